This is an optimization exercise on Yosys and OpenROAD, whose aim is small area and a short achievable clock period, not a production implementation. Function was checked by simulation only, so behaviour that the tests miss may differ from the original. Runs are listed by start time; runs that overlapped did not see each other's results, and the first one shown may already differ from the original design. The series may have gaps, and a smaller design here may also do less where the tests do not look. No activity file was given, so power comes from the tool's default toggle rates.

--- flow/run.sh ---
#!/bin/bash
# synth_recipe.tcl (not shown) runs the flow's synth.tcl, then flattens the netlist and writes it again
# the make line also repeats each setting of config.mk as NAME=value (left out here)
make -C /OpenROAD-flow-scripts/flow DESIGN_CONFIG=/design/flow/config.mk WORK_HOME=/design/flow/orfs CLKGATE_MAP_FILE= SYNTH_SCRIPT=/design/flow/synth_recipe.tcl finish
--- flow/config.mk ---
export PLATFORM = sky130hd
export DESIGN_NAME = pipeline_riscv
export DESIGN_NICKNAME = pipeline_riscv
export VERILOG_FILES = /design/flow/design.v
export SDC_FILE = /design/flow/constraint.sdc
export NUM_CORES = 4
export LEC_CHECK = 0
export CAP_MARGIN = 20
export CORE_MARGIN = 2
export CORE_UTILIZATION = 40
export SLEW_MARGIN = 20
--- flow/constraint.sdc ---
create_clock -name core_clock -period 16.0 [get_ports {clk}]
set_input_delay 3.2000 -clock core_clock [delete_from_list [all_inputs] [get_ports {clk}]]
set_output_delay 3.2000 -clock core_clock [all_outputs]
set_load 0.01 [all_outputs]
--- flow/design.v ---
module alu(
    input [31:0] input_a,
    input [31:0] input_b,
    input [4:0] instruction,
    output reg [31:0] result
);
    reg [32:0] temp;       
    wire overflow;       
    wire zero;       
    wire lt_unsigned;       
    wire lt;       
    always @(input_a or input_b or instruction)
        begin
            case (instruction)
                5'b00000: temp <= {1'b0, input_a} + {1'b0, input_b};
                5'b00110: temp <= {1'b0, input_a} & {1'b0, input_b};
                5'b00100:  temp <= {1'b0, input_a} | {1'b0, input_b};
                5'b00101: temp <= {1'b0, input_a} ^ {1'b0, input_b};
                5'b00111: temp <= {1'b0, input_b};
                default:temp <= {1'b0, input_a} - {1'b0, input_b};  
            endcase
        end
    assign overflow = (input_a[31:31] & (~input_b[31:31]) & (~temp[31:31])) | (~input_a[31:31] & input_b[31:31] & temp[31:31]);
    assign zero = temp == 0;
    assign lt_unsigned = temp[32:32] == 0;
    assign lt = temp[31:31] ^ overflow;
    always @(temp or zero or lt_unsigned or lt or instruction)
        begin
            case (instruction)
                5'b01010:result <= lt ? 1:0;
                5'b01100: result <= lt_unsigned ? 1:0;
                5'b01011: result <= lt ? 0:1;
                5'b01101: result <= lt_unsigned ? 0:1;
                5'b01000: result <= zero ? 1:0;
                5'b01001: result <= zero ? 0:1;
                default:result <= temp[31:0];
            endcase
        end
endmodule
module shift(
    input [4:0] instruction,
    input [31:0] input_a,
    input [4:0] input_b,
    output [31:0] result
);
    reg [31:0] tmp;
    always @(instruction or input_a or input_b or tmp)
        begin
            tmp = input_a;
            if (input_b[0]) tmp = (instruction == 5'b10001) ? tmp << 1:(instruction == 5'b10011) ? tmp >> 1:tmp >>> 1;
            if (input_b[1]) tmp = (instruction == 5'b10001) ? tmp << 2:(instruction == 5'b10011) ? tmp >> 2:tmp >>> 2;
            if (input_b[2]) tmp = (instruction == 5'b10001) ? tmp << 4:(instruction == 5'b10011) ? tmp >> 4:tmp >>> 4;
            if (input_b[3]) tmp = (instruction == 5'b10001) ? tmp << 8:(instruction == 5'b10011) ? tmp >> 8:tmp >>> 8;
            if (input_b[4]) tmp = (instruction == 5'b10001) ? tmp << 16:(instruction == 5'b10011) ? tmp >> 16:tmp >>> 16;
        end
    assign result = tmp;
endmodule
module forward(
    input [4:0] execute_destination_register_number,
    input [31:0] execute_result_forward,
    input execute_forward_enable,
    input [4:0] memory_access_destination_register_number,
    input [31:0] memory_access_result_forward,
    input memory_access_forward_enable,
    input [4:0] write_back_destination_register_number,
    input [31:0] write_back_result_forward,
    input [4:0] register_number_a,
    input [31:0] register_value_a,
    output reg [31:0] result_a,
    input [4:0] register_number_b,
    input [31:0] register_value_b,
    output reg [31:0] result_b
);
    always @(*) begin
        result_a = (
                execute_destination_register_number == register_number_a &&
                execute_forward_enable
            ) ? execute_result_forward : ((
                memory_access_destination_register_number == register_number_a &&
                memory_access_forward_enable
            ) ? memory_access_result_forward : ((
                write_back_destination_register_number == register_number_a &&
                write_back_destination_register_number != 0
            ) ? write_back_result_forward : register_value_a));
        result_b = (
                execute_destination_register_number == register_number_b &&
                execute_forward_enable
            ) ? execute_result_forward : ((
                memory_access_destination_register_number == register_number_b &&
                memory_access_forward_enable
            ) ? memory_access_result_forward : ((
                write_back_destination_register_number == register_number_b &&
                write_back_destination_register_number != 0
            ) ? write_back_result_forward : register_value_b));
    end
endmodule
module rf(
    input clk,
    input [4:0] register_number_a,
    input [4:0] register_number_b,
    output [31:0] data_a,
    output [31:0] data_b,
    input [4:0] destination_register_numer,
    input [31:0] write_data
);
    reg [31:0] register_file [1:31];
    always @(posedge clk)
        begin
            if (destination_register_numer != 5'b00000)
                register_file[destination_register_numer] <= write_data;
        end
    assign data_a = (register_number_a != 0) ? register_file[register_number_a]:32'h0000_0000;
    assign data_b = (register_number_b != 0) ? register_file[register_number_b]:32'h0000_0000;
endmodule  
module instruction_decoder(
    input wire [31:0] IR,
    output reg [4:0] alu_instruction,
    output reg [31:0] immediate_value,
    output reg [2:0] instruction_format_type,
    output reg [1:0] write_back_type,
    output reg [1:0] read_status,
    output reg [1:0] write_status,
    output reg [4:0] destination_register_number,
    output reg load_signed,
    output reg pc_for_input_a,
    output reg change_branch_instruction
);
    always @(IR)
        begin
            instruction_format_type <= 3'b000;
            alu_instruction <= 5'b00000;   
            write_back_type <= 2'b00;
            write_status <= 2'b00;   
            read_status <= 2'b00;
            load_signed <= 0;    
            pc_for_input_a <= 0;    
            change_branch_instruction <= 0;   
            case (IR[6:0])
                7'b0110111:
                begin
                    instruction_format_type <= 3'b100;
                    alu_instruction <= 5'b00111;
                end
                7'b0010111:
                begin
                    instruction_format_type <= 3'b100;
                    pc_for_input_a <= 1;
                end
                7'b1101111:
                begin
                    instruction_format_type <= 3'b101;
                    pc_for_input_a <= 1;
                    change_branch_instruction <= 1;
                    write_back_type <= 2'b10;
                end
                7'b1100111:
                begin
                    instruction_format_type <= 3'b010;
                    change_branch_instruction <= 1;
                    write_back_type <= 2'b10;
                end
                7'b1100011:
                begin
                    instruction_format_type <= 3'b110;
                    change_branch_instruction <= 1'b1;
                    case (IR[14:12] )
                        3'b000: begin alu_instruction <= 5'b01000; end  
                        3'b001: begin alu_instruction <= 5'b01001; end  
                        3'b100: begin alu_instruction <= 5'b01010; end  
                        3'b101: begin alu_instruction <= 5'b01011; end  
                        3'b110: begin alu_instruction <= 5'b01100; end  
                        3'b111: begin alu_instruction <= 5'b01101; end  
                    endcase  
                end
                7'b0000011:
                begin
                    instruction_format_type <= 3'b010;
                    write_back_type <= 2'b01;
                    case (IR[14:12] )
                        3'b000: begin
                            read_status <= 2'b01;
                            load_signed <= 1;
                        end  
                        3'b001: begin
                            read_status <= 2'b10;
                            load_signed <= 1;
                        end  
                        3'b010: begin
                            read_status <= 2'b11;
                            load_signed <= 1;
                        end  
                        3'b100: begin read_status <= 2'b01; end  
                        3'b101: begin read_status <= 2'b10; end  
                        3'b110: begin read_status <= 2'b11; end  
                    endcase  
                end
                7'b0100011:
                begin
                    instruction_format_type <= 3'b011;
                    case (IR[14:12])
                        3'b000: begin write_status <= 2'b01; end  
                        3'b001: begin write_status <= 2'b10; end  
                        3'b010: begin write_status <= 2'b11; end  
                    endcase  
                end
                7'b0010011:  
                begin
                    instruction_format_type <= 3'b010;
                    case (IR[14:12])
                        3'b000: begin alu_instruction <= 5'b00000; end  
                        3'b001:
                            begin
                            if (IR[31:25] == 7'b0000000) alu_instruction <= 5'b10001;       
                            end
                        3'b010: begin alu_instruction <= 5'b01010; end  
                        3'b011: begin alu_instruction <= 5'b01100; end  
                        3'b100: begin alu_instruction <= 5'b00101; end  
                        3'b101:
                            begin
                            if (IR[31:25] == 7'b0000000) alu_instruction <= 5'b10011; else  
                            if (IR[31:25] == 7'b0100000) alu_instruction <= 5'b10010;       
                            end
                        3'b110: begin alu_instruction <= 5'b00100; end  
                        3'b111: begin alu_instruction <= 5'b00110; end  
                    endcase  
                end
                7'b0110011:  
                begin
                    instruction_format_type <= 3'b001;
                    case (IR[14:12])
                        3'b000:
                            begin
                            if (IR[31:25] == 7'b0000000) alu_instruction <= 5'b00000; else  
                            if (IR[31:25] == 7'b0100000) alu_instruction <= 5'b00001;       
                            end
                        3'b001:
                            begin
                            if (IR[31:25] == 7'b0000000) alu_instruction <= 5'b10001;       
                            end
                        3'b010:
                            begin
                            if (IR[31:25] == 7'b0000000) alu_instruction <= 5'b01010;        
                            end
                        3'b011:
                            begin
                            if (IR[31:25] == 7'b0000000) alu_instruction <= 5'b01100;       
                            end
                        3'b100:
                            begin
                            if (IR[31:25] == 7'b0000000) alu_instruction <= 5'b00101;       
                            end
                        3'b101:
                            begin
                            if (IR[31:25] == 7'b0000000) alu_instruction <= 5'b10011; else  
                            if (IR[31:25] == 7'b0100000) alu_instruction <= 5'b10010;       
                            end
                        3'b110:
                            begin
                            if (IR[31:25] == 7'b0000000) alu_instruction <= 5'b00100;        
                            end
                        3'b111:
                            begin
                            if (IR[31:25] == 7'b0000000) alu_instruction <= 5'b00110;       
                            end
                    endcase  
                end
                7'b0001111:  
                begin
                end
                7'b1110011:  
                begin
                end
            endcase  
        end
    always @(*)
        begin
            destination_register_number <= 5'b0000;  
            case (instruction_format_type)
                3'b001, 3'b010, 3'b100, 3'b101 :destination_register_number <= IR[11: 7];
            endcase  
        end
    always @(*)
        begin
            immediate_value <= {{20{IR[31]}}, IR[31:20]};                                               
            case (instruction_format_type)
                3'b011:immediate_value <= {{20{IR[31]}}, IR[31:25], IR[11: 7] };            
                3'b110:immediate_value <= {{20{IR[31]}}, IR[7], IR[30:25], IR[11:8], 1'b0};            
                3'b100:immediate_value <= {IR[31:12], 12'h000};            
                3'b101:immediate_value <= {{11{IR[31]}}, IR[31], IR[19:12], IR[20], IR[30:21], 1'b0};  
            endcase  
        end
endmodule
module daligner#(
    parameter DMEM_BASE=32'h0010_0000
)   (
        input clk,
        input [31:0] alu_result,
        input [31:0] input_data,
        output reg [31:0] read_output,
        input [1:0] write_status,  
        input [1:0] read_status,  
        input load_signed,  
        output [14:0] mem_addr,
        input [31:0] mem_rdata,
        output mem_we,
        output [3:0] mem_wstrb,
        output [31:0] mem_wdata
    );
    wire [31:2] memory_address;
    wire enable_data_memory;
    wire [31:0] data_memory_output;
    reg [3:0] write_flag;
    reg [31:0] write_data;
    assign memory_address = alu_result[31:2];
    always @(*)
        begin
            case (write_status)
                2'b01: 
                    case (alu_result[1:0])  
                        2'b00:
                            begin
                                write_data <= {input_data[7:0], 24'h00_0000};
                                write_flag <= 4'b1000;
                            end
                        2'b01:
                            begin
                                write_data <= {8'h00, input_data[7:0], 16'h0000};
                                write_flag <= 4'b0100;
                            end
                        2'b10:
                            begin
                                write_data <= {16'h0000, input_data[7:0], 8'h00};
                                write_flag <= 4'b0010;
                            end
                        2'b11:
                            begin
                                write_data <= {24'h0000_00, input_data[7:0]};
                                write_flag <= 4'b0001;
                            end
                    endcase
                2'b10: 
                    case (alu_result[1])  
                        1'b0:
                            begin
                                write_data <= {input_data[7:0], input_data[15:8], 16'h0000};
                                write_flag <= 4'b1100;
                            end
                        1'b1:
                            begin
                                write_data <= {16'h0000, input_data[7:0], input_data[15:8]};
                                write_flag <= 4'b0011;
                            end
                    endcase
                2'b11:         
                    begin
                        write_data <= {input_data[7:0], input_data[15:8], input_data[23:16], input_data[31:24]};
                        write_flag <= 4'b1111;
                    end
                default:     
                    begin
                        write_data <= 32'h0000_0000;
                        write_flag <= 4'b0000;
                    end
            endcase
        end
    always @(*)
        begin
            case (read_status)
                2'b01:
                    case (alu_result[1:0])     
                        2'b00: read_output <= {{24{(load_signed) ? data_memory_output[31]:1'b0}}, data_memory_output[31:24]};
                        2'b01: read_output <= {{24{(load_signed) ? data_memory_output[23]:1'b0}}, data_memory_output[23:16]};
                        2'b10: read_output <= {{24{(load_signed) ? data_memory_output[15]:1'b0}}, data_memory_output[15:8]};
                        2'b11: read_output <= {{24{(load_signed) ? data_memory_output[7]:1'b0}}, data_memory_output[7:0]};
                    endcase
                2'b10:
                    case (alu_result[1])     
                        1'b0: read_output <= {{16{(load_signed) ? data_memory_output[23]:1'b0}}, data_memory_output[23:16], data_memory_output[31:24]};
                        1'b1: read_output <= {{16{(load_signed) ? data_memory_output[7]:1'b0}}, data_memory_output[7:0], data_memory_output[15:8]};
                    endcase
                2'b11:   
                    read_output <= {data_memory_output[7:0], data_memory_output[15:8], data_memory_output[23:16], data_memory_output[31:24]};
                default:
                    read_output <= 32'h0000_0000;
            endcase  
        end
    assign enable_data_memory = ((write_status != 2'b00) && (memory_address[31:20] == DMEM_BASE[31:20]));
    assign data_memory_output = mem_rdata;
    assign mem_addr = memory_address[16:2];
    assign mem_we = enable_data_memory && (| write_flag);
    assign mem_wstrb = write_flag;
    assign mem_wdata = write_data;
endmodule
module fetch_decode(
    input clk,
    input reset,
    input [31: 0] predict_pc,
    input jalr,
    input ret,
    input [31: 0] stage_r_pc,
    input mispredict,
    input [31: 0] stage_e_pc,
    output [31:0] imem_addr,
    input [31:0] imem_data,
    output reg [4:0] execute_instruction,
    output reg [31:0] immediate_value,
    output reg [2:0] instruction_format_type,
    output reg [1:0] write_back_type,
    output reg [1:0] read_status,
    output reg [1:0] write_status,
    output reg [4:0] destination_register_number,
    output reg [4:0] register_number_a,
    output reg [4:0] register_number_b,
    output reg load_signed,
    output reg pc_for_input_a,
    output reg immediate_value_for_b,
    output reg change_branch_instruction,
    output reg jalr_output,
    output reg condition_branch,
    output reg taken,
    output reg [31: 0] predict_pc_output,
    output reg reset_ra_and_ex,
    output reg [31:0] pc
);
    reg[31:0] pc_internal;
    wire[31:0] be_instruction;
    wire[31:0] instruction;
    reg prev_hiccup;
    reg prev_jalr;
    wire need_hiccup;
    reg prev_load;
    reg [4:0] prev_destination_register_number;
    wire [4:0] register_number_a_wire;
    wire [4:0] register_number_b_wire;
    always @(posedge clk or posedge reset)
        begin
            if(reset) begin
                pc_internal <= 32'h0000_0000;
                reset_ra_and_ex <= 0;
            end else begin
                if (jalr == 1) begin  
                    pc_internal <= stage_r_pc;
                    reset_ra_and_ex <= 0;
                end else if (mispredict == 1) begin  
                    pc_internal <= stage_e_pc;
                    reset_ra_and_ex <= 1;
                end else if (!prev_hiccup) begin  
                    pc_internal <= predict_pc;
                    reset_ra_and_ex <= 0;
                end
            end
        end
    assign imem_addr = pc_internal;
    assign be_instruction = imem_data;
    assign instruction = {be_instruction[7:0], be_instruction[15:8], be_instruction[23:16], be_instruction[31:24]};
    assign register_number_a_wire = instruction[19:15];
    assign register_number_b_wire = instruction[24:20];
    assign need_hiccup = (
        !prev_hiccup && ((
            prev_load == 1 && (
                prev_destination_register_number == register_number_a_wire ||
                prev_destination_register_number == register_number_b_wire
            )
        ) ||(prev_jalr))) || ret;
    wire [4:0] execute_instruction_wire;
    wire [31:0] immediate_value_wire;
    wire [2:0] instruction_format_type_wire;
    wire [1:0] write_back_type_wire;
    wire [1:0] read_status_wire;
    wire [1:0] write_status_wire;
    wire [4:0] destination_register_number_wire;
    wire load_signed_wire;
    wire pc_for_input_a_wire;
    wire change_branch_instruction_wire;
    instruction_decoder decoder(
        .IR(instruction),
        .alu_instruction(execute_instruction_wire),
        .immediate_value(immediate_value_wire),
        .instruction_format_type(instruction_format_type_wire),
        .write_back_type(write_back_type_wire),
        .read_status(read_status_wire),
        .write_status(write_status_wire),
        .load_signed(load_signed_wire),
        .destination_register_number(destination_register_number_wire),
        .pc_for_input_a(pc_for_input_a_wire),
        .change_branch_instruction(change_branch_instruction_wire)
    );
    always @(negedge clk) begin
        execute_instruction <= execute_instruction_wire;
        immediate_value <= immediate_value_wire;
        instruction_format_type <= instruction_format_type_wire;
        read_status <= read_status_wire;
        write_status <= write_status_wire;
        load_signed <= load_signed_wire;
        destination_register_number <= destination_register_number_wire;
        pc_for_input_a <= pc_for_input_a_wire;
        immediate_value_for_b <= (instruction_format_type_wire != 3'b001 && instruction_format_type_wire != 3'b110);
        change_branch_instruction <= change_branch_instruction_wire;
        register_number_a <= register_number_a_wire;
        register_number_b <= register_number_b_wire;
        pc <= pc_internal;
        condition_branch <= instruction_format_type_wire == 3'b110;
        jalr_output <= (write_back_type_wire == 2'b10 && instruction_format_type_wire == 3'b010);
        taken <= instruction_format_type_wire != 3'b110;
        if(change_branch_instruction_wire && instruction_format_type_wire == 3'b101) begin
            predict_pc_output <= pc_internal + immediate_value_wire;
        end else begin  
            predict_pc_output <= pc_internal + 4;
        end
        prev_jalr <= (write_back_type_wire == 2'b10 && instruction_format_type_wire == 3'b010);
    end
    always @(negedge clk or posedge reset) begin
        if (reset) begin
            write_back_type <= 2'b11;
            prev_load <= 0;
            prev_destination_register_number <= 5'b00000;
            prev_hiccup <= 0;
        end else begin
            write_back_type <= need_hiccup ? 2'b11 : write_back_type_wire;
            prev_load <= write_back_type_wire == 2'b01;
            prev_destination_register_number <= destination_register_number_wire;
            prev_hiccup <= prev_hiccup ? 0 : need_hiccup;
        end
    end
endmodule
module register_access(
    input clk,
    input reset,
    input core_reset,
    input [4:0] register_number_a,
    input [4:0] register_number_b,
    input pc_for_a,
    input immediate_value_for_b,
    input [31:0] pc,
    input [31:0] immediate_value,
    input [4:0] execute_instruction_input,
    input condition_branch_input,
    input taken_input,
    input [1:0] read_status_input,
    input [1:0] write_status_input,
    input load_signed_input,
    input [4:0] destination_register_number_input,
    input [1:0] write_back_type_input,
    output reg [31:0] data_a,
    output reg [31:0] data_b,
    output reg [31: 0] rs2_value,
    output reg [4:0] execute_instruction_output,
    output reg condition_branch_output,
    output reg taken_output,
    output reg [31:0] immediate_value_output,
    output reg [31:0] pc_output,
    output reg [1:0] read_status_output,
    output reg [1:0] write_status_output,
    output reg load_signed_output,
    output reg [4:0] destination_register_number_output,
    output reg [1:0] write_back_type_output,
    input [4:0] destination_register_number,
    input [31:0] write_back_data,
    input jalr_input,
    output reg jalr_output,
    output reg [31:0] new_pc,
    output reg ret,
    input [4:0] execute_destination_register_number,
    input [31:0] execute_result_forward,
    input execute_forward_enable,
    input [4:0] memory_access_destination_register_number,
    input [31:0] memory_access_result_forward,
    input memory_access_forward_enable
);
    wire [31:0] register_data_a_internal;
    wire [31:0] register_data_b_internal;
    wire [31:0] result_a_internal;
    wire [31:0] result_b_internal;
    rf rf(
        .clk(clk),
        .register_number_a(register_number_a),
        .data_a(register_data_a_internal),
        .register_number_b(register_number_b),
        .data_b(register_data_b_internal),
        .destination_register_numer(destination_register_number),
        .write_data(write_back_data)
    );
    reg jalr_internal;
    reg pc_for_a_internal;
    reg immediate_value_for_b_internal;
    reg [31:0] pc_internal;
    reg [31:0] immediate_value_internal;
    reg condition_branch_internal;
    reg taken_internal;
    reg [1:0] read_status_internal;
    reg [1:0] write_status_internal;
    reg load_signed_internal;
    reg [4:0] destination_register_number_internal;
    reg [1:0] write_back_type_internal;
    reg [4:0] execute_instruction_internal;
    always @(posedge clk) begin
        pc_internal <= pc;
        destination_register_number_internal <= destination_register_number_input;
        write_back_type_internal <= write_back_type_input;
        pc_for_a_internal <= pc_for_a;
        immediate_value_for_b_internal <= immediate_value_for_b;
        immediate_value_internal <= immediate_value;
        execute_instruction_internal <= execute_instruction_input;
        condition_branch_internal <= condition_branch_input;
        taken_internal <= taken_input;
        read_status_internal <= read_status_input;
        write_status_internal <= write_status_input;
        load_signed_internal <= load_signed_input;
        jalr_internal <= jalr_input;
    end
    forward fd (
        .execute_destination_register_number(execute_destination_register_number),
        .execute_result_forward(execute_result_forward),
        .execute_forward_enable(execute_forward_enable),
        .memory_access_destination_register_number(memory_access_destination_register_number),
        .memory_access_result_forward(memory_access_result_forward),
        .memory_access_forward_enable(memory_access_forward_enable),
        .write_back_destination_register_number(destination_register_number),
        .write_back_result_forward(write_back_data),
        .register_number_a(register_number_a),
        .register_value_a(register_data_a_internal),
        .result_a(result_a_internal),
        .register_number_b(register_number_b),
        .register_value_b(register_data_b_internal),
        .result_b(result_b_internal)
    );
    always @(negedge clk or posedge core_reset) begin
        if (core_reset)
            ret <= 0;
        else if (jalr_internal)
            ret <= write_back_type_internal !=2'b11 && destination_register_number_internal == 5'b00000;
    end
    always@(negedge clk) begin
        jalr_output <= jalr_internal && write_back_type_internal !=2'b11;
        if(jalr_internal) begin
            new_pc <= (pc_for_a_internal ? pc_internal : result_a_internal) + immediate_value_internal;
        end
        data_a <= pc_for_a_internal ? pc_internal : result_a_internal;
        data_b <= immediate_value_for_b_internal ? immediate_value_internal : result_b_internal;
        rs2_value <= result_b_internal;
        execute_instruction_output <= execute_instruction_internal;
        condition_branch_output <= condition_branch_internal;
        taken_output <= taken_internal;
        immediate_value_output <= immediate_value_internal;
        pc_output <= pc_internal;
        read_status_output <= read_status_internal;
        write_status_output <= reset ? 2'b00 : write_status_internal;
        load_signed_output <= load_signed_internal;
        destination_register_number_output <= destination_register_number_internal;
        write_back_type_output <= reset ? 2'b11 : write_back_type_internal;
    end
endmodule
module execute(
    input clk,
    input reset,
    input [31:0] data_a,
    input [31:0] data_b,
    input [31:0] rs2_value_input,
    input [31:0] immediate_value,
    input [4:0] instruction,
    input [31:0] pc,
    input condition_branch,
    input taken,
    input [1:0] read_status_input,
    input [1:0] write_status_input,
    input load_signed_input,
    input [4:0] destination_register_number_input,
    input [1:0] write_back_type_input,
    output reg [31:0] pc_output,
    output reg [31:0] result,
    output reg mispredict,
    output reg [31:0] new_pc,
    output reg [31:0] rs2_value_output,
    output reg [1:0] read_status_output,
    output reg [1:0] write_status_output,
    output reg load_signed_output,
    output reg [4:0] destination_register_number_output,
    output reg [1:0] write_back_type_output,
    output [31:0] value_forward,
    output [4:0] register_forward,
    output forward_enable
);
    wire [31:0] alu_output;
    wire [31:0] shift_output;
    alu alu(
        .input_a(data_a),
        .input_b(data_b),
        .instruction(instruction),
        .result(alu_output)
    );
    shift shift(
        .input_a(data_a),
        .input_b(data_b[4:0]),
        .instruction(instruction),
        .result(shift_output)
    );
    reg [31:0] result_internal;
    reg mispredict_internal;
    reg [31:0] new_pc_internal;
    reg [31:0] rs2_value_internal;
    reg [1:0] read_status_internal;
    reg [1:0] write_status_internal;
    reg load_signed_internal;
    reg [31:0] pc_internal;
    reg [4:0] destination_register_number_internal;
    reg [1:0] write_back_type_internal;
    reg condition_branch_internal;
    reg taken_internal;
    reg [31:0] immediate_value_internal;
    assign value_forward = (instruction[4:2] == 3'b100) ? shift_output : alu_output;
    assign forward_enable = (write_back_type_input == 2'b00) && (write_back_type_input != 2'b11) && destination_register_number_input != 0;
    assign register_forward = destination_register_number_input;
    always @(posedge clk) begin
        pc_internal <= pc;
        result_internal <= (instruction[4:2] == 3'b100) ? shift_output : alu_output;
        rs2_value_internal <= rs2_value_input;
        read_status_internal <= read_status_input;
        write_status_internal <= write_status_input;
        load_signed_internal <= load_signed_input;
        destination_register_number_internal <= destination_register_number_input;
        write_back_type_internal <= write_back_type_input;
        condition_branch_internal <= condition_branch;
        taken_internal <= taken;
        immediate_value_internal <= immediate_value;
    end
    always @(negedge clk) begin
        result <= result_internal;
        if (write_back_type_internal != 2'b11 && condition_branch_internal && result_internal[0] && !taken_internal) begin
            mispredict <= 1;
            new_pc <= pc_internal + immediate_value_internal;
        end else begin
            mispredict <= 0;
        end
        rs2_value_output <= rs2_value_internal;
        read_status_output <= read_status_internal;
        write_status_output <= reset ? 2'b00 : write_status_internal;
        load_signed_output <= load_signed_internal;
        pc_output <= pc_internal;
        destination_register_number_output <=  destination_register_number_internal;
        write_back_type_output <= reset ? 2'b11 : write_back_type_internal;
    end
endmodule
module memory_access#(
    parameter DMEM_BASE=32'h0010_0000
) (
    input clk,
    input [31:0] execute_result,
    input [31:0] write_input,
    input [1:0] read_status,
    input [1:0] write_status,
    input load_signed,
    input [31:0] pc_input,
    input [4:0] destination_register_number_input,
    input [1:0] write_back_type_input,
    output reg [31:0] read_output,
    output reg [31:0] execute_result_output,
    output reg [31:0] pc_output,
    output reg [4:0] destination_register_number_output,
    output reg [1:0] write_back_type_output,
    output [31:0] value_forward,
    output [4:0] register_forward,
    output forward_enable,
    output [14:0] mem_addr,
    input [31:0] mem_rdata,
    output mem_we,
    output [3:0] mem_wstrb,
    output [31:0] mem_wdata
);
    wire [31:0] da_output;  
    reg [31:0] pc_internal; 
    reg [4:0] destination_register_number_internal;
    reg [1:0] write_back_type_internal;
    reg [31:0] write_input_internal;
    reg [31:0] read_output_internal;
    reg [1:0] write_status_internal;
    reg [31:0] execute_result_internal;
    reg load_signed_internal;
    reg hiccup_internal;
    wire hiccup;
    wire [1:0] write_status_for_da;
    assign hiccup = (write_back_type_input == 2'b11);
    assign write_status_for_da = hiccup ? 2'b00 : write_status;
    daligner #(
        .DMEM_BASE(DMEM_BASE)
    ) da (
        .clk(clk),
        .alu_result(execute_result),
        .input_data(write_input_internal),
        .read_output(da_output),
        .read_status(read_status),
        .write_status(write_status_internal),
        .load_signed(load_signed),
        .mem_addr(mem_addr),
        .mem_rdata(mem_rdata),
        .mem_we(mem_we),
        .mem_wstrb(mem_wstrb),
        .mem_wdata(mem_wdata)
    );
    assign forward_enable = (write_back_type_input == 2'b01 || write_back_type_input == 2'b00) && destination_register_number_input != 0;
    assign value_forward = write_back_type_input == 2'b01 ? da_output : execute_result;
    assign register_forward = destination_register_number_input;
    always @(posedge clk) begin
        pc_internal <= pc_input;
        destination_register_number_internal <= destination_register_number_input;
        write_back_type_internal <= write_back_type_input;
        write_input_internal <= write_input;
        write_status_internal <= write_status_for_da;
        load_signed_internal <= load_signed;
        execute_result_internal <= execute_result;
        hiccup_internal <= hiccup;
        read_output_internal <= da_output;
    end
    always @(negedge clk) begin
        pc_output <= pc_internal;
        read_output <= read_output_internal;
        execute_result_output <= execute_result_internal;
        destination_register_number_output <= destination_register_number_internal;
        write_back_type_output <= write_back_type_internal;
    end
endmodule
module write_back(
    input clk,
    input [1:0] write_back_type,
    input [31:0] pc,
    input [31:0] memory_read_output,
    input [31:0] execute_result,
    input [4:0] write_back_register_input,
    output [31:0] write_back_value,
    output [4:0] write_back_register
);
    reg [31:0] write_back_value_internal;
    reg [4:0] write_back_register_internal;
    assign write_back_value = (write_back_type == 2'b01) ? 
        memory_read_output : (
            (write_back_type == 2'b10) ? pc + 4 : (
                (write_back_type == 2'b00) ? execute_result : 0
            )
        );
    assign write_back_register = write_back_type == 2'b11 ? 5'b00000 : write_back_register_input;
endmodule
module pipeline_riscv#(
    parameter DMEM_BASE=32'h0010_0000
)(
    input clk,   
    input reset_n,  
    output [31:0] imem_addr,
    input [31:0] imem_data,
    output [14:0] dmem_addr,
    input [31:0] dmem_rdata,
    output dmem_we,
    output [3:0] dmem_wstrb,
    output [31:0] dmem_wdata,
    output [31:0] write_back_value,
    output [4:0] write_back_register
);
    wire reset;
    assign reset = ~reset_n;
    wire [31: 0] predict_pc;
    wire ra_jalr_output;
    wire ra_jalr_input;
    wire [31: 0] stage_e_pc;
    wire mispredict;
    wire [31: 0] stage_r_pc;
    wire jalr;
    wire ret;
    wire [4:0] execute_instruction_input_ra;
    wire [31:0] immediate_value_ra_input;
    wire [2:0] instruction_format_type;
    wire [1:0] write_back_type_ra_input;
    wire [1:0] read_status_ra_input;
    wire [1:0] write_status_ra_input;
    wire [4:0] destination_register_number_ra_input;
    wire [4:0] register_number_a;
    wire [4:0] register_number_b;
    wire load_signed_ra_input;
    wire pc_for_input_a;
    wire immediate_value_for_b;
    wire change_branch_instruction;
    wire [31:0] pc_ra_input;
    wire condition_branch_input_ra;
    wire taken_input_ra;
    wire reset_ra_and_ex;
    wire [31:0] data_a;
    wire [31:0] data_b;
    wire [4:0] execute_instruction;
    wire condition_branch;
    wire taken;
    wire [31:0] pc_ex_input;
    wire [31:0]immediate_value_ex_input;
    wire [31:0] rs2_value_ex_input;
    wire [1:0] read_status_ex_input;
    wire [1:0] write_status_ex_input;
    wire load_signed_ex_input;
    wire [4:0] destination_register_number_ex_input;
    wire [1:0] write_back_type_ex_input;
    wire [31:0] ex_result_ma_input;
    wire [31:0] rs2_value;
    wire [1:0] read_status;
    wire [1:0] write_status;
    wire load_signed;
    wire [31:0] pc_ma_input;
    wire [4:0] destination_register_number_ma_input;
    wire [1:0] write_back_type_ma_input;
    wire [31:0] ex_value_forward;
    wire [4:0] ex_register_forward;
    wire ex_forward_enable;
    wire [31:0] read_ouput;
    wire [31:0] ex_result;
    wire [31:0] pc;
    wire [4:0] destination_register_number_wb_input;
    wire [1:0] write_back_type;
    wire [31:0] ma_value_forward;
    wire [4:0] ma_register_forward;
    wire ma_forward_enable;
    wire [4:0] destination_register_number;
    fetch_decode fd (
        .clk(clk),
        .reset(reset),
        .predict_pc(predict_pc),
        .jalr(ra_jalr_output),
        .ret(ret),
        .stage_r_pc(stage_r_pc),
        .mispredict(mispredict),
        .stage_e_pc(stage_e_pc),
        .imem_addr(imem_addr),
        .imem_data(imem_data),
        .execute_instruction(execute_instruction_input_ra),
        .immediate_value(immediate_value_ra_input),
        .instruction_format_type(instruction_format_type),
        .write_back_type(write_back_type_ra_input),
        .read_status(read_status_ra_input),
        .write_status(write_status_ra_input),
        .destination_register_number(destination_register_number_ra_input),
        .register_number_a(register_number_a),
        .register_number_b(register_number_b),
        .load_signed(load_signed_ra_input),
        .pc_for_input_a(pc_for_input_a),
        .immediate_value_for_b(immediate_value_for_b),
        .change_branch_instruction(change_branch_instruction),
        .jalr_output(jalr),
        .predict_pc_output(predict_pc),
        .pc(pc_ra_input),
        .condition_branch(condition_branch_input_ra),
        .taken(taken_input_ra),
        .reset_ra_and_ex(reset_ra_and_ex)
    );
    register_access ra(
        .clk(clk),
        .reset(reset_ra_and_ex),
        .core_reset(reset),
        .register_number_a(register_number_a),
        .register_number_b(register_number_b),
        .pc_for_a(pc_for_input_a),
        .immediate_value_for_b(immediate_value_for_b),
        .immediate_value(immediate_value_ra_input),
        .pc(pc_ra_input),
        .execute_instruction_input(execute_instruction_input_ra),
        .condition_branch_input(condition_branch_input_ra),
        .taken_input(taken_input_ra),
        .read_status_input(read_status_ra_input),
        .write_status_input(write_status_ra_input),
        .load_signed_input(load_signed_ra_input),
        .destination_register_number_input(destination_register_number_ra_input),
        .write_back_type_input(write_back_type_ra_input),
        .data_a(data_a),
        .data_b(data_b),
        .execute_instruction_output(execute_instruction),
        .condition_branch_output(condition_branch),
        .taken_output(taken),
        .read_status_output(read_status_ex_input),
        .write_status_output(write_status_ex_input),
        .load_signed_output(load_signed_ex_input),
        .destination_register_number_output(destination_register_number_ex_input),
        .write_back_type_output(write_back_type_ex_input),
        .destination_register_number(destination_register_number),
        .write_back_data(write_back_value),
        .jalr_input(jalr),
        .jalr_output(ra_jalr_output),
        .new_pc(stage_r_pc),
        .ret(ret),
        .pc_output(pc_ex_input),
        .immediate_value_output(immediate_value_ex_input),
        .rs2_value(rs2_value_ex_input),
        .execute_destination_register_number(ex_register_forward),
        .execute_result_forward(ex_value_forward),
        .execute_forward_enable(ex_forward_enable),
        .memory_access_destination_register_number(ma_register_forward),
        .memory_access_result_forward(ma_value_forward),
        .memory_access_forward_enable(ma_forward_enable)
    );
    execute ex(
        .clk(clk),
        .reset(reset_ra_and_ex),
        .data_a(data_a),
        .data_b(data_b),
        .rs2_value_input(rs2_value_ex_input),
        .immediate_value(immediate_value_ex_input),
        .instruction(execute_instruction),
        .pc(pc_ex_input),
        .condition_branch(condition_branch),
        .taken(taken),
        .read_status_input(read_status_ex_input),
        .write_status_input(write_status_ex_input),
        .load_signed_input(load_signed_ex_input),
        .destination_register_number_input(destination_register_number_ex_input),
        .write_back_type_input(write_back_type_ex_input),
        .pc_output(pc_ma_input),
        .result(ex_result_ma_input),
        .mispredict(mispredict),
        .new_pc(stage_e_pc),
        .rs2_value_output(rs2_value),
        .read_status_output(read_status),
        .write_status_output(write_status),
        .load_signed_output(load_signed),
        .destination_register_number_output(destination_register_number_ma_input),
        .write_back_type_output(write_back_type_ma_input),
        .value_forward(ex_value_forward),
        .register_forward(ex_register_forward),
        .forward_enable(ex_forward_enable)
    );
    memory_access #(
        .DMEM_BASE(DMEM_BASE)
    ) ma (
        .clk(clk),
        .pc_input(pc_ma_input),
        .execute_result(ex_result_ma_input),
        .write_input(rs2_value),
        .read_status(read_status),
        .write_status(write_status),
        .load_signed(load_signed),
        .destination_register_number_input(destination_register_number_ma_input),
        .write_back_type_input(write_back_type_ma_input),
        .read_output(read_ouput),
        .execute_result_output(ex_result),
        .pc_output(pc),
        .destination_register_number_output(destination_register_number_wb_input),
        .write_back_type_output(write_back_type),
        .value_forward(ma_value_forward),
        .register_forward(ma_register_forward),
        .forward_enable(ma_forward_enable),
        .mem_addr(dmem_addr),
        .mem_rdata(dmem_rdata),
        .mem_we(dmem_we),
        .mem_wstrb(dmem_wstrb),
        .mem_wdata(dmem_wdata)
    );
    assign write_back_register = destination_register_number;
    write_back wb(
        .clk(clk),
        .write_back_type(write_back_type),
        .pc(pc),
        .memory_read_output(read_ouput),
        .execute_result(ex_result),
        .write_back_register_input(destination_register_number_wb_input),
        .write_back_value(write_back_value),
        .write_back_register(destination_register_number)
    );
endmodule
==> flow_summary.toml, run 1 <==
[status]
outcome = "complete, no violations"

[worst_setup_path]
r2r-start = "ra.execute_instruction_output[4]"
end_kind = "register"
r2r_cells = 19
criticalPathCategory = "in -> reg"
worstSetupStartpointType = "input pin"
setup.worst_path.start = "dmem_rdata[9]"
crit_path_max_fanout = 3
crit_slowest_cell = "mux4_2"
worstPathRequired_ps = 8580
cpPeakStageDelay_ps = 460
regToRegSetupSlack_ps = 1250
arrival_ps = 8350

[global_routing]
grt-ovfl-total = 0
use_met2 = 0.416
grt_busiest_layer = "met2"
antenna_found_initial = 28
grt_max_degree = 112
grt_use_met3 = 0.0610
grt_pass1_wl_mm = 445
met1_usage = 0.385
grt_pass1_vias = 61208
grt.total_usage = 0.278

[floorplanning]
initial_core_util = 0.403
fp.dieH_um = 472
core_region_area_um2 = 217000
die_w_um = 472
rows = 171
io_pins = 187
dieArea_um2 = 223000

[cells_and_area]
layout_commonest_cell = "edfxtp_1"
nFillCells = 19169
final_area_um2 = 104000
regMostFlops = "ra.rf.register_file"
area_delta_synth_final_pct = 18.3
post-route-util = 0.477
fin_cells = 10713
drive_gt1_frac = 0.169
largest_register_ffs = 992
most-common-layout-cells = "1056 x edfxtp_1, 864 x dfxtp_1, 780 x inv_1, 483 x nor2_1, 429 x a21oi_1"
finalNetCount = 7943

[synthesis]
synth.avg_cell_area_um2 = 13.0
synth_fa_ha_area_frac = 0.0286
synth_top_area_frac = 0.362
synthMuxAreaShare = 0.167
ys_async_sr_fraction = 0.0217
ys_seq_elements = 1982
synth_cells = 6759
synth_top_flop_cell = "edfxtp_1"
synth_edf_count = 1056
synthSimpleGateAreaFrac = 0.0686
synth_compound_area_frac = 0.108
synth_top_family_by_area = "multiplexers"
yosysUniqueCellTypes = 99
yosysSeqAreaShare = 0.576
synth_xor_area_frac = 0.0225
synth_warnings = 10
netlist_top_cells_area = "edfxtp_1 36%, dfxtp_1 20%, mux4_2 11%, mux2i_1 4.7%, ha_1 2.8%"
yosys.area.top_type = "edfxtp_1"
synthesis.area_um2 = 87600

[clock_tree]
clk_latency_ps = 870
clkTransAtPathRegs_ps = 50
clockRootBuffer = "clkbuf_16"
cts_tree = "built"
cts-htree-levels = 4
numCtsBuffers = 198
cts.path.max_buffers = 3
clock-sinks = 1982

[min_path]
hp-class = "reg -> reg"
holdPathStages = 1
hold_start = "fd.prev_hiccup"

[sta]
final.setup.tns_ps = 0
timing.hold.ws_ps = 453
slew_headroom = 0.167
setup_viol = 0
finalWorstSetupSlack_ps = 225
hold_viol_final = 0
final_max_slew_viol_count = 0
worst_slew_pin_slew_ps = 1240
skew_ps = 107

[placement]
place_area_um2 = 94500
routabilityCongestion = 0.986
pre_cts_ws_ps = -1190
dp.cells = 9746
port_buffers = 186
dp_hpwl_mm = 212

[route]
dr.first_iter.drc_count = 7991
wl_mm = 318
drc = 0
ant_nets = 0
firstDrtPassIters = 6
wl_per_cell_um = 29.7
vias = 64052
via_per_inst = 5.98

[power_and_ir_drop]
p_per_area_nw_per_um2 = 141
cellLeakagePower_nw = 40.8
peakVddDrop_v = 0.000123
total_power_mw = 14.6

[flow_run]
maxCapViolations = 0
==> worst paths after layout <==
| kind | to |
|---|---|
| worst min-delay path | fd.prev_hiccup |
| max in group asynchronous | fd.write_back_type[1] |
| worst max register to register | ex.result_internal[0] |
| min in group asynchronous | fd.pc_internal[29] |
| worst max-delay path | ra.new_pc[23] |
| worst min register to register | fd.prev_hiccup |
==> critical path, delay by kind of cell <==
| family | cells | cell delay [ps] |
|---|---|---|
| mux | 4 | 1350 |
| compound gates | 9 | 1630 |
| xor+xnor | 1 | 90 |
| fa+ha+maj | 1 | 280 |
| simple gates | 9 | 950 |
| buf+inv | 4 | 860 |
==> metal layers <==
metal  part of all wire  wire length, µm
met1               0.41           130000
met3               0.10            31700
met5            0.00064              204
met2               0.44           139000
met4              0.052            16600
==> repair_timing <==
action,4_1_cts,5_1_grt
resized for setup,4,19
endpoints found under the setup margin,9,10
pin swaps,1,7
hold buffers,0,0
setup buffers,1,4
==> report_power, final <==
part / switching, mW / internal, mW
sequential: 0.541 / 6.01
clock: 2.46 / 2.92
combinational: 1.60 / 1.07
==> cells in the mapped netlist (all sizes together) (24+ instances only) <==
master and number:
a211oi 74, a21o 70, a21oi 437, a221oi 136
a22oi 63, a31oi 69, and2 44, and3 36
buf 146, clkbuf 282, dfrtp 33, dfxtp 883
edfxtp 1056, ha 194, inv 201, mux2 81
mux2i 415, mux4 425, nand2 405, nand3 84
nand4 26, nor2 517, nor2b 39, nor3 59
o211ai 49, o21a 24, o21ai 293, o22ai 57
xnor2 149, xor2 76
==> final cells by class <==
type / count / area (µm²) / share of cell area
multi-input cells: 4145 / 35000 / 0.338
clock inverters: 707 / 3610 / 0.0348
inverters: 203 / 767 / 0.00740
clock buffers: 246 / 5330 / 0.0514
repair buffers: 565 / 4790 / 0.0462
well taps: 2854 / 3570 / 0.0345
flip-flops and latches: 1982 / 50500 / 0.487
diodes: 11 / 27.5 / 0.000266
==> logic make-up (layout without fill, tap and decap cells) <==
family / count (synthesis) / after routing
compound gates: 1465 / 1465
xor+xnor: 225 / 225
fa+ha+maj: 198 / 198
buf+inv: 632 / 1721
flops: 1982 / 1982
mux: 921 / 921
other cells: 0 / 11
simple gates: 1336 / 1336
==> run 2, diff against run 1 <==
==> flow/design.v (replaced) <==
module pipeline_riscv(
    input clk,
    input reset_n,
    output [31:0] imem_addr,
    input [31:0] imem_data,
    output [14:0] dmem_addr,
    input [31:0] dmem_rdata,
    output dmem_we,
    output [3:0] dmem_wstrb,
    output [31:0] dmem_wdata,
    output [31:0] write_back_value,
    output [4:0] write_back_register
);
    localparam [1:0] WB_NORMAL = 2'b00, WB_LOAD = 2'b01, WB_JAL = 2'b10, WB_HICCUP = 2'b11;
    localparam [1:0] DM_NONE = 2'b00, DM_BYTE = 2'b01, DM_HWORD = 2'b10, DM_WORD = 2'b11;
    reg [31:0] f_ir;       
    reg [31:0] f_pc;       
    reg [1:0]  f_wbt;      
    reg        f_pload;    
    reg        f_phic;     
    reg        f_rst;      
    reg [31:0] r_a;        
    reg [31:0] r_b;        
    reg [31:0] r_x;        
    reg [4:0]  r_op;       
    reg        r_cb;       
    reg [1:0]  r_ws;       
    reg [1:0]  r_rs;       
    reg        r_ls;       
    reg [4:0]  r_rd;
    reg [1:0]  r_wbt;
    reg        r_jalr;     
    reg        r_ret;      
    reg [31:0] e_res;      
    reg [31:0] e_wd;       
    reg        e_mis;      
    reg        e_we;       
    reg [1:0]  e_ws;
    reg [1:0]  e_rs;
    reg        e_ls;
    reg [4:0]  e_rd;
    reg [1:0]  e_wbt;
    reg        fl_prev;    
    reg [31:0] rf [1:31];
    wire [31:0] alu_sum;
    wire f_isjal  = f_ir[6:0] == 7'b1101111;
    wire f_isjalr = f_ir[6:0] == 7'b1100111;
    wire [31:0] f_immj = {{11{f_ir[31]}}, f_ir[31], f_ir[19:12], f_ir[20], f_ir[30:21], 1'b0};
    wire [31:0] f_next = f_pc + (f_isjal ? f_immj : 32'd4);
    wire [31:0] pc_cur = r_jalr ? alu_sum :
                         e_mis ? e_res :
                         (f_phic | f_rst) ? f_pc : f_next;
    assign imem_addr = pc_cur;
    wire [31:0] ins = {imem_data[7:0], imem_data[15:8], imem_data[23:16], imem_data[31:24]};
    wire in_load = ins[6:0] == 7'b0000011;
    wire in_jal  = ins[6:0] == 7'b1101111 || ins[6:0] == 7'b1100111;
    wire need_hiccup = (!f_phic && ((f_pload && (f_ir[11:7] == ins[19:15] || f_ir[11:7] == ins[24:20])) || f_isjalr)) || r_ret;
    always @(posedge clk or negedge reset_n) begin
        if (!reset_n) begin
            f_pc <= 32'd0;
            f_wbt <= WB_HICCUP;
            f_pload <= 1'b0;
            f_phic <= 1'b0;
            f_rst <= 1'b1;
        end else begin
            f_pc <= pc_cur;
            f_wbt <= need_hiccup ? WB_HICCUP : (in_jal ? WB_JAL : in_load ? WB_LOAD : WB_NORMAL);
            f_pload <= in_load;
            f_phic <= f_phic ? 1'b0 : need_hiccup;
            f_rst <= 1'b0;
        end
    end
    always @(posedge clk)
        f_ir <= ins;
    wire [6:0] op = f_ir[6:0];
    wire [2:0] f3 = f_ir[14:12];
    wire [6:0] f7 = f_ir[31:25];
    wire d_lui = op == 7'b0110111, d_auipc = op == 7'b0010111, d_jal = op == 7'b1101111, d_jalr = op == 7'b1100111;
    wire d_br = op == 7'b1100011, d_load = op == 7'b0000011, d_store = op == 7'b0100011;
    wire d_f1 = op == 7'b0010011, d_f2 = op == 7'b0110011;
    wire ft_u = d_lui | d_auipc;
    wire ft_i = d_jalr | d_load | d_f1;
    wire has_rd = ft_u | ft_i | d_jal | d_f2;
    wire [4:0] d_rd = has_rd ? f_ir[11:7] : 5'd0;
    wire [31:0] d_imm = d_store ? {{20{f_ir[31]}}, f7, f_ir[11:7]} :
                        d_br ? {{20{f_ir[31]}}, f_ir[7], f_ir[30:25], f_ir[11:8], 1'b0} :
                        ft_u ? {f_ir[31:12], 12'h000} :
                        d_jal ? f_immj :
                        {{20{f_ir[31]}}, f_ir[31:20]};
    wire d_pfa = d_auipc | d_jal;
    wire d_ifb = !(d_f2 | d_br);
    reg [4:0] d_op;
    always @(*) begin
        d_op = 5'b00000;
        if (d_lui) d_op = 5'b00111;
        else if (d_br) begin
            case (f3)
                3'b000: d_op = 5'b01000;
                3'b001: d_op = 5'b01001;
                3'b100: d_op = 5'b01010;
                3'b101: d_op = 5'b01011;
                3'b110: d_op = 5'b01100;
                3'b111: d_op = 5'b01101;
                default: d_op = 5'b00000;
            endcase
        end else if (d_f1 || d_f2) begin
            case (f3)
                3'b000: d_op = (d_f2 && f7 == 7'b0100000) ? 5'b00001 : 5'b00000;
                3'b001: d_op = (f7 == 7'b0000000) ? 5'b10001 : 5'b00000;
                3'b010: d_op = (d_f1 || f7 == 7'b0000000) ? 5'b01010 : 5'b00000;
                3'b011: d_op = (d_f1 || f7 == 7'b0000000) ? 5'b01100 : 5'b00000;
                3'b100: d_op = (d_f1 || f7 == 7'b0000000) ? 5'b00101 : 5'b00000;
                3'b101: d_op = (f7 == 7'b0000000) ? 5'b10011 : (f7 == 7'b0100000) ? 5'b10010 : 5'b00000;
                3'b110: d_op = (d_f1 || f7 == 7'b0000000) ? 5'b00100 : 5'b00000;
                default: d_op = (d_f1 || f7 == 7'b0000000) ? 5'b00110 : 5'b00000;
            endcase
        end
    end
    wire [1:0] d_ws = (d_store && f3 == 3'b000) ? DM_BYTE :
                      (d_store && f3 == 3'b001) ? DM_HWORD :
                      (d_store && f3 == 3'b010) ? DM_WORD : DM_NONE;
    wire d_ldok = d_load && f3[1:0] != 2'b11;
    wire [1:0] d_rs = d_ldok ? (f3[1:0] == 2'b00 ? DM_BYTE : f3[1:0] == 2'b01 ? DM_HWORD : DM_WORD) : DM_NONE;
    wire d_ls = d_ldok && !f3[2];
    wire [31:0] alu_out;
    wire [31:0] wbv;
    wire [4:0] ra = f_ir[19:15];
    wire [4:0] rb = f_ir[24:20];
    wire [31:0] rf_a = (ra != 5'd0) ? rf[ra] : 32'd0;
    wire [31:0] rf_b = (rb != 5'd0) ? rf[rb] : 32'd0;
    wire r_fwd = r_wbt == WB_NORMAL && r_rd != 5'd0;
    wire e_fwd = (e_wbt == WB_LOAD || e_wbt == WB_NORMAL) && e_rd != 5'd0;
    wire [31:0] fwd_a = (r_fwd && r_rd == ra) ? alu_out : (e_fwd && e_rd == ra) ? wbv : rf_a;
    wire [31:0] fwd_b = (r_fwd && r_rd == rb) ? alu_out : (e_fwd && e_rd == rb) ? wbv : rf_b;
    wire fl = r_jalr ? 1'b0 : e_mis ? 1'b1 : !f_phic ? 1'b0 : fl_prev;
    always @(posedge clk) begin
        r_a <= d_pfa ? f_pc : fwd_a;
        r_b <= d_ifb ? d_imm : fwd_b;
        r_x <= d_store ? fwd_b : f_pc + (d_br ? d_imm : 32'd4);
        r_op <= d_op;
        r_cb <= d_br;
        r_ws <= d_ws;
        r_rs <= d_rs;
        r_ls <= d_ls;
        r_rd <= d_rd;
        r_wbt <= fl ? WB_HICCUP : f_wbt;
        fl_prev <= fl;
    end
    always @(posedge clk or negedge reset_n) begin
        if (!reset_n) begin
            r_jalr <= 1'b0;
            r_ret <= 1'b0;
        end else begin
            r_jalr <= d_jalr && f_wbt != WB_HICCUP;
            if (d_jalr) r_ret <= f_wbt != WB_HICCUP && f_ir[11:7] == 5'd0;
        end
    end
    wire sub = r_op != 5'b00000;
    wire [32:0] sum = {1'b0, r_a} + {1'b0, r_b ^ {32{sub}}} + {32'd0, sub};
    assign alu_sum = sum[31:0];
    wire eq = r_a == r_b;
    wire lt = (r_a[31] ^ r_b[31]) ? r_a[31] : sum[31];
    wire geu = sum[32];
    wire cmp = (r_op[2:1] == 2'b00 ? eq : r_op[2:1] == 2'b01 ? lt : geu) ^ r_op[0];
    wire shl = r_op[1] == 1'b0;
    reg [31:0] sh_in, sh_rev;
    integer k;
    always @(*) for (k = 0; k < 32; k = k + 1) sh_in[k] = shl ? r_a[31 - k] : r_a[k];
    wire [31:0] sh_o = sh_in >> r_b[4:0];
    always @(*) for (k = 0; k < 32; k = k + 1) sh_rev[k] = shl ? sh_o[31 - k] : sh_o[k];
    reg [31:0] alu_r;
    always @(*) begin
        case (r_op[4:3])
            2'b10, 2'b11: alu_r = sh_rev;
            2'b01: alu_r = {31'd0, cmp};
            default:
                case (r_op[2:0])
                    3'b100: alu_r = r_a | r_b;
                    3'b101: alu_r = r_a ^ r_b;
                    3'b110: alu_r = r_a & r_b;
                    3'b111: alu_r = r_b;
                    default: alu_r = sum[31:0];
                endcase
        endcase
    end
    assign alu_out = alu_r;
    wire [31:0] st_fmt = r_ws == DM_BYTE ? {4{r_x[7:0]}} :
                         r_ws == DM_HWORD ? {2{r_x[7:0], r_x[15:8]}} :
                         {r_x[7:0], r_x[15:8], r_x[23:16], r_x[31:24]};
    always @(posedge clk) begin
        e_res <= (r_wbt == WB_JAL || r_cb) ? r_x : alu_out;
        e_wd <= st_fmt;
        e_we <= !fl && r_wbt != WB_HICCUP && r_ws != DM_NONE && alu_out[31:20] == 12'h001;
        e_ws <= r_ws;
        e_rs <= r_rs;
        e_ls <= r_ls;
        e_rd <= r_rd;
        e_wbt <= fl ? WB_HICCUP : r_wbt;
    end
    always @(posedge clk or negedge reset_n) begin
        if (!reset_n) e_mis <= 1'b0;
        else e_mis <= r_wbt != WB_HICCUP && r_cb && alu_out[0];
    end
    assign dmem_addr = e_res[16:2];
    assign dmem_we = e_we;
    assign dmem_wdata = e_wd;
    assign dmem_wstrb = e_ws == DM_BYTE ? (4'b1000 >> e_res[1:0]) :
                        e_ws == DM_HWORD ? (e_res[1] ? 4'b0011 : 4'b1100) :
                        e_ws == DM_WORD ? 4'b1111 : 4'b0000;
    wire [31:0] d = dmem_rdata;
    reg [31:0] ldata;
    reg [7:0] lb;
    always @(*) begin
        case (e_res[1:0])
            2'b00: lb = d[31:24];
            2'b01: lb = d[23:16];
            2'b10: lb = d[15:8];
            default: lb = d[7:0];
        endcase
        case (e_rs)
            DM_BYTE: ldata = {{24{e_ls & lb[7]}}, lb};
            DM_HWORD: ldata = e_res[1] ? {{16{e_ls & d[7]}}, d[7:0], d[15:8]} : {{16{e_ls & d[23]}}, d[23:16], d[31:24]};
            DM_WORD: ldata = {d[7:0], d[15:8], d[23:16], d[31:24]};
            default: ldata = 32'd0;
        endcase
    end
    assign wbv = (e_wbt == WB_LOAD) ? ldata : e_res;
    wire [4:0] wbr = (e_wbt == WB_HICCUP) ? 5'd0 : e_rd;
    assign write_back_value = wbv;
    assign write_back_register = wbr;
    always @(posedge clk)
        if (wbr != 5'd0) rf[wbr] <= wbv;
endmodule
==> run 2 against run 1 <==
Effect of this change: sequential cell count fell by 726; sequential power decreased by 33%; largest cell class unchanged; final cell count shrank 30%; clock power decreased by 39%; wire length is 15% lower.
==> flow_summary.toml, run 2 <==
[status]
outcome = "complete, no violations"

[sta]
period_needed_ps = 10040
skew_ps = 43.7
final_max_slew_viol_count = 0
timing.fmax_mhz = 99.6
hold_viol_final = 0
final.setup.tns_ps = 0
worst_slew_pin_slew_ps = 1300
setup_viol = 0
slew_headroom = 0.135
grt_setup_unrepaired = "no"
finalWorstSetupSlack_ps = 5960
fin_crit_sh = 0.627

[clock_tree]
clockRootBuffer = "clkbuf_16"
ctsResizeCount = 0
cts-htree-levels = 4
cts.path.max_buffers = 3
clkTransAtPathRegs_ps = 60
clk_latency_ps = 830
clock-sinks = 1256
post-cts-setup-buffers = 0
numCtsBuffers = 140
cts_tree = "built"
cts_hold_buf = 0

[synthesis]
synth_warnings = 1
synthMuxAreaShare = 0.236
yosys-top-cells-count = "992 x edfxtp_1, 569 x mux4_2, 379 x a21oi_1"
yosys.area.top_type = "edfxtp_1"
synthesis.area_um2 = 68100
synth_cells = 5078
synth_top_family_by_area = "multiplexers"
synthSimpleGateAreaFrac = 0.0660
synth_compound_area_frac = 0.101
synth.avg_cell_area_um2 = 13.4
yosysUniqueCellTypes = 85
synth_xor_area_frac = 0.0174
yosysSeqAreaShare = 0.518
ys_async_sr_fraction = 0.0318
netlist_top_cells_area = "edfxtp_1 44%, mux4_2 19%, dfxtp_1 6.6%, mux2i_1 3.5%, ha_1 2.9%"
synth_top_flop_cell = "edfxtp_1"
synth_edf_count = 992
ys_seq_elements = 1256
synth_fa_ha_area_frac = 0.0295
synth_most_common_cell = "edfxtp_1"
synth_top_area_frac = 0.437

[cells_and_area]
nFillCells = 15026
largest_register_ffs = 992
drive_gt1_frac = 0.214
post-route-util = 0.458
layout_commonest_cell = "edfxtp_1"
most-common-layout-cells = "992 x edfxtp_1, 569 x mux4_2, 377 x a21oi_1, 363 x nand2_1, 332 x nor2_1"
regMostFlops = "rf"
area_delta_synth_final_pct = 13.8
finalNetCount = 5418

[floorplanning]
die_w_um = 417
core_region_area_um2 = 169000
initial_core_util = 0.402
fp.dieH_um = 417
io_pins = 187
rows = 151
dieArea_um2 = 174000

[route]
drc = 0
wl_met1_mm = 101
firstDrtPassIters = 6
route.met3.wl_mm = 28.2
ant_nets = 0
routed.top_layer = "met5"
vias = 49566
wl_per_cell_um = 35.8
dr.first_iter.drc_count = 7052
via_per_inst = 6.59
wl_met2_mm = 123
wl_mm = 270

[worst_setup_path]
crit_family = "compound AO/OA/AOI/OAI gates"
end_kind = "output port"
worstPathRequired_ps = 12800
criticalPathCategory = "reg -> out"
cpPeakStageDelay_ps = 660
crit_path_max_fanout = 32
regToRegSetupSlack_ps = 9560
crit_path_cell_trace = "buf_4, or2_1, or2_2, buf_4, xnor2_1, ha_1, nand2_1, o211a_1, nor4_1, o21a_1, o21ai_1, o21bai_1, a21oi_1, xor2_1, a21oi_1, o21ai_0, a21oi_1, clkdlybuf4s50_1"
path_buf_inv = 3
arrival_ps = 6840
cpMostUsedCell = "a21oi_1"
worstSetupStartpointType = "register"
crit_slowest_cell = "nor4_1"

[placement]
dp_hpwl_mm = 173
port_buffers = 186
routabilityCongestion = 1.01
pre_cts_ws_ps = 6360

[global_routing]
grt-ovfl-total = 0
grt_pass1_vias = 47534
grt.total_usage = 0.305
grt_pass1_wl_mm = 372
antenna_found_initial = 16
grt_max_degree = 105

[min_path]
hp-class = "reg -> reg"

[power_and_ir_drop]
peakVddDrop_v = 0.000127
total_power_mw = 9.93
p_per_area_nw_per_um2 = 128
cellLeakagePower_nw = 26.9

[flow_run]
maxCapViolations = 0
## run 2: path summary, 6_finish.rpt
kind	startpoint	end	depth (start not counted)
min in group asynchronous	reset_n	f_pc[9]	2
worst min register to register	r_rs[0]	e_rs[0]	0
worst max-delay path	r_op[4]	imem_addr[26]	18
max in group asynchronous	reset_n	f_pc[20]	2
worst max register to register	r_op[4]	e_we	16
worst min-delay path	r_rs[0]	e_rs[0]	0
## run 2: routing by layer
metal | up-vias | global-route usage
met5 | - | 0
met4 | 12 | 0.174
met3 | 685 | 0.0783
met2 | 3076 | 0.474
met1 | 25511 | 0.390
li1 | 20282 | -
## run 2: worst register-to-register path: stages, from the launching register on
cell and delay [ps]:
dfxtp_1 310, buf_4 320, or2_1 590, or2_2 220, buf_4 470, xnor2_1 140
ha_1 370, nand2_1 150, o211a_1 280, nor4_1 660, o21ai_0 360, a21oi_1 250
xor2_1 200, a221oi_1 860, and4_1 320, nand4b_1 130, nor4_2 620
## run 2: metrics by stage
step / instance area [µm²] / std cells / hold WS (ps)
final: 77500 / 7527 / 345
after global routing: 77500 / 7523 / 345
after CTS: 77500 / 7523 / 337
after detailed placement: 72900 / 7269 / 321
after global placement: 72800 / 7268 / 317
after floorplan: 68100 / 5079 / 310
## run 2: layout make-up
cell class | count | area, µm² | share of cell area
diodes | 4 | 10.0 | 0.000129
clock buffers | 167 | 3670 | 0.0473
inverters | 145 | 549 | 0.00708
flip-flops and latches | 1256 | 35300 | 0.456
well taps | 2218 | 2780 | 0.0358
multi-input cells | 3306 | 31100 | 0.401
repair buffers | 344 | 3100 | 0.0399
clock inverters | 87 | 1010 | 0.0130
## run 2: cell families after synthesis
kind of cell,count (synthesis)
flops,1256
compound gates,1106
fa+ha+maj,159
simple gates,1017
buf+inv,517
mux,887
xor+xnor,135
other cells,1
## run 2: report_power, final
| part | switching (mW) | internal [mW] | total [mW] | leakage (nW) |
|---|---|---|---|---|
| combinational | 1.44 | 0.828 | 2.27 | 13.4 |
| sequential | 0.371 | 4.00 | 4.37 | 11.3 |
| clock | 1.45 | 1.85 | 3.30 | 2.26 |
==> run 3, diff against run 2 <==
--- a/flow/design.v
+++ b/flow/design.v
@@ -13,16 +13,17 @@
 );
     localparam [1:0] WB_NORMAL = 2'b00, WB_LOAD = 2'b01, WB_JAL = 2'b10, WB_HICCUP = 2'b11;
     localparam [1:0] DM_NONE = 2'b00, DM_BYTE = 2'b01, DM_HWORD = 2'b10, DM_WORD = 2'b11;
+    reg [31:0] pc;         
     reg [31:0] f_ir;       
     reg [31:0] f_pc;       
     reg [1:0]  f_wbt;      
     reg        f_pload;    
     reg        f_phic;     
-    reg        f_rst;      
     reg [31:0] r_a;        
     reg [31:0] r_b;        
     reg [31:0] r_x;        
     reg [4:0]  r_op;       
+    reg        r_sub;      
     reg        r_cb;       
     reg [1:0]  r_ws;       
     reg [1:0]  r_rs;       
@@ -35,43 +36,42 @@
     reg [31:0] e_wd;       
     reg        e_mis;      
     reg        e_we;       
-    reg [1:0]  e_ws;
-    reg [1:0]  e_rs;
-    reg        e_ls;
-    reg [4:0]  e_rd;
-    reg [1:0]  e_wbt;
+    reg [1:0]  e_ws;       
+    reg [4:0]  e_wbr;      
+    reg        e_jal;      
+    reg        e_nl;       
+    reg        e_l0_31, e_l0_23, e_l0_15, e_l0_7;    
+    reg        e_l1_23, e_l1_7;                      
+    reg        e_bs31, e_bs23, e_bs15, e_bs7;        
+    reg        e_w;                                  
+    reg        e_hs31, e_hs23, e_hs15, e_hs7;        
     reg        fl_prev;    
     reg [31:0] rf [1:31];
-    wire [31:0] alu_sum;
-    wire f_isjal  = f_ir[6:0] == 7'b1101111;
-    wire f_isjalr = f_ir[6:0] == 7'b1100111;
-    wire [31:0] f_immj = {{11{f_ir[31]}}, f_ir[31], f_ir[19:12], f_ir[20], f_ir[30:21], 1'b0};
-    wire [31:0] f_next = f_pc + (f_isjal ? f_immj : 32'd4);
-    wire [31:0] pc_cur = r_jalr ? alu_sum :
-                         e_mis ? e_res :
-                         (f_phic | f_rst) ? f_pc : f_next;
-    assign imem_addr = pc_cur;
+    assign imem_addr = pc;
     wire [31:0] ins = {imem_data[7:0], imem_data[15:8], imem_data[23:16], imem_data[31:24]};
     wire in_load = ins[6:0] == 7'b0000011;
-    wire in_jal  = ins[6:0] == 7'b1101111 || ins[6:0] == 7'b1100111;
+    wire in_jal  = ins[6:0] == 7'b1101111;
+    wire in_jl   = in_jal || ins[6:0] == 7'b1100111;
+    wire [31:0] in_immj = {{11{ins[31]}}, ins[31], ins[19:12], ins[20], ins[30:21], 1'b0};
+    wire f_isjalr = f_ir[6:0] == 7'b1100111;
     wire need_hiccup = (!f_phic && ((f_pload && (f_ir[11:7] == ins[19:15] || f_ir[11:7] == ins[24:20])) || f_isjalr)) || r_ret;
+    wire phic_n = f_phic ? 1'b0 : need_hiccup;
+    wire [31:0] ppc = pc + (in_jal ? in_immj : 32'd4);
     always @(posedge clk or negedge reset_n) begin
         if (!reset_n) begin
-            f_pc <= 32'd0;
             f_wbt <= WB_HICCUP;
             f_pload <= 1'b0;
             f_phic <= 1'b0;
-            f_rst <= 1'b1;
         end else begin
-            f_pc <= pc_cur;
-            f_wbt <= need_hiccup ? WB_HICCUP : (in_jal ? WB_JAL : in_load ? WB_LOAD : WB_NORMAL);
+            f_wbt <= need_hiccup ? WB_HICCUP : (in_jl ? WB_JAL : in_load ? WB_LOAD : WB_NORMAL);
             f_pload <= in_load;
-            f_phic <= f_phic ? 1'b0 : need_hiccup;
-            f_rst <= 1'b0;
+            f_phic <= phic_n;
         end
     end
-    always @(posedge clk)
+    always @(posedge clk) begin
         f_ir <= ins;
+        f_pc <= pc;
+    end
     wire [6:0] op = f_ir[6:0];
     wire [2:0] f3 = f_ir[14:12];
     wire [6:0] f7 = f_ir[31:25];
@@ -85,7 +85,7 @@
     wire [31:0] d_imm = d_store ? {{20{f_ir[31]}}, f7, f_ir[11:7]} :
                         d_br ? {{20{f_ir[31]}}, f_ir[7], f_ir[30:25], f_ir[11:8], 1'b0} :
                         ft_u ? {f_ir[31:12], 12'h000} :
-                        d_jal ? f_immj :
+                        d_jal ? {{11{f_ir[31]}}, f_ir[31], f_ir[19:12], f_ir[20], f_ir[30:21], 1'b0} :
                         {{20{f_ir[31]}}, f_ir[31:20]};
     wire d_pfa = d_auipc | d_jal;
     wire d_ifb = !(d_f2 | d_br);
@@ -126,38 +126,43 @@
     wire [31:0] wbv;
     wire [4:0] ra = f_ir[19:15];
     wire [4:0] rb = f_ir[24:20];
-    wire [31:0] rf_a = (ra != 5'd0) ? rf[ra] : 32'd0;
-    wire [31:0] rf_b = (rb != 5'd0) ? rf[rb] : 32'd0;
+    reg [31:0] rf_a, rf_b;
+    integer i;
+    always @(*) begin
+        rf_a = 32'd0;
+        rf_b = 32'd0;
+        for (i = 1; i < 32; i = i + 1) begin
+            rf_a = rf_a | ({32{ra == i}} & rf[i]);
+            rf_b = rf_b | ({32{rb == i}} & rf[i]);
+        end
+    end
     wire r_fwd = r_wbt == WB_NORMAL && r_rd != 5'd0;
-    wire e_fwd = (e_wbt == WB_LOAD || e_wbt == WB_NORMAL) && e_rd != 5'd0;
-    wire [31:0] fwd_a = (r_fwd && r_rd == ra) ? alu_out : (e_fwd && e_rd == ra) ? wbv : rf_a;
-    wire [31:0] fwd_b = (r_fwd && r_rd == rb) ? alu_out : (e_fwd && e_rd == rb) ? wbv : rf_b;
+    wire e_fwd = !e_jal && e_wbr != 5'd0;
+    wire [31:0] fwd_a = (r_fwd && r_rd == ra) ? alu_out : (e_fwd && e_wbr == ra) ? wbv : rf_a;
+    wire [31:0] fwd_b = (r_fwd && r_rd == rb) ? alu_out : (e_fwd && e_wbr == rb) ? wbv : rf_b;
     wire fl = r_jalr ? 1'b0 : e_mis ? 1'b1 : !f_phic ? 1'b0 : fl_prev;
+    wire jalr_n = d_jalr && f_wbt != WB_HICCUP;
+    wire [31:0] x_n = d_store ? fwd_b : f_pc + (d_br ? d_imm : 32'd4);
     always @(posedge clk) begin
         r_a <= d_pfa ? f_pc : fwd_a;
         r_b <= d_ifb ? d_imm : fwd_b;
-        r_x <= d_store ? fwd_b : f_pc + (d_br ? d_imm : 32'd4);
+        r_x <= x_n;
         r_op <= d_op;
+        r_sub <= d_op != 5'b00000;
         r_cb <= d_br;
         r_ws <= d_ws;
         r_rs <= d_rs;
         r_ls <= d_ls;
         r_rd <= d_rd;
         r_wbt <= fl ? WB_HICCUP : f_wbt;
+        r_jalr <= jalr_n;
         fl_prev <= fl;
     end
     always @(posedge clk or negedge reset_n) begin
-        if (!reset_n) begin
-            r_jalr <= 1'b0;
-            r_ret <= 1'b0;
-        end else begin
-            r_jalr <= d_jalr && f_wbt != WB_HICCUP;
-            if (d_jalr) r_ret <= f_wbt != WB_HICCUP && f_ir[11:7] == 5'd0;
-        end
-    end
-    wire sub = r_op != 5'b00000;
-    wire [32:0] sum = {1'b0, r_a} + {1'b0, r_b ^ {32{sub}}} + {32'd0, sub};
-    assign alu_sum = sum[31:0];
+        if (!reset_n) r_ret <= 1'b0;
+        else if (d_jalr) r_ret <= f_wbt != WB_HICCUP && f_ir[11:7] == 5'd0;
+    end
+    wire [32:0] sum = {1'b0, r_a} + {1'b0, r_b ^ {32{r_sub}}} + {32'd0, r_sub};
     wire eq = r_a == r_b;
     wire lt = (r_a[31] ^ r_b[31]) ? r_a[31] : sum[31];
     wire geu = sum[32];
@@ -184,22 +189,48 @@
         endcase
     end
     assign alu_out = alu_r;
+    wire mis_n = r_wbt != WB_HICCUP && r_cb && alu_out[0];
     wire [31:0] st_fmt = r_ws == DM_BYTE ? {4{r_x[7:0]}} :
                          r_ws == DM_HWORD ? {2{r_x[7:0], r_x[15:8]}} :
                          {r_x[7:0], r_x[15:8], r_x[23:16], r_x[31:24]};
+    wire [1:0] off = alu_out[1:0];
+    wire lw = r_rs == DM_WORD;
+    wire lh0 = r_rs == DM_HWORD && !off[1];
+    wire lh1 = r_rs == DM_HWORD && off[1];
+    wire lb0 = r_rs == DM_BYTE && off == 2'd0;
+    wire lb1 = r_rs == DM_BYTE && off == 2'd1;
+    wire lb2 = r_rs == DM_BYTE && off == 2'd2;
+    wire lb3 = r_rs == DM_BYTE && off == 2'd3;
     always @(posedge clk) begin
         e_res <= (r_wbt == WB_JAL || r_cb) ? r_x : alu_out;
         e_wd <= st_fmt;
+        e_mis <= mis_n;
         e_we <= !fl && r_wbt != WB_HICCUP && r_ws != DM_NONE && alu_out[31:20] == 12'h001;
         e_ws <= r_ws;
-        e_rs <= r_rs;
-        e_ls <= r_ls;
-        e_rd <= r_rd;
-        e_wbt <= fl ? WB_HICCUP : r_wbt;
-    end
+        e_wbr <= (fl || r_wbt == WB_HICCUP) ? 5'd0 : r_rd;
+        e_jal <= r_wbt == WB_JAL;
+        e_nl <= r_wbt != WB_LOAD;
+        e_l0_31 <= lw | lh0 | lb0;
+        e_l0_23 <= lb1;
+        e_l0_15 <= lh1 | lb2;
+        e_l0_7 <= lb3;
+        e_l1_23 <= lw | lh0;
+        e_l1_7 <= lh1;
+        e_bs31 <= r_ls & lb0;
+        e_bs23 <= r_ls & lb1;
+        e_bs15 <= r_ls & lb2;
+        e_bs7 <= r_ls & lb3;
+        e_w <= lw;
+        e_hs31 <= r_ls & lb0;
+        e_hs23 <= r_ls & (lb1 | lh0);
+        e_hs15 <= r_ls & lb2;
+        e_hs7 <= r_ls & (lb3 | lh1);
+    end
+    wire [31:0] jt_n = fwd_a + d_imm;
+    wire [31:0] pc_n = jalr_n ? jt_n : mis_n ? r_x : phic_n ? pc : ppc;
     always @(posedge clk or negedge reset_n) begin
-        if (!reset_n) e_mis <= 1'b0;
-        else e_mis <= r_wbt != WB_HICCUP && r_cb && alu_out[0];
+        if (!reset_n) pc <= 32'd0;
+        else pc <= pc_n;
     end
     assign dmem_addr = e_res[16:2];
     assign dmem_we = e_we;
@@ -208,26 +239,14 @@
                         e_ws == DM_HWORD ? (e_res[1] ? 4'b0011 : 4'b1100) :
                         e_ws == DM_WORD ? 4'b1111 : 4'b0000;
     wire [31:0] d = dmem_rdata;
-    reg [31:0] ldata;
-    reg [7:0] lb;
-    always @(*) begin
-        case (e_res[1:0])
-            2'b00: lb = d[31:24];
-            2'b01: lb = d[23:16];
-            2'b10: lb = d[15:8];
-            default: lb = d[7:0];
-        endcase
-        case (e_rs)
-            DM_BYTE: ldata = {{24{e_ls & lb[7]}}, lb};
-            DM_HWORD: ldata = e_res[1] ? {{16{e_ls & d[7]}}, d[7:0], d[15:8]} : {{16{e_ls & d[23]}}, d[23:16], d[31:24]};
-            DM_WORD: ldata = {d[7:0], d[15:8], d[23:16], d[31:24]};
-            default: ldata = 32'd0;
-        endcase
-    end
-    assign wbv = (e_wbt == WB_LOAD) ? ldata : e_res;
-    wire [4:0] wbr = (e_wbt == WB_HICCUP) ? 5'd0 : e_rd;
+    wire bsign = e_bs31 & d[31] | e_bs23 & d[23] | e_bs15 & d[15] | e_bs7 & d[7];
+    wire hsign = e_hs31 & d[31] | e_hs23 & d[23] | e_hs15 & d[15] | e_hs7 & d[7];
+    wire [7:0] lane0 = {8{e_l0_31}} & d[31:24] | {8{e_l0_23}} & d[23:16] | {8{e_l0_15}} & d[15:8] | {8{e_l0_7}} & d[7:0];
+    wire [7:0] lane1 = {8{e_l1_23}} & d[23:16] | {8{e_l1_7}} & d[7:0] | {8{bsign}};
+    wire [15:0] lane23 = {16{e_w}} & {d[7:0], d[15:8]} | {16{hsign}};
+    assign wbv = {lane23, lane1, lane0} | ({32{e_nl}} & e_res);
     assign write_back_value = wbv;
-    assign write_back_register = wbr;
+    assign write_back_register = e_wbr;
     always @(posedge clk)
-        if (wbr != 5'd0) rf[wbr] <= wbv;
+        if (e_wbr != 5'd0) rf[e_wbr] <= wbv;
 endmodule
==> run 3 against run 2 <==
Effect of this change: first-iteration DRC count is 97% higher; global-route usage rose by 8.2 points; critical path depth fell by 13; sequential power up 6.6%.
==> flow_summary.toml, run 3 <==
[clock_tree]
clk_latency_ps = 820
clkTransAtPathRegs_ps = 60
cts_hold_buf = 0
cts_tree = "built"
ctsResizeCount = 0
clock-sinks = 1298
cts.path.max_buffers = 3
numCtsBuffers = 136
cts-htree-levels = 4
clockRootBuffer = "clkbuf_16"
post-cts-setup-buffers = 0

[cells_and_area]
layout_commonest_cell = "edfxtp_1"
area_delta_synth_final_pct = 15.1
post-route-util = 0.465
most-common-layout-cells = "992 x edfxtp_1, 443 x a22oi_1, 316 x nand2_1, 265 x dfxtp_1, 253 x a22o_1"
finalNetCount = 5732
drive_gt1_frac = 0.130
largest_register_ffs = 992
regMostFlops = "rf"

[floorplanning]
initial_core_util = 0.404
io_pins = 187
rows = 146
fp.dieH_um = 404
dieArea_um2 = 164000
die_w_um = 404
core_region_area_um2 = 159000

[global_routing]
grt-ovfl-total = 0
grt.total_usage = 0.387
grt_pass1_vias = 52347
antenna_found_initial = 18
grt_max_degree = 67
grt_pass1_wl_mm = 435

[sta]
setup_viol = 0
fin_crit_sh = 0.561
final.setup.tns_ps = 0
timing.fmax_mhz = 111
skew_ps = 44.7
hold_viol_final = 0
final_max_slew_viol_count = 0
worst_slew_pin_slew_ps = 1310
grt_setup_unrepaired = "no"
slew_headroom = 0.122
period_needed_ps = 8970

[worst_setup_path]
r2r_cells = 22
criticalPathCategory = "in -> out"
crit_path_max_fanout = 34
arrival_ps = 5770
worstPathRequired_ps = 12800
regToRegSetupSlack_ps = 7370
worstSetupStartpointType = "input pin"
end_kind = "output port"

[placement]
port_buffers = 186
dp_hpwl_mm = 199
routabilityCongestion = 1.01

[synthesis]
synthesis.area_um2 = 64100
synth_edf_count = 992
synth_cells = 5321
synth_warnings = 1
ys_seq_elements = 1298
synth_most_common_cell = "edfxtp_1"
yosysSeqAreaShare = 0.563
yosysUniqueCellTypes = 99
synth_top_area_frac = 0.465
synth.avg_cell_area_um2 = 12.0
yosys.area.top_type = "edfxtp_1"
synth_top_flop_cell = "edfxtp_1"
yosys-top-cells-count = "992 x edfxtp_1, 443 x a22oi_1, 317 x nand2_1"
netlist_top_cells_area = "edfxtp_1 46%, dfxtp_1 8.4%, a22oi_1 5.2%, ha_1 3.6%, a22o_1 3.5%"
ys_async_sr_fraction = 0.0285

[route]
firstDrtPassIters = 11
wl_mm = 327
vias = 57254
drc = 0
dr.first_iter.drc_count = 13916
wl_per_cell_um = 42.6
ant_nets = 0
via_per_inst = 7.47

[min_path]
hp-class = "reg -> reg"
holdPathStages = 0

[power_and_ir_drop]
cellLeakagePower_nw = 25.9
p_per_area_nw_per_um2 = 142
peakVddDrop_v = 0.000121

[flow_run]
maxCapViolations = 0

[status]
outcome = "complete, no violations"
-- run 3: report_power, final --
part           switching (mW)  leakage [nW]  total, mW  internal, mW
registers               0.438          11.6       4.66          4.22
logic                    1.70          12.2       2.60         0.905
clock network            1.44          2.14       3.26          1.81
total                    3.58          25.9       10.5          6.94
-- run 3: worst paths after layout --
path,from,end
max,dmem_rdata[0],write_back_value[8]
min,pc[0],f_pc[0]
max reg2reg,f_ir[15],pc[28]
min reg2reg,pc[0],f_pc[0]
max in group asynchronous,reset_n,f_wbt[1]
min in group asynchronous,reset_n,pc[19]
-- run 3: area by class of cell --
type                    instances  area, µm²
diodes                          8       20.0
repair buffers                387       3400
multi-input cells            3505      26600
fillers                     14064      84900
clock inverters                73        835
flip-flops and latches       1298      36100
clock buffers                 171       3640
well taps                    2072       2590
inverters                     147        557
-- run 3: metrics by stage --
step                instance area, µm²  power [mW]  setup slack [ps]  hold WS, ps  instances
floorplan                        64100        5.76              8240          373       5321
global placement                 69200        7.16              6720          399       7403
detailed placement               69200        7.17              6670          399       7403
CTS                              73700        10.3              6670          417       7647
global route                     73800        10.7              6950          434       7653
finish                           73800        10.5              7030          421       7661
-- run 3: critical path: stages --
cell	delay, ps
clkdlybuf4s50_1	720
a222oi_1	810
nand2_1	130
buf_4	270
clkdlybuf4s50_1	630
-- run 3: logic make-up (layout without fill, tap and decap cells) --
family / Yosys count / count (layout) / synth area share
adder cells (fa/ha/maj): 191 / 191 / 0.0377
AND/OR/NAND/NOR: 1152 / 1152 / 0.0859
flip-flops: 1298 / 1298 / 0.563
other: 1 / 9 / 0.0000585
AO/OA/AOI/OAI: 1772 / 1772 / 0.207
multiplexers: 229 / 229 / 0.0508
buffers and inverters: 518 / 778 / 0.0332
XOR/XNOR: 160 / 160 / 0.0219
-- run 3: layer usage --
metal,vias to the layer above,global-route usage,wire (µm)
li1,21667,-,-
met1,27776,0.520,118000
met2,6297,0.511,124000
met3,1504,0.171,59200
met4,10,0.226,25400
met5,-,0,98
==> run 4, diff against run 3 <==
--- a/flow/design.v
+++ b/flow/design.v
@@ -13,6 +13,26 @@
 );
     localparam [1:0] WB_NORMAL = 2'b00, WB_LOAD = 2'b01, WB_JAL = 2'b10, WB_HICCUP = 2'b11;
     localparam [1:0] DM_NONE = 2'b00, DM_BYTE = 2'b01, DM_HWORD = 2'b10, DM_WORD = 2'b11;
+    function [32:0] add32;
+        input [31:0] a;
+        input [31:0] b;
+        input ci;
+        reg [31:0] g, p, p0;
+        integer i, k;
+        begin
+            p0 = a ^ b;
+            g = a & b;
+            p = p0;
+            g[0] = g[0] | (p0[0] & ci);
+            for (k = 1; k < 32; k = k * 2)
+                for (i = 31; i >= 0; i = i - 1)
+                    if (i & k) begin
+                        g[i] = g[i] | (p[i] & g[(i & ~(k - 1)) - 1]);
+                        p[i] = p[i] & p[(i & ~(k - 1)) - 1];
+                    end
+            add32 = {g[31], p0 ^ {g[30:0], ci}};
+        end
+    endfunction
     reg [31:0] pc;         
     reg [31:0] f_ir;       
     reg [31:0] f_pc;       
@@ -45,9 +65,13 @@
     reg        e_bs31, e_bs23, e_bs15, e_bs7;        
     reg        e_w;                                  
     reg        e_hs31, e_hs23, e_hs15, e_hs7;        
+    reg [1:0]  e_rs;       
+    reg        e_ls;       
     reg        fl_prev;    
     reg [31:0] rf [1:31];
-    assign imem_addr = pc;
+    wire [32:0] sum;
+    wire [31:0] cur_pc = r_jalr ? sum[31:0] : pc;
+    assign imem_addr = cur_pc;
     wire [31:0] ins = {imem_data[7:0], imem_data[15:8], imem_data[23:16], imem_data[31:24]};
     wire in_load = ins[6:0] == 7'b0000011;
     wire in_jal  = ins[6:0] == 7'b1101111;
@@ -56,7 +80,8 @@
     wire f_isjalr = f_ir[6:0] == 7'b1100111;
     wire need_hiccup = (!f_phic && ((f_pload && (f_ir[11:7] == ins[19:15] || f_ir[11:7] == ins[24:20])) || f_isjalr)) || r_ret;
     wire phic_n = f_phic ? 1'b0 : need_hiccup;
-    wire [31:0] ppc = pc + (in_jal ? in_immj : 32'd4);
+    wire [32:0] ppc_s = add32(cur_pc, in_jal ? in_immj : 32'd4, 1'b0);
+    wire [31:0] ppc = ppc_s[31:0];
     always @(posedge clk or negedge reset_n) begin
         if (!reset_n) begin
             f_wbt <= WB_HICCUP;
@@ -70,7 +95,7 @@
     end
     always @(posedge clk) begin
         f_ir <= ins;
-        f_pc <= pc;
+        f_pc <= cur_pc;
     end
     wire [6:0] op = f_ir[6:0];
     wire [2:0] f3 = f_ir[14:12];
@@ -142,7 +167,8 @@
     wire [31:0] fwd_b = (r_fwd && r_rd == rb) ? alu_out : (e_fwd && e_wbr == rb) ? wbv : rf_b;
     wire fl = r_jalr ? 1'b0 : e_mis ? 1'b1 : !f_phic ? 1'b0 : fl_prev;
     wire jalr_n = d_jalr && f_wbt != WB_HICCUP;
-    wire [31:0] x_n = d_store ? fwd_b : f_pc + (d_br ? d_imm : 32'd4);
+    wire [32:0] x_s = add32(f_pc, d_br ? d_imm : 32'd4, 1'b0);
+    wire [31:0] x_n = d_store ? fwd_b : x_s[31:0];
     always @(posedge clk) begin
         r_a <= d_pfa ? f_pc : fwd_a;
         r_b <= d_ifb ? d_imm : fwd_b;
@@ -162,7 +188,7 @@
         if (!reset_n) r_ret <= 1'b0;
         else if (d_jalr) r_ret <= f_wbt != WB_HICCUP && f_ir[11:7] == 5'd0;
     end
-    wire [32:0] sum = {1'b0, r_a} + {1'b0, r_b ^ {32{r_sub}}} + {32'd0, r_sub};
+    assign sum = add32(r_a, r_b ^ {32{r_sub}}, r_sub);
     wire eq = r_a == r_b;
     wire lt = (r_a[31] ^ r_b[31]) ? r_a[31] : sum[31];
     wire geu = sum[32];
@@ -225,9 +251,10 @@
         e_hs23 <= r_ls & (lb1 | lh0);
         e_hs15 <= r_ls & lb2;
         e_hs7 <= r_ls & (lb3 | lh1);
-    end
-    wire [31:0] jt_n = fwd_a + d_imm;
-    wire [31:0] pc_n = jalr_n ? jt_n : mis_n ? r_x : phic_n ? pc : ppc;
+        e_rs <= r_rs;
+        e_ls <= r_ls;
+    end
+    wire [31:0] pc_n = mis_n ? r_x : phic_n ? cur_pc : ppc;
     always @(posedge clk or negedge reset_n) begin
         if (!reset_n) pc <= 32'd0;
         else pc <= pc_n;
@@ -244,8 +271,24 @@
     wire [7:0] lane0 = {8{e_l0_31}} & d[31:24] | {8{e_l0_23}} & d[23:16] | {8{e_l0_15}} & d[15:8] | {8{e_l0_7}} & d[7:0];
     wire [7:0] lane1 = {8{e_l1_23}} & d[23:16] | {8{e_l1_7}} & d[7:0] | {8{bsign}};
     wire [15:0] lane23 = {16{e_w}} & {d[7:0], d[15:8]} | {16{hsign}};
-    assign wbv = {lane23, lane1, lane0} | ({32{e_nl}} & e_res);
-    assign write_back_value = wbv;
+    reg [31:0] ldata;
+    reg [7:0] lb;
+    always @(*) begin
+        case (e_res[1:0])
+            2'b00: lb = d[31:24];
+            2'b01: lb = d[23:16];
+            2'b10: lb = d[15:8];
+            default: lb = d[7:0];
+        endcase
+        case (e_rs)
+            DM_BYTE: ldata = {{24{e_ls & lb[7]}}, lb};
+            DM_HWORD: ldata = e_res[1] ? {{16{e_ls & d[7]}}, d[7:0], d[15:8]} : {{16{e_ls & d[23]}}, d[23:16], d[31:24]};
+            DM_WORD: ldata = {d[7:0], d[15:8], d[23:16], d[31:24]};
+            default: ldata = 32'd0;
+        endcase
+    end
+    assign wbv = e_nl ? e_res : ldata;
+    assign write_back_value = {lane23, lane1, lane0} | ({32{e_nl}} & e_res);
     assign write_back_register = e_wbr;
     always @(posedge clk)
         if (e_wbr != 5'd0) rf[e_wbr] <= wbv;
==> flow/flow/run.sh (new file) <==
#!/bin/bash
set -euo pipefail
bash standard.sh CORE_UTILIZATION=55 CTS_BUF_LIST=sky130_fd_sc_hd__clkbuf_8 SETUP_SLACK_MARGIN=8.5 "BUFFER_PORTS_ARGS=-buffer_cell sky130_fd_sc_hd__buf_2" finish > standard_flow.log 2>&1
==> flow/standard.sh (new file) <==
#!/bin/bash
# synth_recipe.tcl (not shown) runs the flow's synth.tcl, then flattens the netlist and writes it again
# the make line also repeats each setting of config.mk as NAME=value (left out here)
make -C /OpenROAD-flow-scripts/flow DESIGN_CONFIG=/design/flow/config.mk WORK_HOME=/design/flow/orfs CLKGATE_MAP_FILE= SYNTH_SCRIPT=/design/flow/synth_recipe.tcl "${@:-finish}"
removed: flow/run.sh
==> run 4 against run 3 <==
Effect of this change: area after synthesis decreased by 1.9%; sequential share of layout area increased by 1.7 points; worst hold slack got worse by 27 ps; clock-buffer cell count increased by 52; critical path type unchanged; final cell count decreased by 7.7%; critical path depth unchanged; clock power decreased by about 10%; wire length decreased by 4.9%; register-to-register slack improved by 2400 ps; non-clock buffer count increased by 4; core utilization increased by 16 points.
==> flow_summary.toml, run 4 <==
[synthesis]
synth_top_family_by_area = "compound AO/OA/AOI/OAI gates"
synth_xor_area_frac = 0.0182
netlist_top_cells_area = "edfxtp_1 47%, dfxtp_1 8.7%, a22oi_1 5.1%, a221oi_1 3.6%, a22o_1 3.5%"
synth_fa_ha_area_frac = 0.0351
yosysSeqAreaShare = 0.575
synth_edf_count = 992
synthesis.area_um2 = 62900
yosys.area.top_type = "edfxtp_1"
yosysUniqueCellTypes = 93
synthSimpleGateAreaFrac = 0.0858
synth_warnings = 1
synth_compound_area_frac = 0.194
synth_most_common_cell = "edfxtp_1"
synth_cells = 5167
synth_top_flop_cell = "edfxtp_1"
yosys-top-cells-count = "992 x edfxtp_1, 428 x a22oi_1, 341 x nor2_1"
synth_top_area_frac = 0.473
synth.avg_cell_area_um2 = 12.2
synthMuxAreaShare = 0.0576
ys_seq_elements = 1301
ys_async_sr_fraction = 0.0284

[sta]
skew_ps = 74.9
final_max_slew_viol_count = 0
grt_setup_unrepaired = "yes"
period_needed_ps = 7700
hold_viol_final = 0
final.setup.tns_ps = 0
setup_viol = 0
timing.fmax_mhz = 130
worst_slew_pin_slew_ps = 1300
fin_crit_sh = 0.481
slew_headroom = 0.124

[floorplanning]
io_pins = 187
initial_core_util = 0.553
fp.dieH_um = 342
rows = 124
dieArea_um2 = 117000
core_region_area_um2 = 114000
die_w_um = 342

[worst_setup_path]
criticalPathCategory = "in -> out"
worstPathRequired_ps = 12800
crit_family = "compound AO/OA/AOI/OAI gates"
cpPeakStageDelay_ps = 480
crit_path_cell_trace = "buf_12, a22o_4, a221o_4, a221o_1, buf_2"
crit_slowest_cell = "a221o_4"
arrival_ps = 4500
path_buf_inv = 2
end_kind = "output port"
worstSetupStartpointType = "input pin"
crit_path_max_fanout = 8

[route]
dr.first_iter.drc_count = 13149
vias = 55924
wl_per_cell_um = 43.9
drc = 0
firstDrtPassIters = 13
ant_nets = 0
via_per_inst = 7.91
wl_mm = 311

[power_and_ir_drop]
switching_share = 0.351
power.switching_mw = 3.54
peakVddDrop_v = 0.000110
p_seq_frac = 0.459
pwr-share-comb = 0.250
pwr-share-clk = 0.291
p_per_area_nw_per_um2 = 141
p_int_mw = 6.54
cellLeakagePower_nw = 25.9

[cells_and_area]
largest_register_ffs = 992
nFillCells = 8977
area_delta_synth_final_pct = 13.5
most-common-layout-cells = "992 x edfxtp_1, 428 x a22oi_1, 279 x nand2_1, 266 x dfxtp_1, 256 x a221oi_1"
finalNetCount = 5619
final_area_um2 = 71400
layout_commonest_cell = "edfxtp_1"
drive_gt1_frac = 0.192
regMostFlops = "rf"

[clock_tree]
clk_latency_ps = 980
numCtsBuffers = 208
cts_tree = "built"
cts.path.max_buffers = 3
clock-sinks = 1301
clkTransAtPathRegs_ps = 50
clockRootBuffer = "clkbuf_8"
cts-htree-levels = 4
cts_hold_buf = 0

[global_routing]
grt_pass1_wl_mm = 416
grt-ovfl-total = 0
grt.total_usage = 0.519
grt_max_degree = 68
antenna_found_initial = 24
grt_pass1_vias = 51995

[status]
outcome = "complete, no violations"

[placement]
port_buffers = 186
routabilityCongestion = 1.06
dp_hpwl_mm = 186
place_area_um2 = 66400

[flow_run]
maxCapViolations = 0

[min_path]
hp-class = "reg -> reg"
==> run 4: path summary, 6_finish.rpt <==
path	slack [ps]	to	start	cells past startpoint
worst min register to register	390	e_ls	r_ls	0
worst min-delay path	390	e_ls	r_ls	0
max in group asynchronous	12980	pc[15]	reset_n	1
worst max-delay path	8300	write_back_value[18]	dmem_rdata[15]	5
worst max register to register	9790	pc[30]	r_sub	21
min in group asynchronous	2410	pc[12]	reset_n	1
==> run 4: through the flow <==
step / total power, mW / cells / setup WS [ps] / utilization / hold WS [ps]
3_5_place_dp: 6.95 / 6656 / 8010 / 0.583 / 377
6_report: 10.1 / 7074 / 8300 / 0.627 / 395
2_1_floorplan: 5.74 / 5167 / 8530 / - / 351
3_3_place_gp: 6.93 / 6656 / 8030 / 0.583 / 358
5_1_grt: 10.3 / 7072 / 8280 / 0.627 / 404
4_1_cts: 9.85 / 7060 / 8320 / 0.624 / 389
==> run 4: cell type report <==
type | instances | area, µm² | area share
Timing Repair Buffer | 391 | 2610 | 0.0365
Antenna cell | 4 | 10.0 | 0.000140
Clock buffer | 223 | 3070 | 0.0430
Sequential cell | 1301 | 36200 | 0.507
Tap cell | 1512 | 1890 | 0.0265
Inverter | 155 | 584 | 0.00818
Clock inverter | 160 | 1090 | 0.0153
Multi-Input combinational cell | 3328 | 26000 | 0.364
==> run 4: timing repair <==
| item | CTS | global route |
|---|---|---|
| endpoints found under the setup margin | 53 | 46 |
| gates cloned | 3 | 0 |
| buffers inserted | 18 | 9 |
| pin swaps | 18 | 24 |
| gates resized for setup | 65 | 44 |
==> run 4: kinds of logic after synthesis <==
| group | Yosys count |
|---|---|
| and+or+nand+nor | 1137 |
| muxes | 258 |
| adders and majority gates | 168 |
| xor gates and xnor gates | 131 |
| buffers and inverters | 539 |
| DFF | 1301 |
| other | 1 |
| AOI/OAI and AO/OA | 1632 |
==> run 4: metal layers <==
metal | GRT usage | part of all wire
met3 | 0.278 | 0.20
met4 | 0.301 | 0.076
met5 | 0.00368 | 0.0022
met2 | 0.672 | 0.38
met1 | 0.684 | 0.34
==> run 4: power groups by stage <==
stage	sequential (mW)	combinational, mW	clock, mW
after floorplan	4.45	1.28	0
after global placement	4.66	2.27	0
after detailed placement	4.65	2.29	0
after CTS	4.59	2.36	2.91
after global routing	4.61	2.62	3.05
final	4.63	2.52	2.93
==> run 5, diff against run 4 <==
==> flow/flow/run.sh (replaced) <==
#!/bin/bash
set -euo pipefail
bash standard.sh CORE_UTILIZATION=55 CTS_BUF_LIST=sky130_fd_sc_hd__clkbuf_8 SLEW_MARGIN=10 CAP_MARGIN=10 SETUP_SLACK_MARGIN=8.5 "BUFFER_PORTS_ARGS=-buffer_cell sky130_fd_sc_hd__buf_2" finish > standard_flow.log 2>&1
==> run 5 against run 4 <==
Effect of this change: first-iteration DRC count shrank 1.7%; combinational power is essentially flat; synthesized cell count is the same; final cell count grew 0.57%; die area is the same; worst setup slack lost 1.5 ps; critical path depth is the same; wire length grew 0.27%; largest cell class unchanged; largest power group unchanged.
==> flow_summary.toml, run 5 <==
[sta]
final_max_slew_viol_count = 0
slew_headroom = 0.0898
final.setup.tns_ps = 0
grt_setup_unrepaired = "yes"
worst_slew_pin_slew_ps = 1360
setup_viol = 0
hold_viol_final = 0
timing.fmax_mhz = 130
fin_crit_sh = 0.482
finalWorstSetupSlack_ps = 8290
period_needed_ps = 7710
skew_ps = 55.6

[global_routing]
grt_pass1_vias = 52084
grt_pass1_wl_mm = 417
grt_max_degree = 68
grt.total_usage = 0.521
antenna_found_initial = 19
grt-ovfl-total = 0

[synthesis]
synth_edf_count = 992
netlist_top_cells_area = "edfxtp_1 47%, dfxtp_1 8.7%, a22oi_1 5.1%, a221oi_1 3.6%, a22o_1 3.5%"
synth.avg_cell_area_um2 = 12.2
yosys.area.top_type = "edfxtp_1"
ys_seq_elements = 1301
synth_most_common_cell = "edfxtp_1"
yosysSeqAreaShare = 0.575
synth_warnings = 1
synth_top_flop_cell = "edfxtp_1"
synthesis.area_um2 = 62900
yosys-top-cells-count = "992 x edfxtp_1, 428 x a22oi_1, 341 x nor2_1"
ys_async_sr_fraction = 0.0284
synth_top_area_frac = 0.473
synth_cells = 5167
yosysUniqueCellTypes = 93

[clock_tree]
clk_latency_ps = 1010
cts_hold_buf = 0
numCtsBuffers = 211
cts.path.max_buffers = 3
cts-htree-levels = 4
clockRootBuffer = "clkbuf_8"
clkTransAtPathRegs_ps = 50
cts_tree = "built"
clock-sinks = 1301

[route]
wl_mm = 312
firstDrtPassIters = 19
vias = 56658
wl_per_cell_um = 43.8
drc = 0
ant_nets = 0
via_per_inst = 7.96
dr.first_iter.drc_count = 12923

[flow_run]
maxCapViolations = 0

[placement]
place_area_um2 = 66300
port_buffers = 186
routabilityCongestion = 1.06
pre_cts_ws_ps = 8010
dp_hpwl_mm = 186

[min_path]
hold_path_end = "e_ls"
hold_start = "r_ls"
holdPathStages = 0
hp-class = "reg -> reg"

[floorplanning]
die_w_um = 342
rows = 124
core_region_area_um2 = 114000
initial_core_util = 0.553
io_pins = 187
dieArea_um2 = 117000
fp.dieH_um = 342

[worst_setup_path]
criticalPathCategory = "in -> out"
reg2reg_to = "pc[30]"
worstPathRequired_ps = 12800
r2r_cells = 21
crit_path_cell_trace = "buf_12, a22o_4, a221o_4, a221o_1, buf_2"
end_kind = "output port"
regToRegSetupSlack_ps = 9710
crit_path_max_fanout = 8
worstSetupStartpointType = "input pin"
cpPeakStageDelay_ps = 470
crit_slowest_cell = "a221o_4"
arrival_ps = 4510
r2r-start = "r_sub"
setup.worst_path.start = "dmem_rdata[15]"

[cells_and_area]
largest_register_ffs = 992
regMostFlops = "rf"
nFillCells = 9004
most-common-layout-cells = "992 x edfxtp_1, 428 x a22oi_1, 279 x nand2_1, 266 x dfxtp_1, 256 x a221oi_1"
finalNetCount = 5648
drive_gt1_frac = 0.194
layout_commonest_cell = "edfxtp_1"
final_area_um2 = 71600
area_delta_synth_final_pct = 13.8

[power_and_ir_drop]
peakVddDrop_v = 0.000114
p_per_area_nw_per_um2 = 142
cellLeakagePower_nw = 26.0

[status]
outcome = "complete, no violations"
## run 5: through the flow
step | hold slack, ps | cells | utilization | power (mW)
after floorplan | 351 | 5167 | - | 5.74
after global placement | 358 | 6656 | 0.583 | 6.93
after detailed placement | 372 | 6656 | 0.583 | 6.95
after CTS | 384 | 7073 | 0.626 | 9.90
after global routing | 402 | 7100 | 0.629 | 10.3
final | 387 | 7114 | 0.629 | 10.1
## run 5: final cells by class
cell class,count,area (µm²),share of cell area
repair buffers,417,2830,0.0394
clock buffers,226,3110,0.0434
well taps,1512,1890,0.0264
flip-flops and latches,1301,36200,0.505
diodes,17,42.5,0.000594
clock inverters,158,1110,0.0154
multi-input cells,3328,25900,0.361
inverters,155,582,0.00812
## run 5: power breakdown
part           internal (mW)  switching, mW
Combinational          0.819           1.72
Sequential              4.24          0.392
Clock                   1.52           1.44
## run 5: logic make-up after synthesis
family                     synth area share
AOI/OAI and AO/OA                     0.194
xor gates and xnor gates             0.0182
adders and majority gates            0.0351
buffers and inverters                0.0341
DFF                                   0.575
muxes                                0.0576
other                             0.0000596
and+or+nand+nor                      0.0858
## run 5: worst max path at each step
stage | endpoint | slack (ps) | cells past startpoint
after floorplan | write_back_value[17] | 8530 | 4
after global placement | write_back_value[19] | 8030 | 5
after detailed placement | write_back_value[26] | 8010 | 5
after CTS | write_back_value[26] | 8320 | 5
after global routing | write_back_value[30] | 8290 | 5
final | write_back_value[26] | 8290 | 5
## run 5: critical path: cells and delay by family
kind            cells  cell delay, ps
buf+inv             2             260
compound gates      3            1030
## run 5: layer usage
layer / vias to the layer above / GRT usage / share of wire
li1: 21152 / - / -
met1: 27367 / 0.693 / 0.35
met2: 6539 / 0.672 / 0.38
met3: 1580 / 0.270 / 0.20
met4: 20 / 0.300 / 0.076
met5: - / 0.0102 / 0.0016
## run 5: timing repair
item	CTS	global route
pin swaps	18	34
cloned	4	0
setup endpoints to repair	53	48
buffers inserted	29	24
gates resized for setup	74	28
==> run 6, diff against run 5 <==
--- a/flow/design.v
+++ b/flow/design.v
@@ -1,3 +1,17 @@
+module wb_ao6(
+    input [5:0] s,
+    input [5:0] v,
+    output y
+);
+    assign y = |(s & v);
+endmodule
+module wb_ao7(
+    input [6:0] s,
+    input [6:0] v,
+    output y
+);
+    assign y = |(s & v);
+endmodule
 module pipeline_riscv(
     input clk,
     input reset_n,
@@ -141,6 +155,7 @@
             endcase
         end
     end
+    wire d_sub = d_op == 5'b00001 || d_op[4:3] == 2'b01;
     wire [1:0] d_ws = (d_store && f3 == 3'b000) ? DM_BYTE :
                       (d_store && f3 == 3'b001) ? DM_HWORD :
                       (d_store && f3 == 3'b010) ? DM_WORD : DM_NONE;
@@ -171,10 +186,10 @@
     wire [31:0] x_n = d_store ? fwd_b : x_s[31:0];
     always @(posedge clk) begin
         r_a <= d_pfa ? f_pc : fwd_a;
-        r_b <= d_ifb ? d_imm : fwd_b;
+        r_b <= (d_ifb ? d_imm : fwd_b) ^ {32{d_sub}};
         r_x <= x_n;
         r_op <= d_op;
-        r_sub <= d_op != 5'b00000;
+        r_sub <= d_sub;
         r_cb <= d_br;
         r_ws <= d_ws;
         r_rs <= d_rs;
@@ -188,9 +203,9 @@
         if (!reset_n) r_ret <= 1'b0;
         else if (d_jalr) r_ret <= f_wbt != WB_HICCUP && f_ir[11:7] == 5'd0;
     end
-    assign sum = add32(r_a, r_b ^ {32{r_sub}}, r_sub);
-    wire eq = r_a == r_b;
-    wire lt = (r_a[31] ^ r_b[31]) ? r_a[31] : sum[31];
+    assign sum = add32(r_a, r_b, r_sub);
+    wire eq = sum[31:0] == 32'd0;
+    wire lt = (r_a[31] ^ ~r_b[31]) ? r_a[31] : sum[31];
     wire geu = sum[32];
     wire cmp = (r_op[2:1] == 2'b00 ? eq : r_op[2:1] == 2'b01 ? lt : geu) ^ r_op[0];
     wire shl = r_op[1] == 1'b0;
@@ -266,11 +281,7 @@
                         e_ws == DM_HWORD ? (e_res[1] ? 4'b0011 : 4'b1100) :
                         e_ws == DM_WORD ? 4'b1111 : 4'b0000;
     wire [31:0] d = dmem_rdata;
-    wire bsign = e_bs31 & d[31] | e_bs23 & d[23] | e_bs15 & d[15] | e_bs7 & d[7];
-    wire hsign = e_hs31 & d[31] | e_hs23 & d[23] | e_hs15 & d[15] | e_hs7 & d[7];
     wire [7:0] lane0 = {8{e_l0_31}} & d[31:24] | {8{e_l0_23}} & d[23:16] | {8{e_l0_15}} & d[15:8] | {8{e_l0_7}} & d[7:0];
-    wire [7:0] lane1 = {8{e_l1_23}} & d[23:16] | {8{e_l1_7}} & d[7:0] | {8{bsign}};
-    wire [15:0] lane23 = {16{e_w}} & {d[7:0], d[15:8]} | {16{hsign}};
     reg [31:0] ldata;
     reg [7:0] lb;
     always @(*) begin
@@ -288,7 +299,23 @@
         endcase
     end
     assign wbv = e_nl ? e_res : ldata;
-    assign write_back_value = {lane23, lane1, lane0} | ({32{e_nl}} & e_res);
+    wire [31:0] wd_sw = {d[7:0], d[15:8], d[23:16], d[31:24]};
+    wire [31:0] wbo;
+    assign wbo[7:0] = lane0 | ({8{e_nl}} & e_res[7:0]);
+    genvar gk;
+    generate
+        for (gk = 8; gk < 16; gk = gk + 1) begin : wbl1
+            wb_ao7 u(.s({e_l1_23, e_l1_7, e_nl, e_bs31, e_bs23, e_bs15, e_bs7}),
+                     .v({d[gk + 8], d[gk - 8], e_res[gk], d[31], d[23], d[15], d[7]}),
+                     .y(wbo[gk]));
+        end
+        for (gk = 16; gk < 32; gk = gk + 1) begin : wbl2
+            wb_ao6 u(.s({e_w, e_nl, e_hs31, e_hs23, e_hs15, e_hs7}),
+                     .v({wd_sw[gk], e_res[gk], d[31], d[23], d[15], d[7]}),
+                     .y(wbo[gk]));
+        end
+    endgenerate
+    assign write_back_value = wbo;
     assign write_back_register = e_wbr;
     always @(posedge clk)
         if (e_wbr != 5'd0) rf[e_wbr] <= wbv;
==> flow/flow/run.sh (replaced) <==
#!/bin/bash
set -euo pipefail
bash standard.sh SYNTH_HIERARCHICAL=1 SYNTH_MINIMUM_KEEP_SIZE=0 CORE_UTILIZATION=55 CTS_BUF_LIST=sky130_fd_sc_hd__clkbuf_8 SETUP_SLACK_MARGIN=8.5 "BUFFER_PORTS_ARGS=-buffer_cell sky130_fd_sc_hd__buf_2" finish > standard_flow.log 2>&1
--- a/flow/config.mk
+++ b/flow/config.mk
@@ -7,5 +7,7 @@
 export LEC_CHECK = 0
 export CAP_MARGIN = 20
 export CORE_MARGIN = 2
-export CORE_UTILIZATION = 40
+export CORE_UTILIZATION = 55
 export SLEW_MARGIN = 20
+export SYNTH_HIERARCHICAL = 1
+export SYNTH_MINIMUM_KEEP_SIZE = 0
==> run 6 against run 5 <==
Effect of this change: now fails the layout checks on capacitance limit, slew limit; die area is essentially flat; core utilization fell by 0.22 points; final cell count is 1.0% higher; combinational power fell by 4%; wire length about the same; clock skew rose by 33 ps; synthesized cell count is 1.4% higher; critical path depth fell by 1; register-to-register slack worse by 330 ps; sequential share of layout area is 0.25 points higher; via count rose by 0.91%; largest cell class unchanged.
==> flow_summary.toml, run 6 <==
[status]
outcome = "complete, but fails checks"
so_faults = "capacitance limit, slew limit"

[cells_and_area]
most-common-layout-cells = "992 x edfxtp_1, 491 x a22oi_1, 279 x nand2_1, 258 x a221oi_1, 252 x a22o_1"
finalNetCount = 5676
drive_gt1_frac = 0.187
largest_register_ffs = 992
final_area_um2 = 71400
layout_commonest_cell = "edfxtp_1"
area_delta_synth_final_pct = 13.5
fin_cells = 7186
regMostFlops = "rf"
post-route-util = 0.627

[synthesis]
yosys-top-cells-count = "992 x edfxtp_1, 491 x a22oi_1, 337 x nor2_1"
synth_edf_count = 992
synth_cells = 5237
yosysUniqueCellTypes = 84
synth_top_area_frac = 0.474
synthesis.area_um2 = 62900
ys_async_sr_fraction = 0.0284
ys_seq_elements = 1301
netlist_top_cells_area = "edfxtp_1 47%, dfxtp_1 8.7%, a22oi_1 5.9%, a221oi_1 3.6%, a22o_1 3.5%"
yosysSeqAreaShare = 0.575
synth.avg_cell_area_um2 = 12.0
synth_warnings = 7
synth_top_flop_cell = "edfxtp_1"
yosys.area.top_type = "edfxtp_1"
synth_most_common_cell = "edfxtp_1"

[route]
wl_mm = 311
vias = 57172
firstDrtPassIters = 13
ant_nets = 0
dr.first_iter.drc_count = 14014
drc = 0
via_per_inst = 7.96
wl_per_cell_um = 43.3

[worst_setup_path]
reg2reg_to = "pc[17]"
crit_path_max_fanout = 29
r2r-start = "r_b[0]"
criticalPathCategory = "in -> out"
r2r_cells = 24
arrival_ps = 4270
end_kind = "output port"
worstSetupStartpointType = "input pin"
crit_path_cell_trace = "buf_2, a222oi_1, nand2_1, buf_2"
worstPathRequired_ps = 12800
regToRegSetupSlack_ps = 9380
crit_slowest_cell = "a222oi_1"
cpPeakStageDelay_ps = 450
cpMostUsedCell = "buf_2"

[clock_tree]
cts.path.max_buffers = 3
cts_tree = "built"
cts-htree-levels = 4
clkTransAtPathRegs_ps = 60
cts_hold_buf = 0
clock-sinks = 1301
clk_latency_ps = 950
clockRootBuffer = "clkbuf_8"
numCtsBuffers = 203

[placement]
routabilityCongestion = 1.03
pre_cts_ws_ps = 7990
dp_hpwl_mm = 186
dp.cells = 6742
port_buffers = 186
place_area_um2 = 66500

[floorplanning]
core_region_area_um2 = 114000
dieArea_um2 = 117000
io_pins = 187
die_w_um = 342
fp.dieH_um = 342
initial_core_util = 0.552
rows = 124

[global_routing]
grt_max_degree = 80
antenna_found_initial = 26
grt_pass1_vias = 51772
grt-ovfl-total = 0
grt_pass1_wl_mm = 415
grt.total_usage = 0.518

[power_and_ir_drop]
cellLeakagePower_nw = 25.4
peakVddDrop_v = 0.0000915
total_power_mw = 10.0
p_per_area_nw_per_um2 = 140

[min_path]
hold_start = "r_rs[0]"
hp-class = "reg -> reg"
hold_path_end = "e_rs[0]"
holdPathStages = 0

[flow_run]
maxCapViolations = 1

[sta]
fin_crit_sh = 0.467
final.setup.tns_ps = 0
timing.fmax_mhz = 134
timing.hold.ws_ps = 422
grt_setup_unrepaired = "yes"
finalWorstSetupSlack_ps = 8530
slew_headroom = -0.0443
skew_ps = 88.8
hold_viol_final = 0
worst_slew_pin_slew_ps = 1560
setup_viol = 0
final_max_slew_viol_count = 5
period_needed_ps = 7470
run 6: changes by cell type after synthesis, sizes merged, moves of 13 or more:
cell and delta:
nand3 +18, a21oi +34, o21ai +23, ha -30, a22oi +63, xor2 -19
a221o -13, mux2i +21, mux2 -46
run 6: cell families after synthesis:
kind of cell | count (synthesis) | share of synthesized area
compound gates | 1731 | 0.203
flops | 1301 | 0.575
simple gates | 1162 | 0.0883
buf+inv | 549 | 0.0344
mux | 230 | 0.0522
fa+ha+maj | 140 | 0.0298
xor+xnor | 123 | 0.0171
other cells | 1 | 0.0000596
run 6: worst max-delay path, delay by kind of cell:
kind / cells / cell delay, ps
AOI/OAI and AO/OA: 1 / 450
buffers and inverters: 2 / 460
and+or+nand+nor: 1 / 150
run 6: area by class of cell:
cell class / count / area (µm²)
Antenna cell: 27 / 67.6
Clock buffer: 210 / 2890
Clock inverter: 172 / 1230
Fill cell: 9128 / 42500
Inverter: 166 / 638
Multi-Input combinational cell: 3387 / 25600
Sequential cell: 1301 / 36200
Tap cell: 1512 / 1890
Timing Repair Buffer: 410 / 2790
Timing Repair inverter: 1 / 5.00
run 6: worst max-delay path by stage:
stage / to / start / cells past startpoint
global placement: imem_addr[17] / r_b[4] / 14
CTS: imem_addr[31] / r_a[3] / 13
global route: imem_addr[17] / r_b[3] / 15
floorplan: imem_addr[16] / r_b[1] / 16
finish: write_back_value[7] / dmem_rdata[23] / 4
detailed placement: imem_addr[17] / r_b[4] / 14
run 6: layer usage:
layer | global-route usage | part of all wire | vias up
met2 | 0.679 | 0.38 | 6713
met3 | 0.281 | 0.20 | 1705
li1 | - | - | 21456
met1 | 0.665 | 0.34 | 27280
met4 | 0.314 | 0.081 | 18
met5 | 0.0221 | 0.0010 | -
run 6: what timing repair did:
item | 4_1_cts | 5_1_grt
gates cloned | 1 | 2
setup buffers | 17 | 14
gates resized for setup | 54 | 38
setup endpoints to repair | 49 | 13
pin swaps | 12 | 14
run 6: report_power, final:
part	switching [mW]	leakage (nW)	total, mW	internal [mW]
clock network	1.44	2.30	2.91	1.47
logic	1.66	11.4	2.43	0.766
registers	0.439	11.6	4.67	4.23
total	3.55	25.4	10.0	6.47
run 6: per-module statistics from Yosys (local to each module, per instance):
module	flops+latches	cell area, µm²	copies in the design	cells inside
pipeline_riscv	1301	62200	1	5141
wb_ao6	0	27.5	16	4
wb_ao7	0	30.0	8	4
==> run 7, diff against run 6 <==
==> flow/flow/run.sh (replaced) <==
#!/bin/bash
set -euo pipefail
bash standard.sh SYNTH_HIERARCHICAL=1 SYNTH_MINIMUM_KEEP_SIZE=0 CORE_UTILIZATION=55 CTS_BUF_LIST=sky130_fd_sc_hd__clkbuf_8 SETUP_SLACK_MARGIN=9.5 "BUFFER_PORTS_ARGS=-buffer_cell sky130_fd_sc_hd__buf_2" finish > standard_flow.log 2>&1
==> run 7 against run 6 <==
Effect of this change: the layout still fails its checks (capacitance limit, slew limit); first-iteration DRC count rose by 0.48%; register-to-register slack improved by 280 ps; synthesized cell count did not move; area after synthesis did not move; worst setup slack got worse by 38 ps; sequential power fell by 1%; highest routed layer unchanged.
==> flow_summary.toml, run 7 <==
[synthesis]
synthesis.area_um2 = 62900
synth_top_flop_cell = "edfxtp_1"
yosysUniqueCellTypes = 84
yosys.area.top_type = "edfxtp_1"
synth_top_area_frac = 0.474
ys_seq_elements = 1301
synth_most_common_cell = "edfxtp_1"
netlist_top_cells_area = "edfxtp_1 47%, dfxtp_1 8.7%, a22oi_1 5.9%, a221oi_1 3.6%, a22o_1 3.5%"
synth.avg_cell_area_um2 = 12.0
synth_warnings = 7
ys_async_sr_fraction = 0.0284
synth_cells = 5237
synth_edf_count = 992
yosysSeqAreaShare = 0.575
yosys-top-cells-count = "992 x edfxtp_1, 491 x a22oi_1, 337 x nor2_1"

[worst_setup_path]
arrival_ps = 4310
crit_path_cell_trace = "buf_12, clkinvlp_4, ha_4, o211ai_1, a21oi_2, o21a_4, a221o_1, a21oi_2, nor2b_1, o21ai_1, nand2b_1, fa_2, mux2i_4, inv_2, buf_6"
path_buf_inv = 4
worstSetupStartpointType = "register"
cpPeakStageDelay_ps = 650
criticalPathCategory = "reg -> out"
end_kind = "output port"
crit_slowest_cell = "fa_2"
crit_path_max_fanout = 5
cpMostUsedCell = "a21oi_2"
crit_family = "compound AO/OA/AOI/OAI gates"
worstPathRequired_ps = 12800

[route]
wl_mm = 323
wl_per_cell_um = 44.5
dr.first_iter.drc_count = 14081
ant_nets = 0
via_per_inst = 8.04
firstDrtPassIters = 15
drc = 0
vias = 58338

[clock_tree]
clk_latency_ps = 1010
numCtsBuffers = 210
cts.path.max_buffers = 3
cts_hold_buf = 0
cts_tree = "built"
clock-sinks = 1301
clockRootBuffer = "clkbuf_8"
cts-htree-levels = 4
clkTransAtPathRegs_ps = 70

[status]
outcome = "complete, but fails checks"
so_faults = "capacitance limit, slew limit"

[sta]
period_needed_ps = 7510
timing.fmax_mhz = 133
final_max_slew_viol_count = 5
timing.hold.ws_ps = 381
hold_viol_final = 0
slew_headroom = -0.0382
final.setup.tns_ps = 0
skew_ps = 79.3
fin_crit_sh = 0.469
grt_setup_unrepaired = "yes"
worst_slew_pin_slew_ps = 1550
setup_viol = 0

[cells_and_area]
layout_commonest_cell = "edfxtp_1"
largest_register_ffs = 992
most-common-layout-cells = "992 x edfxtp_1, 449 x a22oi_1, 278 x nand2_1, 267 x buf_4, 255 x a221oi_1"
finalNetCount = 5748
final_area_um2 = 73000
area_delta_synth_final_pct = 16.0
regMostFlops = "rf"
drive_gt1_frac = 0.211

[power_and_ir_drop]
p_per_area_nw_per_um2 = 140
peakVddDrop_v = 0.0000964
total_power_mw = 10.2
cellLeakagePower_nw = 26.0

[placement]
routabilityCongestion = 1.06
place_area_um2 = 66700
port_buffers = 186
dp_hpwl_mm = 192

[min_path]
hp-class = "reg -> reg"

[floorplanning]
dieArea_um2 = 117000
io_pins = 187
initial_core_util = 0.552
core_region_area_um2 = 114000
rows = 124
fp.dieH_um = 342
die_w_um = 342

[global_routing]
grt_pass1_wl_mm = 429
grt_max_degree = 80
grt_pass1_vias = 52618
grt.total_usage = 0.536
grt-ovfl-total = 0
antenna_found_initial = 28

[flow_run]
maxCapViolations = 1
==> run 7: path summary, 6_finish.rpt <==
check | start | endpoint | slack (ps) | depth (start not counted)
worst max-delay path | r_b[3] | imem_addr[16] | 8490 | 15
worst min-delay path | r_ls | e_ls | 380 | 0
worst max register to register | r_op[1] | e_bs23 | 9660 | 13
worst min register to register | r_ls | e_ls | 380 | 0
max in group asynchronous | reset_n | pc[7] | 12980 | 1
min in group asynchronous | reset_n | pc[31] | 2380 | 1
==> run 7: logic make-up (layout without fill, tap and decap cells) <==
family / Yosys count / after routing / synth area share
AOI/OAI and AO/OA: 1731 / 1731 / 0.203
xor gates and xnor gates: 123 / 123 / 0.0171
adders and majority gates: 140 / 140 / 0.0298
buffers and inverters: 549 / 1026 / 0.0344
DFF: 1301 / 1301 / 0.575
muxes: 230 / 230 / 0.0522
other: 1 / 28 / 0.0000596
and+or+nand+nor: 1162 / 1164 / 0.0883
==> run 7: metal layers <==
metal	share of wire	GRT usage	vias to the layer above
met5	0.00075	0.00776	-
met1	0.34	0.694	28067
met4	0.078	0.311	28
met3	0.20	0.286	1763
met2	0.38	0.706	6849
li1	-	-	21631
==> run 7: modules after synthesis (local to each module, per instance) <==
module | cells inside | flops+latches | cell area (µm²) | times used
wb_ao6 | 4 | 0 | 27.5 | 16
pipeline_riscv | 5141 | 1301 | 62200 | 1
wb_ao7 | 4 | 0 | 30.0 | 8
==> run 7: cell type report <==
class                           count  area [µm²]
Timing Repair Buffer              474        3700
Fill cell                        8868       40900
Inverter                          166         632
Sequential cell                  1301       36300
Multi-Input combinational cell   3389       26300
Tap cell                         1512        1890
Clock buffer                      223        3070
Clock inverter                    163        1060
Antenna cell                       27        67.6
==> run 7: timing repair <==
| action | 4_1_cts | 5_1_grt |
|---|---|---|
| pin swaps | 62 | 48 |
| gates cloned | 12 | 1 |
| buffers inserted | 46 | 32 |
| setup endpoints to repair | 110 | 89 |
| resized for setup | 209 | 64 |
==> run 7: power breakdown <==
group | total [mW] | internal, mW | switching (mW)
sequential | 4.60 | 4.24 | 0.365
clock | 2.92 | 1.45 | 1.47
combinational | 2.69 | 0.865 | 1.83
total | 10.2 | 6.55 | 3.67
==> run 7: stage by stage <==
step / worst slack [ps] / instances / util
after floorplan: 9160 / 5237 / -
after global placement: 8180 / 6751 / 0.586
after detailed placement: 8120 / 6751 / 0.586
after CTS: 8550 / 7195 / 0.635
after global routing: 8460 / 7232 / 0.640
final: 8490 / 7255 / 0.641
==> run 8, diff against run 7 <==
==> flow/flow/run.sh (replaced) <==
#!/bin/bash
set -euo pipefail
bash standard.sh SYNTH_HIERARCHICAL=1 SYNTH_MINIMUM_KEEP_SIZE=0 CORE_UTILIZATION=55 CTS_BUF_LIST=sky130_fd_sc_hd__clkbuf_8 CTS_CLUSTER_SIZE=13 CTS_CLUSTER_DIAMETER=81 SLEW_MARGIN=30 CAP_MARGIN=30 SETUP_SLACK_MARGIN=9.5 "BUFFER_PORTS_ARGS=-buffer_cell sky130_fd_sc_hd__buf_2" finish > standard_flow.log 2>&1
==> run 8 against run 7 <==
Effect of this change: now clean on timing, DRC and antenna; clock skew decreased by 17 ps; critical path depth unchanged; final cell count decreased by 3.3%; register-to-register slack improved by 170 ps; area after synthesis unchanged; non-clock buffer count increased by 2; sequential cell count unchanged; via count decreased by 2.4%; die area unchanged; sequential power about the same; largest power group unchanged.
==> flow_summary.toml, run 8 <==
[status]
outcome = "complete, no violations"

[worst_setup_path]
reg2reg_to = "e_hs23"
crit_slowest_cell = "fa_2"
arrival_ps = 4160
cpPeakStageDelay_ps = 610
r2r-start = "r_b[0]"
criticalPathCategory = "reg -> out"
regToRegSetupSlack_ps = 9830
cpMostUsedCell = "fa_2"
crit_path_cell_trace = "fa_2, inv_2, fa_2, nand2b_4, a21oi_4, o21a_4, a221o_1, a21oi_2, nor2b_1, o21ai_1, nand2b_1, fa_2, mux2i_4, inv_2, buf_6"
worstPathRequired_ps = 12800
end_kind = "output port"
worstSetupStartpointType = "register"
crit_path_max_fanout = 5
r2r_cells = 23

[synthesis]
synth_top_area_frac = 0.474
synth_cells = 5237
synth_top_flop_cell = "edfxtp_1"
yosysSeqAreaShare = 0.575
synth.avg_cell_area_um2 = 12.0
yosysUniqueCellTypes = 84
yosys.area.top_type = "edfxtp_1"
yosys-top-cells-count = "992 x edfxtp_1, 491 x a22oi_1, 337 x nor2_1"
synth_warnings = 7
ys_seq_elements = 1301
synth_edf_count = 992
netlist_top_cells_area = "edfxtp_1 47%, dfxtp_1 8.7%, a22oi_1 5.9%, a221oi_1 3.6%, a22o_1 3.5%"
ys_async_sr_fraction = 0.0284
synthesis.area_um2 = 62900
synth_most_common_cell = "edfxtp_1"

[cells_and_area]
most-common-layout-cells = "992 x edfxtp_1, 451 x a22oi_1, 278 x nand2_1, 259 x buf_4, 255 x a221oi_1"
post-route-util = 0.621
layout_commonest_cell = "edfxtp_1"
seq_area_um2 = 36300
drive_gt1_frac = 0.193
multi_input_area_um2 = 26300
nFillCells = 9077
area_delta_synth_final_pct = 12.5
finalNetCount = 5651
largest_register_ffs = 992
regMostFlops = "rf"

[route]
firstDrtPassIters = 14
ant_nets = 0
via_per_inst = 8.11
wl_per_cell_um = 45.5
dr.first_iter.drc_count = 13959
drc = 0
wl_mm = 319
vias = 56933

[min_path]
hold_start = "r_ls"
hp-class = "reg -> reg"
hold_path_end = "e_ls"
holdPathStages = 0

[sta]
final.setup.tns_ps = 0
skew_ps = 62.2
timing.hold.ws_ps = 404
worst_slew_pin_slew_ps = 1240
timing.fmax_mhz = 136
setup_viol = 0
hold_viol_final = 0
finalWorstSetupSlack_ps = 8640
fin_crit_sh = 0.460
final_max_slew_viol_count = 0
slew_headroom = 0.167
period_needed_ps = 7360
grt_setup_unrepaired = "yes"

[power_and_ir_drop]
peakVddDrop_v = 0.0000883
cellLeakagePower_nw = 24.8
p_per_area_nw_per_um2 = 129
total_power_mw = 9.15

[placement]
dp_hpwl_mm = 192
pre_cts_ws_ps = 8130
port_buffers = 186
routabilityCongestion = 1.06

[clock_tree]
cts_hold_buf = 0
clockRootBuffer = "clkbuf_8"
clock-sinks = 1301
cts.path.max_buffers = 3
numCtsBuffers = 112
clkTransAtPathRegs_ps = 90
cts-htree-levels = 3
clk_latency_ps = 910
cts_tree = "built"

[floorplanning]
io_pins = 187
fp.dieH_um = 342
dieArea_um2 = 117000
initial_core_util = 0.552
core_region_area_um2 = 114000
die_w_um = 342
rows = 124

[global_routing]
antenna_found_initial = 22
grt-ovfl-total = 0
grt_max_degree = 80
grt.total_usage = 0.530
grt_pass1_vias = 51372
grt_pass1_wl_mm = 424

[flow_run]
maxCapViolations = 0
==> run 8: area by class of cell <==
cell class / instances / area share
clock inverter: 40 / 0.00392
tap: 1512 / 0.0267
clock buffer: 113 / 0.0220
timing repair buffer: 476 / 0.0541
antenna: 21 / 0.000743
sequential: 1301 / 0.513
inverter: 166 / 0.00893
multi-input combinational: 3388 / 0.371
==> run 8: power breakdown <==
part           total, mW  internal [mW]  leakage [nW]  switching [mW]
clock               1.85          0.672          1.04            1.18
combinational       2.71          0.886          12.1            1.82
sequential          4.59           4.22          11.6           0.368
==> run 8: layer usage <==
| layer | GRT usage | wire (µm) |
|---|---|---|
| met5 | 0.00204 | 561 |
| met4 | 0.316 | 26500 |
| met3 | 0.265 | 62000 |
| met2 | 0.691 | 121000 |
| met1 | 0.701 | 109000 |
==> run 8: logic make-up (layout without fill, tap and decap cells) <==
group | count (synthesis) | in the layout | synth area share
multiplexers | 230 | 230 | 0.0522
adder cells (fa/ha/maj) | 140 | 140 | 0.0298
XOR/XNOR | 123 | 123 | 0.0171
other | 1 | 22 | 0.0000596
flip-flops | 1301 | 1301 | 0.575
AND/OR/NAND/NOR | 1162 | 1163 | 0.0883
AO/OA/AOI/OAI | 1731 | 1731 | 0.203
buffers and inverters | 549 | 795 | 0.0344
==> run 8: how the worst max path moves through the flow <==
stage,startpoint,to,cells past startpoint
2_1_floorplan,dmem_rdata[7],write_back_value[10],2
3_3_place_gp,r_b[4],imem_addr[16],14
3_5_place_dp,r_b[4],imem_addr[16],14
4_1_cts,r_b[0],imem_addr[16],15
5_1_grt,r_b[0],imem_addr[16],15
6_report,r_b[0],imem_addr[16],15
==> run 8: modules after synthesis, one instance, submodules excluded <==
module | flops+latches | area, µm²
wb_ao6 | 0 | 27.5
wb_ao7 | 0 | 30.0
pipeline_riscv | 1301 | 62200
==> run 8: critical path, delay by kind of cell (launching register included) <==
| kind | cells | cell delay (ps) |
|---|---|---|
| AOI/OAI and AO/OA | 5 | 980 |
| adders and majority gates | 3 | 1230 |
| buffers and inverters | 3 | 290 |
| DFF | 1 | 360 |
| muxes | 1 | 100 |
| and+or+nand+nor | 3 | 340 |
==> run 8: repair_timing <==
item                       CTS  global route
setup buffers               49            21
resized for setup          219            49
cloned                      11             0
setup endpoints to repair  110            66
pin swaps                   59            37
hold endpoints to repair     0             0
==> run 8: metrics by stage <==
| stage | cells | cell area [µm²] |
|---|---|---|
| CTS | 6965 | 70100 |
| global route | 7002 | 70700 |
| floorplan | 5237 | 63000 |
| detailed placement | 6752 | 66700 |
| global placement | 6751 | 66700 |
| finish | 7017 | 70800 |
==> run 9, diff against run 8 <==
==> flow/flow/run.sh (replaced) <==
#!/bin/bash
set -euo pipefail
bash standard.sh SYNTH_HIERARCHICAL=1 SYNTH_MINIMUM_KEEP_SIZE=0 CORE_UTILIZATION=55 CTS_BUF_LIST=sky130_fd_sc_hd__clkbuf_8 CTS_CLUSTER_SIZE=13 CTS_CLUSTER_DIAMETER=81 SLEW_MARGIN=30 CAP_MARGIN=30 SETUP_SLACK_MARGIN=8.6 "BUFFER_PORTS_ARGS=-buffer_cell sky130_fd_sc_hd__buf_2" finish > standard_flow.log 2>&1
==> run 9 against run 8 <==
Effect of this change: sequential power rose by 2%; worst hold slack improved by 5.8 ps; clock-buffer cell count rose by 1.
==> flow_summary.toml, run 9 <==
[floorplanning]
fp.dieH_um = 342
core_region_area_um2 = 114000
die_w_um = 342
initial_core_util = 0.552
dieArea_um2 = 117000
rows = 124
io_pins = 187

[global_routing]
grt_pass1_wl_mm = 414
grt_max_degree = 60
antenna_found_initial = 20
grt-ovfl-total = 0
grt.total_usage = 0.515
grt_pass1_vias = 51383

[synthesis]
synth_fa_ha_area_frac = 0.0298
netlist_top_cells_area = "edfxtp_1 47%, dfxtp_1 8.7%, a22oi_1 5.9%, a221oi_1 3.6%, a22o_1 3.5%"
yosysSeqAreaShare = 0.575
synth_xor_area_frac = 0.0171
synthSimpleGateAreaFrac = 0.0883
synth_compound_area_frac = 0.203
synth.avg_cell_area_um2 = 12.0
synth_top_family_by_area = "compound AO/OA/AOI/OAI gates"
yosys-top-cells-count = "992 x edfxtp_1, 491 x a22oi_1, 337 x nor2_1"
synthesis.area_um2 = 62900
ys_seq_elements = 1301
yosysUniqueCellTypes = 84
yosys.area.top_type = "edfxtp_1"
synth_most_common_cell = "edfxtp_1"
ys_async_sr_fraction = 0.0284
synth_edf_count = 992
synth_warnings = 7
synth_cells = 5237
synth_top_area_frac = 0.474
synthMuxAreaShare = 0.0522
synth_top_flop_cell = "edfxtp_1"

[worst_setup_path]
r2r-start = "f_ir[5]"
regToRegSetupSlack_ps = 9510
end_kind = "output port"
criticalPathCategory = "reg -> out"
crit_path_max_fanout = 7
r2r_cells = 16
arrival_ps = 4230
reg2reg_to = "r_x[31]"
worstPathRequired_ps = 12800
worstSetupStartpointType = "register"

[route]
wl_per_cell_um = 44.4
via_per_inst = 8.08
firstDrtPassIters = 17
drc = 0
dr.first_iter.drc_count = 13767
ant_nets = 0
vias = 56202
wl_mm = 309

[cells_and_area]
most-common-layout-cells = "992 x edfxtp_1, 491 x a22oi_1, 279 x nand2_1, 258 x a221oi_1, 252 x a22o_1"
finalNetCount = 5594
final_area_um2 = 69200
fin_cells = 6959
largest_register_ffs = 992
regMostFlops = "rf"
area_delta_synth_final_pct = 10.1
nFillCells = 9236
drive_gt1_frac = 0.165
layout_commonest_cell = "edfxtp_1"

[flow_run]
maxCapViolations = 0

[sta]
hold_viol_final = 0
final.setup.tns_ps = 0
timing.fmax_mhz = 135
setup_viol = 0
fin_crit_sh = 0.465
timing.hold.ws_ps = 410
worst_slew_pin_slew_ps = 1250
finalWorstSetupSlack_ps = 8570
slew_headroom = 0.162
skew_ps = 80.7
final_max_slew_viol_count = 0
grt_setup_unrepaired = "yes"
period_needed_ps = 7430

[placement]
place_area_um2 = 66600
port_buffers = 186
pre_cts_ws_ps = 8020
dp_hpwl_mm = 186
dp.cells = 6744
routabilityCongestion = 1.03

[power_and_ir_drop]
peakVddDrop_v = 0.000123
p_per_area_nw_per_um2 = 129
cellLeakagePower_nw = 24.2

[clock_tree]
clkTransAtPathRegs_ps = 100
clockRootBuffer = "clkbuf_8"
clock-sinks = 1301
cts.path.max_buffers = 3
numCtsBuffers = 113
clk_latency_ps = 880
cts-htree-levels = 3
cts_tree = "built"

[min_path]
hp-class = "reg -> reg"
hold_start = "r_ls"
hold_path_end = "e_ls"
holdPathStages = 0

[status]
outcome = "complete, no violations"
run 9: cell counts after synthesis:
No cell type changed its count.
run 9: cells by family after synthesis:
| group | count (synthesis) |
|---|---|
| adders and majority gates | 140 |
| buffers and inverters | 549 |
| AOI/OAI and AO/OA | 1731 |
| muxes | 230 |
| other | 1 |
| xor gates and xnor gates | 123 |
| and+or+nand+nor | 1162 |
| DFF | 1301 |
run 9: critical path, cell delays in order, from the launching register on:
cell	delay, ps
dfxtp_1	620
inv_1	100
ha_1	410
and3_1	230
and2_1	190
a21o_1	210
a211oi_4	260
a211oi_2	120
o21ai_1	130
nand2b_1	90
fa_1	520
mux2_4	310
buf_2	140
run 9: metal layers:
metal / wire [µm] / GRT usage / vias up
met1: 105000 / 0.673 / 26905
met3: 59200 / 0.260 / 1606
met4: 26100 / 0.327 / 12
met5: 143 / 0.00123 / -
li1: - / - / 21144
met2: 118000 / 0.670 / 6535
run 9: report_power, final:
| part | internal (mW) | switching [mW] |
|---|---|---|
| Combinational | 0.769 | 1.66 |
| Clock | 0.662 | 1.17 |
| Sequential | 4.22 | 0.439 |
| Total | 5.65 | 3.27 |
run 9: repair_timing:
item                       4_1_cts  5_1_grt
pin swaps                       11       13
hold buffers                     0        0
resized for setup               63       24
setup buffers                   16       19
hold endpoints to repair         0        0
gates cloned                     3        0
setup endpoints to repair       62       30
run 9: metrics by stage:
step                 util  total power, mW
floorplan               -             5.70
global placement    0.584             6.91
detailed placement  0.585             6.93
CTS                 0.605             8.71
global route        0.608             9.09
finish              0.608             8.92
run 9: how the worst max path moves through the flow:
stage | startpoint | to | depth (start not counted)
global route | r_a[11] | imem_addr[31] | 13
global placement | r_b[4] | imem_addr[17] | 14
floorplan | r_b[1] | imem_addr[16] | 16
finish | r_a[8] | imem_addr[31] | 12
detailed placement | r_b[4] | imem_addr[17] | 14
CTS | r_a[0] | imem_addr[16] | 15
run 9: Yosys stat by module (local to each module, per instance):
module / flip-flops and latches / cell area [µm²]
wb_ao6: 0 / 27.5
wb_ao7: 0 / 30.0
pipeline_riscv: 1301 / 62200
run 9: layout make-up:
type / count / area (µm²) / area share
Clock buffer: 114 / 1570 / 0.0227
Clock inverter: 44 / 269 / 0.00389
Antenna cell: 16 / 40.0 / 0.000578
Timing Repair Buffer: 418 / 2940 / 0.0425
Tap cell: 1512 / 1890 / 0.0273
Multi-Input combinational cell: 3387 / 25600 / 0.370
Timing Repair inverter: 1 / 5.00 / 0.0000723
Sequential cell: 1301 / 36200 / 0.523
Inverter: 166 / 636 / 0.00918
==> run 10, diff against run 9 <==
==> flow/flow/run.sh (replaced) <==
#!/bin/bash
set -euo pipefail
bash standard.sh SYNTH_HIERARCHICAL=1 SYNTH_MINIMUM_KEEP_SIZE=0 CORE_UTILIZATION=62 PLACE_DENSITY=0.68 CTS_BUF_LIST=sky130_fd_sc_hd__clkbuf_8 CTS_CLUSTER_SIZE=13 CTS_CLUSTER_DIAMETER=81 SLEW_MARGIN=30 CAP_MARGIN=30 SETUP_SLACK_MARGIN=9.5 "BUFFER_PORTS_ARGS=-buffer_cell sky130_fd_sc_hd__buf_2" finish > standard_flow.log 2>&1
--- a/flow/config.mk
+++ b/flow/config.mk
@@ -7,7 +7,7 @@
 export LEC_CHECK = 0
 export CAP_MARGIN = 20
 export CORE_MARGIN = 2
-export CORE_UTILIZATION = 55
+export CORE_UTILIZATION = 62
 export SLEW_MARGIN = 20
 export SYNTH_HIERARCHICAL = 1
 export SYNTH_MINIMUM_KEEP_SIZE = 0
==> run 10 against run 9 <==
Effect of this change: clock-buffer cell count did not move; clock power is essentially flat; critical path type unchanged; wire length down 0.98%; critical endpoint is now imem_addr[16].
==> flow_summary.toml, run 10 <==
[route]
firstDrtPassIters = 17
wl_per_cell_um = 44.6
ant_nets = 0
wl_mm = 306
via_per_inst = 8.51
drc = 0
vias = 58390
dr.first_iter.drc_count = 15618

[global_routing]
grt_max_degree = 80
grt_pass1_vias = 52470
grt.total_usage = 0.574
grt_pass1_wl_mm = 408
antenna_found_initial = 21
grt-ovfl-total = 0

[synthesis]
synthMuxAreaShare = 0.0522
ys_seq_elements = 1301
synth_fa_ha_area_frac = 0.0298
synth_warnings = 7
ys_async_sr_fraction = 0.0284
yosys-top-cells-count = "992 x edfxtp_1, 491 x a22oi_1, 337 x nor2_1"
synth_top_area_frac = 0.474
yosysSeqAreaShare = 0.575
synth_edf_count = 992
synth_top_flop_cell = "edfxtp_1"
synth_compound_area_frac = 0.203
netlist_top_cells_area = "edfxtp_1 47%, dfxtp_1 8.7%, a22oi_1 5.9%, a221oi_1 3.6%, a22o_1 3.5%"
yosys.area.top_type = "edfxtp_1"
synthSimpleGateAreaFrac = 0.0883
synth_most_common_cell = "edfxtp_1"
synth_xor_area_frac = 0.0171
yosysUniqueCellTypes = 84
synth_cells = 5237
synthesis.area_um2 = 62900
synth.avg_cell_area_um2 = 12.0
synth_top_family_by_area = "compound AO/OA/AOI/OAI gates"

[sta]
hold_viol_final = 0
timing.fmax_mhz = 135
slew_headroom = 0.0943
fin_crit_sh = 0.463
final.setup.tns_ps = 0
setup_viol = 0
period_needed_ps = 7410
worst_slew_pin_slew_ps = 1350
final_max_slew_viol_count = 0
timing.hold.ws_ps = 434
finalWorstSetupSlack_ps = 8590
grt_setup_unrepaired = "yes"
skew_ps = 55.1

[power_and_ir_drop]
peakVddDrop_v = 0.000167
pwr-share-clk = 0.199
cellLeakagePower_nw = 24.7
p_int_mw = 5.75
p_per_area_nw_per_um2 = 129
power.switching_mw = 3.36
p_seq_frac = 0.514
pwr-share-comb = 0.287
switching_share = 0.368
total_power_mw = 9.11

[cells_and_area]
nFillCells = 7277
drive_gt1_frac = 0.188
layout_commonest_cell = "edfxtp_1"
regMostFlops = "rf"
most-common-layout-cells = "992 x edfxtp_1, 452 x a22oi_1, 279 x nand2_1, 256 x a221oi_1, 252 x a22o_1"
finalNetCount = 5640
fin_cells = 6860
area_delta_synth_final_pct = 11.9
largest_register_ffs = 992

[placement]
routabilityCongestion = 1.06
port_buffers = 186
dp_hpwl_mm = 184
pre_cts_ws_ps = 8070
dp.cells = 6579

[floorplanning]
rows = 116
initial_core_util = 0.627
dieArea_um2 = 104000
io_pins = 187
fp.dieH_um = 323
core_region_area_um2 = 100000
die_w_um = 323

[worst_setup_path]
path_buf_inv = 4
worstSetupStartpointType = "register"
cpPeakStageDelay_ps = 630
crit_slowest_cell = "fa_2"
cpMostUsedCell = "a21oi_4"
crit_path_max_fanout = 41
end_kind = "output port"
crit_family = "compound AO/OA/AOI/OAI gates"
worstPathRequired_ps = 12800
arrival_ps = 4210
criticalPathCategory = "reg -> out"
crit_path_cell_trace = "buf_8, clkinvlp_4, ha_1, nand2b_4, a21oi_4, o21a_4, a221o_1, a21oi_4, nor2b_1, o21ai_1, nand2b_1, fa_2, mux2i_2, inv_1, buf_2"

[clock_tree]
cts_hold_buf = 0
cts_tree = "built"
cts.path.max_buffers = 3
cts-htree-levels = 3
clock-sinks = 1301
clkTransAtPathRegs_ps = 100
clockRootBuffer = "clkbuf_8"
numCtsBuffers = 113
clk_latency_ps = 880

[status]
outcome = "complete, no violations"

[flow_run]
maxCapViolations = 0

[min_path]
hp-class = "reg -> reg"
## run 10: cell counts after synthesis
Identical to the previous run, type by type.
## run 10: worst paths after layout
kind / from / endpoint / slack [ps] / cells past startpoint
setup / recovery: r_b[2] / imem_addr[16] / 8590 / 15
hold / removal: r_x[6] / e_wd[30] / 430 / 0
setup reg to reg: r_b[2] / e_hs7 / 9610 / 24
hold reg to reg: r_x[6] / e_wd[30] / 430 / 0
max in group asynchronous: reset_n / f_wbt[0] / 13290 / 1
min in group asynchronous: reset_n / pc[6] / 2310 / 1
## run 10: layer usage
layer  part of all wire  track usage  routed length [µm]  vias to the layer above
li1                   -            -                   -                    21241
met1               0.32        0.724               97700                    27443
met2               0.37        0.727              113000                     7566
met3               0.22        0.353               66300                     2108
met4              0.094        0.366               28700                       32
met5            0.00098       0.0116                 299                        -
## run 10: worst register-to-register path: stages (launching register included)
cell and delay [ps]:
dfxtp_1 350, buf_8 250, clkinvlp_4 210, ha_1 340, nand2b_4 100, a21oi_4 60
o21a_4 230, a221o_1 370, a21oi_4 160, nor2b_1 60, o21ai_1 150, nand2b_1 110
fa_2 390, xnor2_4 290, buf_4 170, buf_4 90, nand4_1 70, or4_1 490
nor4b_2 270, nand4b_1 150, or4_4 570, nand3_2 100, nand3_1 480, or3b_1 680
a21oi_1 160
## run 10: layout make-up
type | instances | area (µm²) | area share
Multi-Input combinational cell | 3389 | 26300 | 0.373
Antenna cell | 27 | 67.6 | 0.000960
Clock inverter | 43 | 249 | 0.00354
Sequential cell | 1301 | 36200 | 0.515
Timing Repair Buffer | 462 | 3670 | 0.0521
Timing Repair inverter | 1 | 5.00 | 0.0000711
Tap cell | 1357 | 1700 | 0.0241
Inverter | 166 | 639 | 0.00908
Clock buffer | 114 | 1570 | 0.0223
## run 10: through the flow
stage                     cell area [µm²]   util
final                               70400  0.702
after CTS                           69700  0.695
after detailed placement            66400  0.662
after global placement              66300  0.661
after floorplan                     63000      -
after global routing                70300  0.701
## run 10: power groups by stage
stage / Clock (mW) / Sequential, mW / Combinational (mW)
global route: 1.89 / 4.65 / 2.68
detailed placement: 0 / 4.69 / 2.23
floorplan: 0 / 4.44 / 1.27
global placement: 0 / 4.70 / 2.19
CTS: 1.77 / 4.62 / 2.37
finish: 1.81 / 4.68 / 2.62
## run 10: Yosys stat by module, one instance, submodules excluded
module,area (µm²),flops+latches,copies in the design,cells inside
wb_ao6,27.5,0,16,4
pipeline_riscv,62200,1301,1,5141
wb_ao7,30.0,0,8,4
## run 10: repair_timing
action                                  in CTS  in global routing
pin swaps                                   68                 45
endpoints found under the setup margin     110                 96
gates cloned                                11                  1
setup buffers                               56                 23
gates resized for setup                    199                 64
## run 10: kinds of logic (layout without fill, tap and decap cells)
family / Yosys count / count (layout)
AOI/OAI and AO/OA: 1731 / 1731
xor gates and xnor gates: 123 / 123
adders and majority gates: 140 / 140
buffers and inverters: 549 / 786
DFF: 1301 / 1301
muxes: 230 / 230
other: 1 / 28
and+or+nand+nor: 1162 / 1164

port drivers added, routing unchanged:
The results above use ideal ports. As a check the final layouts listed here were re-extracted and re-timed, cells and wires unchanged.
Step 1: set_driving_cell puts a clkbuf_16 on clk and a buf_2 on each other input, an assumption about the parent block.
Step 2 adds t to the input delays and takes it off the output delays; t is the mean of the earliest and latest rising clock arrival at the registers after step 1. Input paths then give back, and output paths get back, about the clock's delay inside the block.
Three values: no drivers, after step 1, after step 2; two values: the first two.
run	t, ns	setup slack, ns	worst register clock-pin slew, ns
run 2	0.885	5.963 / 5.881 / 6.287	0.07 / 0.07
run 3	0.891	7.025 / 7.005 / 6.473	0.07 / 0.07
run 4	1.020	8.296 / 8.239 / 8.239	0.07 / 0.07
run 5	1.050	8.295 / 8.233 / 8.233	0.07 / 0.07
run 6	0.981	8.527 / 8.457 / 8.465	0.08 / 0.08
run 7	1.044	8.489 / 8.412 / 8.533	0.08 / 0.08
run 8	0.954	8.641 / 8.550 / 8.550	0.11 / 0.11
run 9	0.922	8.565 / 8.486 / 8.448	0.11 / 0.11
run 10	0.933	8.588 / 8.510 / 8.613	0.11 / 0.11
For run 3, which loses most, drivers alone change the setup slack by -0.020 ns; drivers and shift together by -0.552 ns.
